This design comes from an exercise in tuning for small area and a short achievable clock period on the open sky130 flow, not from production work. Only simulation tests tie the RTL to the original design; equivalence was not proved. Order is by start time. A run may have started before the one above it ended, and the first run may already hold edits. Not every run is shown, and edits may drop behaviour that the tests do not exercise. Power is estimated from default activity; no workload was simulated.

<file path="flow/design.v">
module float_mul(
	input wire clk,
	input wire [31:0] v1,
	input wire [31:0] v2,
	output wire [31:0] vres
);
	assign vres = res;
	reg [7:0] v1e;
	reg [7:0] v2e;
	reg [23:0] v1v;
	reg [23:0] v2v;
	reg v1o;
	reg v2o;
	reg [7:0] re;
	reg [47:0] rv;
	reg ro;
	reg [31:0] res;
	always @(posedge clk) begin
		v1e <= (v1[30:23] - 8'h7F);
		v2e <= (v2[30:23] - 8'h7F);
		v1v <= {1'b1, v1[22:0]};
		v2v <= {1'b1, v2[22:0]};
		v1o <= v1[31];
		v2o <= v2[31];
		re <= v1e + v2e;
		rv <= v1v * v2v;
		ro <= v1o ^ v2o;
		if (rv[47]) begin
			res <= {ro, re + 8'h80, rv[46:24] + {22'b0, rv[23]}};
		end else begin
			res <= {ro, re + 8'h7F, rv[45:23] + {22'b0, rv[22]}};
		end
	end
endmodule
</file>
<file path="flow/run.sh">
#!/bin/bash
# synth_recipe.tcl (not shown) runs the flow's synth.tcl, then flattens the netlist and writes it again
# the make line also repeats each setting of config.mk as NAME=value (left out here)
make -C /OpenROAD-flow-scripts/flow DESIGN_CONFIG=/design/flow/config.mk WORK_HOME=/design/flow/orfs CLKGATE_MAP_FILE= SYNTH_SCRIPT=/design/flow/synth_recipe.tcl finish
</file>
<file path="flow/config.mk">
export PLATFORM = sky130hd
export DESIGN_NAME = float_mul
export DESIGN_NICKNAME = float_mul
export VERILOG_FILES = /design/flow/design.v
export SDC_FILE = /design/flow/constraint.sdc
export NUM_CORES = 4
export LEC_CHECK = 0
export CAP_MARGIN = 20
export CORE_MARGIN = 2
export CORE_UTILIZATION = 40
export SLEW_MARGIN = 20
</file>
<file path="flow/constraint.sdc">
create_clock -name core_clock -period 8.5 [get_ports {clk}]
set_input_delay 1.7000 -clock core_clock [delete_from_list [all_inputs] [get_ports {clk}]]
set_output_delay 1.7000 -clock core_clock [all_outputs]
set_load 0.01 [all_outputs]
</file>
==> summary.txt, run 1 <==
Final layout
The finished layout holds between 3000 and 4000 standard cells, fillers aside. In the layout the commonest cells are inv_1, fa_1, nand2_1, and2_1, ha_1. The fraction of final layout cells with drive strength greater than 1 is 0.0361. In the final design database the tool counted 3241 nets. The most common cell after layout, fill and taps aside is inv_1. For this run, the share of the core covered by cells in the final layout is 0.450. The number of diodes is 0.

From synthesis to final layout, the design area changed by 10.6%.

Drt
After detailed routing, the number of vias per cell comes to 5.01. The number of routed nets with antenna violations is 0. The average wire per standard cell is 19.2 µm.

The detailed-route via count is roughly 16000. The post-detailed-routing wire length is 62700 µm. For this run, design rule violations remaining after detail routing come to 0.

The DRC marker count from the first detailed-route iteration is 928. The first TritonRoute pass finished after 5 iterations.

Critical path
The critical path goes through clkinv_1 > nor2_1 > fa_1 > fa_1 > inv_1 > fa_1 > inv_1 > fa_1 > fa_1 > fa_1 > fa_1 > ha_1 > a21oi_1 > o211ai_1 > a311oi_1 > o221ai_1 > a31oi_1 > o21ai_0 > a21oi_1 > o21ai_0 > xor2_1. The worst setup path is captured at a flip-flop. The biggest cell delay along the critical path is 0.76 ns. The cell type of the slowest stage on the worst timing path is dfxtp_1.

The required arrival time at the worst endpoint is 8.86 ns. Measured in cells, the most critical reg-to-reg path has a length of 21. The worst setup path is launched from a flip-flop. The startpoint-to-endpoint class of the critical path is flip-flop to flip-flop.

The worst-path maximum fanout is 16. The most prevalent standard cell on the critical path is fa_1. Data on the critical path arrives at its endpoint at roughly 8.0 ns.

Logic synthesis
Synthesis handed over a netlist of 2463 instances. Ranked by total cell area, the synthesized netlist is headed by fa_1, dfxtp_1, ha_1. The number of nets in the synthesized netlist is 3193. The most frequently used flop master after synthesis is dfxtp_1.

Of all cell types, the one taking the most synthesized area is fa_1. The number of flops mapped to enable cells by yosys is 0. The cell area that synthesis handed to floorplanning was 22500 µm². The share of the Yosys chip area taken by registers is 0.116. Counting flops with an async set or reset pin after synthesis yields a share of 0. The share of synthesized area in the top cell type comes to 0.428. For this run, the number of Yosys warnings is 1.

The count of cell types in the netlist is between 50 and 60. The synthesized design contains 131 register bits. The synthesized area per cell is 9.15 µm².

Die
After floorplanning, the core was divided into 86 placement rows. The core region is 55400 µm². For this design the top-level I/O count stands at 97.

The chip width is 241 µm. The area enclosed by the die boundary is 58200 µm². The initial utilization of the core area, before any placement, comes to 0.407. From bottom edge to top edge, the die measures 241 µm.

CTS
The CTS buffer count is 17. The clock sink count is 131. The largest buffer count on any clock path is 2. The clock-pin slew of the registers on the worst-case setup and hold paths is 0.09 ns. The clock latency on the worst-skew pair is about 0.5 ns. In this run, post-CTS hold repair placed 0 buffers. Clock tree synthesis selected as its root buffer the cell clkbuf_16. The number of gates resized after CTS was 0. After clock tree synthesis, the setup repair step added 0 buffers. The CTS tree is built.

The maximum level of the CTS H-tree is 4.

Global routing
The wire length of the first global-routing pass is approximately 100000 µm. The largest net degree at the start of global routing is 54. Global routing finished with a remaining overflow of 0. The total routing usage reported by global routing is 0.233.

The number of global-route vias before repair was between 15000 and 20000. The number of antenna violations at the first check in global routing is 2.

Timing
The worst-case headroom to the max-slew limit is 0.215. Setup slack closes at 0.897 ns. The share of the clock period used by the worst path is 0.894. Setup total negative slack on the finished layout was measured at 0 ns. For the final database, setup skew stands at about 0.022 ns. The number of hold violations in the final report was 0. The top achievable clock speed is 132 MHz. Setup repair after global routing left no endpoint under its margin. For the pin with the worst max-slew slack, the measured transition is 1.18 ns. Subtracting the final worst setup slack from the clock period gives 7.60 ns. The number of max-slew violations in the final report is 0. The number of setup violations in the final report is 0.

Placed design
Summed over all nets, the half-perimeter wirelength after detailed placement is about 51000 µm. At the placement stage, the worst setup path has a slack of 0.938 ns. The number of I/O port buffers is 96. The global placement routability congestion is 0.919.

The cell count after placement is 3240.

Status
The run finished with no timing, DRC or antenna violations.

Hold path
Along the worst hold path, the cell count comes to 0. The path class of the tightest hold or removal check is flip-flop to flip-flop.

Run
The total of max-cap violations is 0.
through the flow:
stage                     hold WS, ns  area (µm²)
after floorplan                 0.310       22500
after global routing            0.344       24900
after detailed placement        0.314       24400
after CTS                       0.334       24900
after global placement          0.316       24400
final                           0.329       24900
flip-flops by register name, indices dropped and copies added, names as in the netlist, 8 cells and up:
register,flops
v1v,23
v2v,23
v1e,8
v2e,8
res,32
rv,26
re,8
cell usage after synthesis (13+ instances only):
cell type  number
nand4_1        13
nor2_1         77
fa_1          482
inv_1         577
ha_1          183
nand2_1       322
nand3_1        23
a21oi_1        54
clkbuf_1      112
xor2_1         39
o21ai_0        25
a21o_1         27
and2_1        241
nor3_1         15
dfxtp_1       131
xnor2_1        55
worst max-delay path, delay by kind of cell, from the launching register on:
kind / cells / cell delay, ns
fa+ha+maj: 8 / 3.71
buf+inv: 3 / 0.57
simple gates: 1 / 0.26
xor+xnor: 1 / 0.16
compound gates: 8 / 2.01
flops: 1 / 0.76
routing by layer:
layer  vias up  wire length [µm]  global-route usage  part of all wire
li1       7317                 -                   -                 -
met1      8428             26000               0.299              0.41
met2       553             30400               0.394              0.48
met3        98              4230              0.0420             0.067
met4         0              2070              0.0862             0.033
met5         -                 0                   0                 0
cell type report:
type	instances	area [µm²]
Fill cell	5401	30500
Multi-Input combinational cell	1640	17300
Sequential cell	131	2630
Inverter	579	2170
Timing Repair Buffer	142	1310
Tap cell	748	936
Clock buffer	17	425
Clock inverter	14	148
kinds of logic after synthesis:
family          count (synthesis)  synth area share
xor+xnor                       94            0.0365
compound gates                154            0.0449
fa+ha+maj                     665             0.530
buf+inv                       692             0.115
mux                             3           0.00144
flops                         131             0.116
simple gates                  724             0.156
worst paths after layout:
check | slack [ns] | start | to
setup / recovery | 0.90 | v2v[8] | rv[38]
hold / removal | 0.33 | ro | res[31]
setup reg to reg | 0.90 | v2v[8] | rv[38]
hold reg to reg | 0.33 | ro | res[31]
Power of run 1 is left out: the tool's default activity adds up to more than one toggle a clock period on the data nets, which glitch-free logic cannot reach.
--- run 2: outline of the changes from run 1 ---
flow/design.v: 34 -> 2663 lines; modules unchanged: 0
  float_mul: edited, 34 -> 2629 lines, shown in part
  fa: new, 4 lines
  g_and2: new, 3 lines
  g_aoi21: new, 3 lines
  g_inv: new, 3 lines
  g_mux2: new, 3 lines
  g_nand2: new, 3 lines
  g_nor2: new, 3 lines
  g_oai21: new, 3 lines
  g_or2: new, 3 lines
  g_xnor2: new, 3 lines
  g_xor2: new, 3 lines
==> module float_mul, changes in run 2, first 133 of 2648 lines <==
@@ -6,28 +6,2623 @@
 );
-	assign vres = res;
-	reg [7:0] v1e;
-	reg [7:0] v2e;
-	reg [23:0] v1v;
-	reg [23:0] v2v;
-	reg v1o;
-	reg v2o;
-	reg [7:0] re;
-	reg [47:0] rv;
-	reg ro;
+	reg [22:0] ma;
+	reg [11:0] bone;
+	reg [11:0] btwo;
+	reg [10:0] bneg;
+	reg [7:0] e1;
+	reg s1;
+	reg [94:0] r2;
+	reg [7:0] e2;
+	reg s2;
 	reg [31:0] res;
+	wire pp1;
+	wire pp2;
+	wire pp3;
+	wire pp4;
+	wire pp5;
+	wire pp6;
+	wire pp7;
+	wire pp8;
+	wire pp9;
+	wire pp10;
+	wire pp11;
+	wire pp12;
+	wire pp13;
+	wire pp14;
+	wire pp15;
+	wire pp16;
+	wire pp17;
+	wire pp18;
+	wire pp19;
+	wire pp20;
+	wire pp21;
+	wire pp22;
+	wire pp23;
+	wire pp24;
+	wire pp25;
+	wire nn26;
+	wire pp27;
+	wire pp28;
+	wire pp29;
+	wire pp30;
+	wire pp31;
+	wire pp32;
+	wire pp33;
+	wire pp34;
+	wire pp35;
+	wire pp36;
+	wire pp37;
+	wire pp38;
+	wire pp39;
+	wire pp40;
+	wire pp41;
+	wire pp42;
+	wire pp43;
+	wire pp44;
+	wire pp45;
+	wire pp46;
+	wire pp47;
+	wire pp48;
+	wire pp49;
+	wire pp50;
+	wire pp51;
+	wire nn52;
+	wire pp53;
+	wire pp54;
+	wire pp55;
+	wire pp56;
+	wire pp57;
+	wire pp58;
+	wire pp59;
+	wire pp60;
+	wire pp61;
+	wire pp62;
+	wire pp63;
+	wire pp64;
+	wire pp65;
+	wire pp66;
+	wire pp67;
+	wire pp68;
+	wire pp69;
+	wire pp70;
+	wire pp71;
+	wire pp72;
+	wire pp73;
+	wire pp74;
+	wire pp75;
+	wire pp76;
+	wire pp77;
+	wire nn78;
+	wire pp79;
+	wire pp80;
+	wire pp81;
+	wire pp82;
+	wire pp83;
+	wire pp84;
+	wire pp85;
+	wire pp86;
+	wire pp87;
+	wire pp88;
+	wire pp89;
+	wire pp90;
+	wire pp91;
+	wire pp92;
+	wire pp93;
+	wire pp94;
+	wire pp95;
+	wire pp96;
+	wire pp97;
+	wire pp98;
+	wire pp99;
+	wire pp100;
+	wire pp101;
+	wire pp102;
+	wire pp103;
+	wire nn104;
+	wire pp105;
+	wire pp106;
+	wire pp107;
+	wire pp108;
+	wire pp109;
+	wire pp110;
+	wire pp111;
==> module fa as of run 2 <==
module fa(input wire a, input wire b, input wire c, output wire s, output wire co);
	assign s = a ^ b ^ c;
	assign co = (a & b) | (a & c) | (b & c);
endmodule
==> module g_and2 as of run 2 <==
module g_and2(input wire a, b, output wire y);
	assign y = a & b;
endmodule
==> module g_aoi21 as of run 2 <==
module g_aoi21(input wire a, b, c, output wire y);
	assign y = ~((a & b) | c);
endmodule
==> module g_inv as of run 2 <==
module g_inv(input wire a, output wire y);
	assign y = ~a;
endmodule
==> module g_mux2 as of run 2 <==
module g_mux2(input wire a, b, s, output wire y);
	assign y = s ? b : a;
endmodule
==> module g_nand2 as of run 2 <==
module g_nand2(input wire a, b, output wire y);
	assign y = ~(a & b);
endmodule
==> module g_nor2 as of run 2 <==
module g_nor2(input wire a, b, output wire y);
	assign y = ~(a | b);
endmodule
==> module g_oai21 as of run 2 <==
module g_oai21(input wire a, b, c, output wire y);
	assign y = ~((a | b) & c);
endmodule
==> module g_or2 as of run 2 <==
module g_or2(input wire a, b, output wire y);
	assign y = a | b;
endmodule
==> module g_xnor2 as of run 2 <==
module g_xnor2(input wire a, b, output wire y);
	assign y = ~(a ^ b);
endmodule
==> module g_xor2 as of run 2 <==
module g_xor2(input wire a, b, output wire y);
	assign y = a ^ b;
endmodule
--- a/flow/config.mk
+++ b/flow/config.mk
@@ -7,5 +7,9 @@
 export LEC_CHECK = 0
+export ABC_CLOCK_PERIOD_IN_PS = 1500
 export CAP_MARGIN = 20
 export CORE_MARGIN = 2
-export CORE_UTILIZATION = 40
+export CORE_UTILIZATION = 60
+export SETUP_SLACK_MARGIN = 5
 export SLEW_MARGIN = 20
+export SYNTH_HIERARCHICAL = 1
+export SYNTH_MINIMUM_KEEP_SIZE = 0
==> summary.txt, run 2 <==
Critical path
The worst-case reg-to-reg path depth is 8 (-62%). The worst-case register-to-register setup slack is 5.02 ns (+4.12 ns). The capture point of the worst reg-to-reg path is r2[50]. The critical path is of the flip-flop to flip-flop type.

The launching point of the worst reg2reg path is bone[1]. The worst-path maximum fanout came to 24 (+8). The arrival time at the worst endpoint was 3.90 ns (-4.06 ns). The worst setup path is captured at a flip-flop. The kind of launch point of the worst setup path is a flip-flop.

The required arrival time at the worst endpoint is 8.91 ns (+0.05 ns).

Logic synthesis
The count of cell types in the netlist is 29 (-44%). Of all cell types, the one taking the most synthesized area is fa_1. The net count of the mapped netlist is 2204 (-31%). The proportion of register bits with asynchronous set or reset after synthesis is 0 (unchanged). The synthesized area per cell was 10.9 µm² (+19%). The area of the mapped netlist came to 19600 µm² (-13%). The area share of the largest cell type after synthesis is 0.260 (-0.168).

The count of state elements after synthesis was 203 (+55%). The number of cells produced by synthesis was 1809 (-27%). Ranked by total cell area, the synthesized netlist is headed by fa_1, dfxtp_1, xnor2_1.

The number of flops mapped to enable cells by yosys was 0 (unchanged). The sequential area share after synthesis is 0.207 (+0.0905). The warning count from the yosys run is 7 (+6). The leading cell type by number of instances after synthesis is xnor2_1. The most frequently used flop master after synthesis is dfxtp_1. By count the netlist is led by xnor2_1, a22oi_1, fa_1, dfxtp_1, xor2_1.

Global routing
The number of global-route vias before repair came to 14800 (-20%). The total overflow reported by the global router came to 0 (unchanged). The met2 global-route usage was 0.495 (+0.101). The wire length of the first global-routing pass was 79200 µm (-22%). In this run the most used layer during global routing was met2.

The global routing usage on met3 is 0.0727 (+0.0307). The number of antenna violations at the first check in global routing is 0 (-2). The largest net degree at the start of global routing is 32 (-41%). The total routing usage reported by global routing is 0.299 (+0.0661).

The met1 track demand over resource in global routing is 0.381 (+0.0814).

Die
The area enclosed by the die boundary is 34200 µm² (-41%). The chip width is 185 µm (-23%). The number of core rows is 66 (-23%). The y dimension of the die is 185 µm (-23%). The area of the core is 32400 µm² (-42%). The number of top-level pins is 97 (unchanged). The starting density of the core is 0.607 (+0.200).

Hold path
The worst hold path startpoint is s1. The tightest min-delay check is of the flip-flop to flip-flop type. For hold timing, the worst endpoint is s2. The depth of the worst hold-timing path was 0 (unchanged).

Drt
The DRC marker count from the first detailed-route iteration is 1260 (+36%). The average wire per standard cell is 21.7 µm (+13%). The post-detailed-routing wire length came to 50400 µm (-20%).

The length of the first detailed-routing pass in iterations is 6 (+1). The mean number of vias per cell was 6.03 (+20%). The detailed-route via count is 14000 (-15%). The post-route DRC violation count came to 0 (unchanged). The number of routed nets with antenna violations is 0 (unchanged).

Timing
The top achievable clock speed came to 287 MHz (+120%). The number of setup violations in the final report is 0 (unchanged). The final setup TNS is 0 ns (unchanged). The worst-case headroom to the max-slew limit is 0.595 (+0.379). The number of hold violations in the final report is 0 (unchanged). The minimum clock period is 3.48 ns (-4.12 ns). Setup repair after global routing could not meet its margin everywhere. The slew at the pin closest to its max-slew limit is 0.608 ns (-0.567 ns).

The setup clock skew after layout is 0.0116 ns (-0.00993 ns). The smallest setup slack after layout is 5.02 ns (+4.12 ns). The share of the clock period used by the worst path was 0.410 (-0.484). The number of max-slew violations in the final report is 0 (unchanged).

Final layout
The filler cell count in the final layout is 2524 (-53%). The register with the highest flop count is r2. The most common cell after layout, fill and taps aside is xnor2_1. Leaving out fill and tap cells, the most frequent cells in the layout are xnor2_1, a22oi_1, fa_1, dfxtp_1, xor2_1. From synthesis to final layout, the design area changed by 14.4%. The final net count came to 2260 (-30%). The number of diodes came to 0 (unchanged).

The fraction of final layout cells with drive strength greater than 1 is 0.141 (+0.105). The largest registers in the layout are r2: 95 flops, res: 32 flops, ma: 23 flops. The number of flip-flops in the largest register was 95 (+200%).

CTS
The hold buffer count at CTS was 0 (unchanged). The CTS buffer count is 25 (+8). The clock-pin slew of the registers on the worst-case setup and hold paths came to 0.06 ns (-0.03 ns).

The CTS tree is built. The clock latency on the worst-skew pair came to 0.54 ns (+0.05 ns). The clock sink count is 203 (+55%). The largest buffer count on any clock path is 3 (+1).

The tree is rooted in a clkbuf_16. The maximum level of the CTS H-tree is 1 (-3).

Placed design
The global placement routability congestion came to 0.854 (-7.1%). The number of I/O port buffers came to 96 (unchanged). The HPWL after detailed placement came to 32300 µm (-36%).

The placement-stage worst setup slack is 4.55 ns (+3.62 ns).

Status
The flow ran to the end and the layout has no timing, DRC or antenna violations.

Run
The total of max-cap violations came to 0 (unchanged).
-- run 2: routing by layer --
layer | vias to the layer above | share of wire
met2 | 752 | 0.47
met4 | 0 | 0.035
met1 | 6993 | 0.39
met3 | 142 | 0.097
met5 | - | 0
li1 | 6126 | -
-- run 2: final cells by class --
class	instances	area, µm²	area share
Multi-Input combinational cell	1369	14600	0.649
Sequential cell	203	4080	0.182
Timing Repair Buffer	158	1970	0.0879
Clock buffer	30	674	0.0300
Tap cell	442	553	0.0246
Inverter	108	405	0.0180
Clock inverter	15	188	0.00835
-- run 2: worst max-delay path, cell delays in order (launching register included) --
cell,delay (ns)
dfxtp_1,0.37
buf_12,0.21
a22oi_1,0.10
xnor2_1,0.29
fa_1,0.49
fa_1,0.49
fa_1,0.43
fa_1,0.55
fa_1,0.41
-- run 2: cells by family after synthesis --
kind of cell,count (synthesis),share of synthesized area
AOI/OAI and AO/OA,352,0.132
xor gates and xnor gates,407,0.181
adders and majority gates,330,0.308
buffers and inverters,237,0.0561
DFF,203,0.207
muxes,91,0.0676
and+or+nand+nor,189,0.0482
-- run 2: Yosys stat by module (local to each module, per instance), a selection --
module | flip-flops and latches | times used | cells
fa | 0 | 254 | 1
float_mul | 203 | 1 | 1097
g_and2 | 0 | 72 | 1
g_aoi21 | 0 | 43 | 1
g_inv | 0 | 27 | 1
g_mux2 | 0 | 81 | 1
g_nor2 | 0 | 23 | 1
g_oai21 | 0 | 25 | 1
g_or2 | 0 | 15 | 1
g_xnor2 | 0 | 12 | 1
g_xor2 | 0 | 106 | 1
-- run 2: worst max-delay path by stage --
stage	from	depth (start not counted)	slack [ns]	endpoint
3_5_place_dp	r2[51]	11	4.55	res[29]
5_1_grt	bone[8]	10	4.98	r2[56]
2_1_floorplan	bneg[7]	10	5.16	r2[56]
6_report	bone[1]	8	5.02	r2[50]
4_1_cts	bone[8]	8	5.01	r2[52]
3_3_place_gp	v1[24]	8	4.67	e1[7]
-- run 2: stage by stage --
stage | instances | util | cell area (µm²) | hold WS, ns
detailed placement | 2274 | 0.645 | 20900 | 0.312
CTS | 2319 | 0.676 | 21900 | 0.326
floorplan | 1809 | - | 19600 | 0.310
global route | 2325 | 0.694 | 22500 | 0.329
global placement | 2274 | 0.645 | 20900 | 0.311
finish | 2325 | 0.694 | 22500 | 0.326
-- run 2: what timing repair did --
action | in CTS | in global routing
resized for setup | 33 | 110
setup endpoints to repair | 42 | 56
buffers inserted | 0 | 0
cloned | 0 | 6
pin swaps | 0 | 11
Power of run 2 is not shown: the default activity estimate is doubtful for this run.
## Run 3: large edit since run 2, in outline
flow/design.v: 2663 -> 2692 lines; modules unchanged: 10
  float_mul: edited, 2629 -> 2661 lines, shown in part
  removed: g_mux2
==> module float_mul, changes in run 3, first 132 of 2870 lines <==
@@ -12,3 +12,4 @@
 	reg s1;
-	reg [94:0] r2;
+	reg [75:0] r2;
+	reg rlc;
 	reg [7:0] e2;
@@ -369,50 +370,50 @@
 	wire c353;
-	wire s354;
-	wire c355;
-	wire s356;
-	wire c357;
-	wire s358;
-	wire c359;
-	wire s360;
-	wire c361;
-	wire s362;
-	wire c363;
-	wire s364;
-	wire c365;
-	wire s366;
-	wire c367;
-	wire s368;
-	wire c369;
-	wire s370;
-	wire c371;
-	wire s372;
-	wire c373;
-	wire s374;
-	wire c375;
-	wire s376;
-	wire c377;
-	wire s378;
-	wire c379;
-	wire s380;
-	wire c381;
-	wire s382;
-	wire c383;
-	wire s384;
-	wire c385;
-	wire s386;
-	wire c387;
-	wire s388;
-	wire c389;
-	wire s390;
-	wire c391;
-	wire s392;
-	wire c393;
-	wire s394;
-	wire c395;
-	wire s396;
-	wire c397;
-	wire s398;
-	wire c399;
-	wire s400;
-	wire c401;
+	wire lg354;
+	wire lp355;
+	wire lg356;
+	wire lp357;
+	wire lg358;
+	wire lp359;
+	wire lg360;
+	wire lp361;
+	wire lg362;
+	wire lp363;
+	wire lg364;
+	wire lp365;
+	wire lg366;
+	wire lp367;
+	wire lg368;
+	wire lp369;
+	wire lg370;
+	wire lp371;
+	wire lg372;
+	wire lp373;
+	wire lg374;
+	wire lp375;
+	wire lg376;
+	wire lp377;
+	wire lg378;
+	wire lp379;
+	wire lg380;
+	wire lp381;
+	wire lg382;
+	wire lp383;
+	wire lg384;
+	wire lp385;
+	wire lg386;
+	wire lp387;
+	wire lg388;
+	wire lp389;
+	wire lg390;
+	wire lp391;
+	wire lg392;
+	wire lp393;
+	wire lg394;
+	wire lp395;
+	wire lg396;
+	wire lp397;
+	wire lg398;
+	wire lp399;
+	wire lg400;
+	wire lp401;
 	wire s402;
@@ -582,96 +583,96 @@
 	wire s566;
-	wire s567;
-	wire c568;
-	wire s569;
-	wire c570;
-	wire s571;
-	wire c572;
-	wire s573;
-	wire c574;
-	wire s575;
-	wire c576;
-	wire s577;
-	wire c578;
-	wire s579;
-	wire c580;
-	wire s581;
-	wire c582;
-	wire s583;
-	wire c584;
-	wire s585;
-	wire c586;
-	wire s587;
-	wire c588;
-	wire s589;
-	wire c590;
-	wire s591;
removed: flow/run.sh
==> flow/flow/run.sh (new file) <==
#!/bin/bash
set -euo pipefail
bash standard.sh "BUFFER_PORTS_ARGS=-buffer_cell sky130_fd_sc_hd__buf_1" finish > standard_make.log 2>&1
==> flow/standard.sh (new file) <==
#!/bin/bash
# synth_recipe.tcl (not shown) runs the flow's synth.tcl, then flattens the netlist and writes it again
# the make line also repeats each setting of config.mk as NAME=value (left out here)
make -C /OpenROAD-flow-scripts/flow DESIGN_CONFIG=/design/flow/config.mk WORK_HOME=/design/flow/orfs CLKGATE_MAP_FILE= SYNTH_SCRIPT=/design/flow/synth_recipe.tcl "${@:-finish}"
==> summary.txt, run 3 <==
Final layout
The most common cell after layout, fill and taps aside is xnor2_1. The filler cell count in the final layout is 2401 (-4.9%). The layout overhead on the synthesized area is 13.3%.

The largest registers in the layout are r2: 76 flops, res: 32 flops, ma: 23 flops. The fraction of final layout cells with drive strength greater than 1 was 0.123 (-0.0174). The number of flip-flops in the largest register is 76 (-20%). The number of diodes is 0 (unchanged). Ranked by flip-flop count, first place goes to r2. In the layout the commonest cells are xnor2_1, fa_1, a22oi_1, dfxtp_1, inv_1.

The final core utilization was 0.691 (-0.00286). The final net count is 2306 (+2.0%).

Logic synthesis
The most frequently used flop master after synthesis is dfxtp_1. The warning count from the yosys run is 7 (unchanged). The number of cells produced by synthesis is 1841 (+1.8%). The area of the mapped netlist is 18700 µm² (-4.7%). The proportion of register bits with asynchronous set or reset after synthesis came to 0 (unchanged).

The sequential area share after synthesis came to 0.198 (-0.00900). The number of flops mapped to enable cells by yosys is 0 (unchanged). The commonest cells after synthesis are xnor2_1, a22oi_1, fa_1, dfxtp_1, xor2_1.

The net count of the mapped netlist is 2246 (+1.9%). The synthesized area per cell came to 10.2 µm² (-6.4%). The largest total area in the synthesized netlist belongs to fa_1.

The count of state elements after synthesis came to 185 (-8.9%). After synthesis, the cell types taking the most area are fa_1, dfxtp_1, xnor2_1. The leading cell type by number of instances after synthesis is xnor2_1. The area share of the largest cell type after synthesis is 0.273 (+0.0129). The count of cell types in the netlist is 39 (+34%).

CTS
The library cell used as clock root buffer is clkbuf_16. The clock latency on the worst-skew pair came to 0.47 ns (-0.07 ns). TritonCTS built the clock tree. The largest buffer count on any clock path came to 2 (-1). The CTS buffer count came to 17 (-32%). The hold buffer count at CTS is 0 (unchanged). The clock-pin slew of the registers on the worst-case setup and hold paths is 0.07 ns (about the same).

The maximum level of the CTS H-tree is 4 (+3). The clock sink count came to 185 (-8.9%).

Drt
The detailed-route via count is 14300 (+1.8%). The length of the first detailed-routing pass in iterations is 7 (+1). The number of routed nets with antenna violations is 0 (unchanged).

The DRC marker count from the first detailed-route iteration is 1469 (+17%). The post-route DRC violation count is 0 (unchanged). The average wire per standard cell is 21.9 µm (+0.80%). The mean number of vias per cell is 6.18 (+2.5%). The post-detailed-routing wire length came to 50500 µm (+0.15%).

Die
The y dimension of the die is 181 µm (-2.3%). The area of the core was 30700 µm² (-5.3%). The number of top-level pins is 97 (unchanged). The number of core rows is 64 (-3.0%). The chip width is 181 µm (-2.3%). The starting density of the core was 0.610 (+0.00344). The area enclosed by the die boundary is 32600 µm² (-4.6%).

Critical path
The worst-path maximum fanout came to 12 (-50%). The worst register-to-register path ends at r2[29]. The arrival time at the worst endpoint is 3.81 ns (-0.09 ns).

The endpoint class of the critical path is a flip-flop. STA classifies the critical path startpoint as a flip-flop. The required arrival time at the worst endpoint came to 8.83 ns (-0.08 ns). In this run the critical register-to-register path is launched from btwo[2].

The critical path startpoint is btwo[2]. The worst-case reg-to-reg path depth is 8 (unchanged). The worst-case register-to-register setup slack is 5.02 ns (about the same). The worst setup path is of the flip-flop to flip-flop kind.

Global routing
The total overflow reported by the global router is 0 (unchanged). The number of global-route vias before repair is 14800 (-0.013%). The total routing usage reported by global routing is 0.301 (+0.00192). The number of antenna violations at the first check in global routing came to 0 (unchanged). The wire length of the first global-routing pass was 77900 µm (-1.6%). The largest net degree at the start of global routing is 55 (+72%).

Hold path
The depth of the worst hold-timing path is 0 (unchanged). In this run the most critical hold path is launched from e1[6]. The capture endpoint of the worst hold path is e2[6]. The min-delay analysis places its worst path in the category flip-flop to flip-flop.

Placed design
The global placement routability congestion is 0.842 (-1.4%). The HPWL after detailed placement came to 33100 µm (+2.3%). The number of I/O port buffers came to 96 (unchanged).

Timing
The slew at the pin closest to its max-slew limit is 0.499 ns (-0.108 ns). The number of max-slew violations in the final report is 0 (unchanged). The number of hold violations in the final report was 0 (unchanged).

The worst-case headroom to the max-slew limit is 0.666 (+0.0712). The setup clock skew after layout is 0.0237 ns (+0.0121 ns). The share of the clock period used by the worst path is 0.410 (about the same). The minimum clock period is 3.48 ns (-0.000400 ns). Setup repair after global routing could not meet its margin everywhere. The top achievable clock speed was 287 MHz (about the same). The number of setup violations in the final report is 0 (unchanged). The final setup TNS came to 0 ns (unchanged).

Run
The total of max-cap violations is 0 (unchanged).

Status
The flow ran to the end and the layout has no timing, DRC or antenna violations.
==> run 3: cell count changes in the layout (fill, tap and decap cells not counted), sizes merged, moves of 10 or more <==
cell | previous run | this run
nor2b | 1 | 25
a31oi | 0 | 22
mux2 | 91 | 12
nand2 | 69 | 108
ha | 75 | 85
buf | 56 | 172
a211oi | 1 | 23
dfxtp | 203 | 185
clkdlybuf4s50 | 96 | 0
==> run 3: repair_timing <==
| item | CTS | global route |
|---|---|---|
| resized for setup | 55 | 151 |
| cloned | 0 | 10 |
| buffers inserted | 1 | 22 |
| setup endpoints to repair | 79 | 56 |
| pin swaps | 0 | 21 |
==> run 3: critical path, stage by stage (launching register included) <==
cell     delay (ns)
dfxtp_2        0.37
buf_12         0.16
a22oi_1        0.20
xnor2_1        0.18
fa_1           0.52
fa_1           0.48
fa_2           0.54
fa_1           0.43
fa_1           0.44
==> run 3: how the worst max path moves through the flow <==
| stage | slack [ns] | cells past startpoint | end |
|---|---|---|---|
| floorplan | 5.00 | 8 | r2[35] |
| global route | 4.96 | 8 | r2[43] |
| detailed placement | 4.41 | 7 | r2[35] |
| finish | 5.02 | 8 | r2[29] |
| global placement | 4.49 | 7 | r2[33] |
| CTS | 4.97 | 7 | r2[35] |
==> run 3: cell families (layout without fill, tap and decap cells) <==
| kind of cell | after synthesis | count (layout) | synth area share |
|---|---|---|---|
| AND/OR/NAND/NOR | 250 | 250 | 0.0652 |
| multiplexers | 17 | 17 | 0.0119 |
| buffers and inverters | 256 | 329 | 0.0549 |
| AO/OA/AOI/OAI | 396 | 396 | 0.155 |
| flip-flops | 185 | 185 | 0.198 |
| adder cells (fa/ha/maj) | 340 | 340 | 0.330 |
| XOR/XNOR | 397 | 397 | 0.186 |
==> run 3: metal layers <==
metal / vias up / routed length (µm) / GRT usage
met2: 763 / 23600 / 0.487
met3: 142 / 4600 / 0.0618
met4: 0 / 1520 / 0.111
met1: 7120 / 20800 / 0.401
li1: 6240 / - / -
met5: - / 0 / 0
==> run 3: metrics by stage <==
step                cell area (µm²)  std cells  worst slack [ns]  hold WS (ns)
global route                  21200       2310              4.96         0.332
finish                        21200       2310              5.02         0.329
CTS                           20100       2278              4.97         0.329
detailed placement            19400       2245              4.41         0.312
global placement              19400       2245              4.49         0.310
floorplan                     18700       1841              5.00         0.310
==> run 3: area by class of cell <==
cell class,count,area (µm²),area share
Sequential cell,185,3770,0.178
Tap cell,396,495,0.0234
Clock inverter,14,160,0.00755
Multi-Input combinational cell,1400,14200,0.670
Clock buffer,18,429,0.0202
Inverter,113,424,0.0200
Timing Repair Buffer,184,1720,0.0809
==> run 3: Yosys stat by module (local to each module, per instance), a selection <==
module,area [µm²],flip-flops and latches,cells
g_aoi21,8.76,0,1
g_oai21,5.00,0,1
g_nor2,3.75,0,1
g_xnor2,8.76,0,1
float_mul,11400,185,1241
g_or2,6.26,0,1
Power of run 3 is not shown: the default activity estimate is doubtful for this run.
==> run 4: changes to the inputs <==
--- a/flow/design.v
+++ b/flow/design.v
@@ -371,3 +371,2 @@
 	wire lg354;
-	wire lp355;
 	wire lg356;
@@ -389,3 +388,2 @@
 	wire lg372;
-	wire lp373;
 	wire lg374;
@@ -398,22 +396,7 @@
 	wire lp381;
-	wire lg382;
-	wire lp383;
 	wire lg384;
-	wire lp385;
-	wire lg386;
-	wire lp387;
 	wire lg388;
 	wire lp389;
-	wire lg390;
-	wire lp391;
-	wire lg392;
-	wire lp393;
-	wire lg394;
-	wire lp395;
 	wire lg396;
-	wire lp397;
-	wire lg398;
-	wire lp399;
 	wire lg400;
-	wire lp401;
 	wire s402;
@@ -1069,3 +1052,2 @@
 	wire p1052;
-	wire g1053;
 	wire p1054;
@@ -1119,3 +1101,2 @@
 	wire p1102;
-	wire g1103;
 	wire p1104;
@@ -1747,3 +1728,2 @@
 	assign lg354 = bneg[0] & pp1;
-	assign lp355 = bneg[0] ^ pp1;
 	assign lg356 = s338 & pp27;
@@ -1765,3 +1745,2 @@
 	assign lg372 = 1'b0 | (pp2 & lg354);
-	assign lp373 = pp2 & lp355;
 	assign lg374 = lg358 | (lp359 & lg356);
@@ -1774,22 +1753,7 @@
 	assign lp381 = lp371 & lp369;
-	assign lg382 = lg356 | (lp357 & lg372);
-	assign lp383 = lp357 & lp373;
 	assign lg384 = lg374 | (lp375 & lg372);
-	assign lp385 = lp375 & lp373;
-	assign lg386 = lg364 | (lp365 & lg376);
-	assign lp387 = lp365 & lp377;
 	assign lg388 = lg378 | (lp379 & lg376);
 	assign lp389 = lp379 & lp377;
-	assign lg390 = lg360 | (lp361 & lg384);
-	assign lp391 = lp361 & lp385;
-	assign lg392 = lg376 | (lp377 & lg384);
-	assign lp393 = lp377 & lp385;
-	assign lg394 = lg386 | (lp387 & lg384);
-	assign lp395 = lp387 & lp385;
 	assign lg396 = lg388 | (lp389 & lg384);
-	assign lp397 = lp389 & lp385;
-	assign lg398 = lg368 | (lp369 & lg396);
-	assign lp399 = lp369 & lp397;
 	assign lg400 = lg380 | (lp381 & lg396);
-	assign lp401 = lp381 & lp397;
 	fa u_s402 (.a(bneg[5]), .b(pp11), .c(pp35), .s(s402), .co(c403));
@@ -2203,3 +2167,2 @@
 	g_xor2 u_p1052 (.a(r2[72]), .b(r2[73]), .y(p1052));
-	g_and2 u_g1053 (.a(r2[74]), .b(r2[75]), .y(g1053));
 	g_xor2 u_p1054 (.a(r2[74]), .b(r2[75]), .y(p1054));
@@ -2253,3 +2216,2 @@
 	g_xor2 u_p1102 (.a(p1052), .b(g1049), .y(p1102));
-	g_and2 u_g1103 (.a(p1054), .b(g1051), .y(g1103));
 	g_xor2 u_p1104 (.a(p1054), .b(g1051), .y(p1104));
--- a/flow/config.mk
+++ b/flow/config.mk
@@ -11,2 +11,4 @@
 export CORE_UTILIZATION = 60
+export CTS_CLUSTER_DIAMETER = 100
+export CTS_CLUSTER_SIZE = 30
 export SETUP_SLACK_MARGIN = 5
@@ -15 +17,2 @@
 export SYNTH_MINIMUM_KEEP_SIZE = 0
+export TNS_END_PERCENT = 5
==> summary.txt, run 4 <==
Placed design
The area of placed instances was 19400 µm² (about the same). The HPWL after detailed placement is 32800 µm (-0.99%). The number of I/O port buffers is 96 (unchanged). The placement-stage worst setup slack is 4.44 ns (+0.0284 ns). The global placement routability congestion came to 0.859 (+2.0%).

Critical path
The worst-path maximum fanout is 25 (+13). The worst-case register-to-register setup slack is 5.05 ns (+0.04 ns). The arrival time at the worst endpoint is 3.78 ns (-0.03 ns). The required arrival time at the worst endpoint came to 8.83 ns (about the same). The kind of launch point of the worst setup path is a flip-flop. The critical path is of the flip-flop to flip-flop type.

The endpoint class of the critical path is a flip-flop.

Die
The chip width is 181 µm (about the same). The area enclosed by the die boundary is 32600 µm² (about the same). The number of core rows came to 64 (unchanged).

The starting density of the core is 0.610 (about the same). The y dimension of the die is 181 µm (about the same). The area of the core came to 30700 µm² (unchanged).

The number of top-level pins is 97 (unchanged).

CTS
The clock sink count came to 185 (unchanged). The CTS buffer count came to 17 (unchanged). The library cell used as clock root buffer is clkbuf_16. The clock-pin slew of the registers on the worst-case setup and hold paths is 0.07 ns (about the same). The largest buffer count on any clock path came to 2 (unchanged). The clock latency on the worst-skew pair is 0.46 ns (about the same). The CTS tree is built. The maximum level of the CTS H-tree is 4 (unchanged).

Timing
The share of the clock period used by the worst path is 0.406 (-0.00434). The number of max-slew violations in the final report is 0 (unchanged). Setup repair after global routing could not meet its margin everywhere.

The number of setup violations in the final report is 0 (unchanged). The number of hold violations in the final report is 0 (unchanged). The smallest setup slack after layout is 5.05 ns (+0.0369 ns). The minimum clock period was 3.45 ns (-0.0369 ns). The slew at the pin closest to its max-slew limit is 0.540 ns (+0.0401 ns). The top achievable clock speed is 290 MHz (+1.1%).

The setup clock skew after layout is 0.0111 ns (-0.0127 ns). The final hold slack is 0.330 ns (+0.000586 ns). The worst-case headroom to the max-slew limit is 0.640 (-0.0256). The final setup TNS is 0 ns (unchanged).

Logic synthesis
The area share of the largest cell type after synthesis is 0.273 (about the same). The synthesized-area fraction occupied by ao, oa, aoi and oai cells was 0.155 (about the same). fa_1 takes more of the synthesized area than any other cell.

Among all flip-flop cells after synthesis, the most frequent one is dfxtp_1. The count of state elements after synthesis was 185 (unchanged). The count of cell types in the netlist is 40 (+2.6%). The proportion of register bits with asynchronous set or reset after synthesis is 0 (unchanged). The leading cell type by number of instances after synthesis is xnor2_1. The net count of the mapped netlist is 2246 (unchanged). The synthesized area per cell is 10.2 µm² (about the same).

The sequential area share after synthesis is 0.198 (about the same). The warning count from the yosys run is 7 (unchanged). The largest family of logic cells by synthesized area is adder cells. The xor-xnor portion of the synthesized cell area is 0.186 (about the same). The area share of fa/ha/maj cells after synthesis came to 0.330 (about the same). The share of synthesized cell area in and, or, nand and nor gates is 0.0653 (+0.0000887). After synthesis, the most frequently instantiated cells are xnor2_1, a22oi_1, fa_1, dfxtp_1, xor2_1. The multiplexer fraction of the synthesized cell area is 0.0119 (about the same). The number of cells produced by synthesis is 1841 (unchanged). The number of flops mapped to enable cells by yosys is 0 (unchanged). The area of the mapped netlist came to 18700 µm² (about the same). By area the synthesized netlist is led by fa_1, dfxtp_1, xnor2_1.

Global routing
The wire length of the first global-routing pass is 77300 µm (-0.88%). The number of global-route vias before repair is 14500 (-2.5%). The largest net degree at the start of global routing came to 55 (unchanged). The total routing usage reported by global routing is 0.301 (about the same).

The total overflow reported by the global router is 0 (unchanged). The number of antenna violations at the first check in global routing is 0 (unchanged).

Final layout
The final net count was 2290 (-0.69%). The number of diodes is 0 (unchanged). The area growth from synthesis to layout is 10.4%.

In the layout the commonest cells are xnor2_1, a22oi_1, fa_1, dfxtp_1, inv_1. The library cell used most frequently in the layout, excluding fill and tap cells, is xnor2_1. The summed area of non-filler cells in the final layout was 20600 µm² (-2.6%). The filler cell count in the final layout is 2466 (+2.7%). In the final layout, the registers with the most flip-flops are r2: 76 flops, res: 32 flops, ma: 23 flops. The number of flip-flops in the largest register is 76 (unchanged). The register with the highest flop count is r2. The fraction of final layout cells with drive strength greater than 1 is 0.101 (-0.0221).

Drt
The length of the first detailed-routing pass in iterations is 6 (-1). The DRC marker count from the first detailed-route iteration came to 1360 (-7.4%). The detailed-route via count is 14000 (-2.2%). The post-detailed-routing wire length is 48200 µm (-4.5%).

The number of routed nets with antenna violations is 0 (unchanged). The average wire per standard cell was 21.0 µm (-3.8%). The mean number of vias per cell is 6.08 (-1.5%). The post-route DRC violation count is 0 (unchanged).

Status
The run finished with no timing, DRC or antenna violations.

Run
The total of max-cap violations is 0 (unchanged).

Hold path
The tightest min-delay check is of the flip-flop to flip-flop type.
## run 4: changes by cell type in the layout (fill, tap and decap cells not counted), sizes merged
| cell | change |
|---|---|
| and2b | +1 |
| buf | -5 |
| bufinv | -1 |
| clkbuf | -11 |
| clkinv | -3 |
| clkinvlp | +1 |
| inv | +3 |
| nor2b | -1 |
## run 4: final cells by class
cell class | instances | area (µm²) | area share
Timing Repair Buffer | 168 | 1260 | 0.0611
Clock buffer | 18 | 429 | 0.0208
Inverter | 113 | 424 | 0.0205
Clock inverter | 14 | 155 | 0.00751
Sequential cell | 185 | 3760 | 0.182
Multi-Input combinational cell | 1400 | 14100 | 0.684
Tap cell | 396 | 495 | 0.0240
## run 4: worst max-delay path, cell delays in order (launching register included)
cell     delay, ns
dfxtp_1       0.32
buf_6         0.23
a21oi_1       0.12
xnor2_1       0.16
fa_1          0.59
fa_1          0.52
fa_1          0.41
fa_1          0.54
fa_1          0.43
## run 4: kinds of logic (layout without fill, tap and decap cells)
group                    after synthesis  in the layout
AND/OR/NAND/NOR                      250            250
buffers and inverters                256            313
AO/OA/AOI/OAI                        396            396
multiplexers                          17             17
flip-flops                           185            185
XOR/XNOR                             397            397
adder cells (fa/ha/maj)              340            340
## run 4: per-module statistics from Yosys (local to each module, per instance), a selection
module	cell area (µm²)	times used	cells inside	flops+latches
fa	20.0	254	1	0
g_inv	3.75	29	1	0
g_oai21	5.00	22	1	0
float_mul	11400	1	1241	185
g_aoi21	8.76	38	1	0
g_xnor2	8.76	12	1	0
g_or2	6.26	15	1	0
## run 4: final timing paths
path / startpoint / to / cells after the start
setup reg to reg: ma[22] / r2[29] / 8
hold reg to reg: e1[7] / e2[7] / 0
hold / removal: e1[7] / e2[7] / 0
setup / recovery: ma[22] / r2[29] / 8
## run 4: repair_timing
item | in CTS | in global routing
hold buffers | 0 | 0
pin swaps | 1 | 8
setup buffers | 0 | 16
resized for setup | 50 | 85
setup endpoints to repair | 75 | 59
gates cloned | 0 | 1
## run 4: metal layers
| layer | GRT usage | wire length (µm) | vias to the layer above |
|---|---|---|---|
| li1 | - | - | 6204 |
| met1 | 0.407 | 20500 | 6960 |
| met2 | 0.473 | 22300 | 692 |
| met3 | 0.0786 | 4300 | 95 |
| met4 | 0.101 | 1150 | 0 |
| met5 | 0 | 0 | - |
## run 4: metrics by stage
step / cells / utilization
after floorplan: 1841 / -
after global placement: 2245 / 0.632
after detailed placement: 2245 / 0.632
after CTS: 2277 / 0.656
after global routing: 2294 / 0.673
final: 2294 / 0.673
Power of run 4 is not shown: the default activity estimate is doubtful for this run.
==> run 5: changes to the inputs <==
--- a/flow/design.v
+++ b/flow/design.v
@@ -1220,72 +1220,2 @@
 	wire q1222;
-	wire n1223;
-	wire h1224;
-	wire h1225;
-	wire h1226;
-	wire h1227;
-	wire h1228;
-	wire h1229;
-	wire h1230;
-	wire h1231;
-	wire h1232;
-	wire h1233;
-	wire h1234;
-	wire h1235;
-	wire h1236;
-	wire h1237;
-	wire h1238;
-	wire h1239;
-	wire h1240;
-	wire h1241;
-	wire h1242;
-	wire h1243;
-	wire h1244;
-	wire h1245;
-	wire h1246;
-	wire h1247;
-	wire h1248;
-	wire h1249;
-	wire h1250;
-	wire h1251;
-	wire h1252;
-	wire h1253;
-	wire h1254;
-	wire h1255;
-	wire h1256;
-	wire h1257;
-	wire h1258;
-	wire h1259;
-	wire h1260;
-	wire h1261;
-	wire h1262;
-	wire h1263;
-	wire h1264;
-	wire h1265;
-	wire h1266;
-	wire h1267;
-	wire h1268;
-	wire h1269;
-	wire h1270;
-	wire h1271;
-	wire h1272;
-	wire h1273;
-	wire h1274;
-	wire h1275;
-	wire h1276;
-	wire h1277;
-	wire h1278;
-	wire h1279;
-	wire h1280;
-	wire h1281;
-	wire h1282;
-	wire h1283;
-	wire h1284;
-	wire h1285;
-	wire h1286;
-	wire h1287;
-	wire h1288;
-	wire h1289;
-	wire h1290;
-	wire h1291;
-	wire h1292;
 	wire k1293;
@@ -1304,79 +1234,126 @@
 	wire k1306;
-	wire k1307;
-	wire m1308;
-	wire m1309;
-	wire m1310;
+	wire n1307;
+	wire h1308;
+	wire h1309;
+	wire h1310;
 	wire m1311;
-	wire m1312;
-	wire m1313;
-	wire m1314;
+	wire h1312;
+	wire h1313;
+	wire h1314;
 	wire m1315;
-	wire m1316;
-	wire m1317;
-	wire m1318;
-	wire m1319;
-	wire m1320;
+	wire n1316;
+	wire h1317;
+	wire h1318;
+	wire h1319;
+	wire h1320;
 	wire m1321;
-	wire m1322;
-	wire m1323;
-	wire m1324;
-	wire m1325;
-	wire m1326;
+	wire h1322;
+	wire h1323;
+	wire n1324;
+	wire h1325;
+	wire h1326;
 	wire m1327;
-	wire m1328;
-	wire m1329;
-	wire m1330;
-	wire m1331;
+	wire h1328;
+	wire h1329;
+	wire h1330;
+	wire h1331;
 	wire m1332;
-	wire m1333;
-	wire m1334;
-	wire m1335;
-	wire m1336;
+	wire h1333;
+	wire h1334;
+	wire h1335;
+	wire h1336;
 	wire m1337;
-	wire m1338;
-	wire m1339;
-	wire m1340;
-	wire m1341;
+	wire h1338;
+	wire h1339;
+	wire h1340;
+	wire h1341;
 	wire m1342;
-	wire m1343;
-	wire m1344;
-	wire m1345;
-	wire m1346;
+	wire h1343;
+	wire h1344;
+	wire h1345;
+	wire h1346;
 	wire m1347;
-	wire m1348;
-	wire m1349;
-	wire m1350;
-	wire m1351;
+	wire h1348;
+	wire h1349;
+	wire h1350;
+	wire h1351;
 	wire m1352;
-	wire m1353;
-	wire m1354;
-	wire m1355;
-	wire m1356;
+	wire h1353;
+	wire h1354;
+	wire h1355;
+	wire h1356;
 	wire m1357;
-	wire m1358;
-	wire m1359;
-	wire m1360;
-	wire m1361;
+	wire h1358;
+	wire h1359;
+	wire h1360;
+	wire h1361;
 	wire m1362;
-	wire m1363;
-	wire m1364;
-	wire m1365;
-	wire m1366;
+	wire h1363;
+	wire h1364;
+	wire h1365;
+	wire h1366;
 	wire m1367;
-	wire m1368;
-	wire m1369;
-	wire m1370;
-	wire m1371;
+	wire h1368;
+	wire h1369;
+	wire h1370;
+	wire h1371;
 	wire m1372;
-	wire m1373;
-	wire m1374;
-	wire m1375;
-	wire m1376;
+	wire h1373;
+	wire h1374;
+	wire h1375;
+	wire h1376;
 	wire m1377;
-	wire m1378;
-	wire m1379;
-	wire m1380;
-	wire m1381;
+	wire h1378;
+	wire h1379;
+	wire h1380;
+	wire h1381;
 	wire m1382;
-	wire m1383;
+	wire h1383;
+	wire h1384;
+	wire h1385;
+	wire h1386;
+	wire m1387;
+	wire h1388;
+	wire h1389;
+	wire h1390;
+	wire h1391;
+	wire m1392;
+	wire h1393;
+	wire h1394;
+	wire h1395;
+	wire h1396;
+	wire m1397;
+	wire h1398;
+	wire h1399;
+	wire h1400;
+	wire h1401;
+	wire m1402;
+	wire h1403;
+	wire h1404;
+	wire h1405;
+	wire h1406;
+	wire m1407;
+	wire h1408;
+	wire h1409;
+	wire h1410;
+	wire h1411;
+	wire m1412;
+	wire h1413;
+	wire h1414;
+	wire h1415;
+	wire h1416;
+	wire m1417;
+	wire h1418;
+	wire h1419;
+	wire h1420;
+	wire h1421;
+	wire m1422;
+	wire m1423;
+	wire m1424;
+	wire m1425;
+	wire m1426;
+	wire m1427;
+	wire m1428;
+	wire m1429;
+	wire m1430;
 	wire [47:0] prod;
@@ -2335,72 +2312,2 @@
 	g_nand2 u_q1222 (.a(q1188), .b(q1206), .y(q1222));
-	g_inv u_n1223 (.a(p1058), .y(n1223));
-	g_xor2 u_h1224 (.a(p1060), .b(g1057), .y(h1224));
-	g_or2 u_h1225 (.a(g1057), .b(p1058), .y(h1225));
-	g_xor2 u_h1226 (.a(p1060), .b(h1225), .y(h1226));
-	g_xnor2 u_h1227 (.a(p1062), .b(q1105), .y(h1227));
-	g_nand2 u_h1228 (.a(q1105), .b(q1106), .y(h1228));
-	g_xor2 u_h1229 (.a(p1062), .b(h1228), .y(h1229));
-	g_xnor2 u_h1230 (.a(p1064), .b(q1129), .y(h1230));
-	g_nand2 u_h1231 (.a(q1129), .b(q1130), .y(h1231));
-	g_xor2 u_h1232 (.a(p1064), .b(h1231), .y(h1232));
-	g_xor2 u_h1233 (.a(p1066), .b(q1131), .y(h1233));
-	g_or2 u_h1234 (.a(q1131), .b(q1132), .y(h1234));
-	g_xor2 u_h1235 (.a(p1066), .b(h1234), .y(h1235));
-	g_xnor2 u_h1236 (.a(p1068), .b(q1161), .y(h1236));
-	g_nand2 u_h1237 (.a(q1161), .b(q1162), .y(h1237));
-	g_xor2 u_h1238 (.a(p1068), .b(h1237), .y(h1238));
-	g_xor2 u_h1239 (.a(p1070), .b(q1165), .y(h1239));
-	g_or2 u_h1240 (.a(q1165), .b(q1166), .y(h1240));
-	g_xor2 u_h1241 (.a(p1070), .b(h1240), .y(h1241));
-	g_xor2 u_h1242 (.a(p1072), .b(q1167), .y(h1242));
-	g_or2 u_h1243 (.a(q1167), .b(q1168), .y(h1243));
-	g_xor2 u_h1244 (.a(p1072), .b(h1243), .y(h1244));
-	g_xnor2 u_h1245 (.a(p1074), .b(q1169), .y(h1245));
-	g_nand2 u_h1246 (.a(q1169), .b(q1170), .y(h1246));
-	g_xor2 u_h1247 (.a(p1074), .b(h1246), .y(h1247));
-	g_xnor2 u_h1248 (.a(p1076), .b(q1191), .y(h1248));
-	g_nand2 u_h1249 (.a(q1191), .b(q1192), .y(h1249));
-	g_xor2 u_h1250 (.a(p1076), .b(h1249), .y(h1250));
-	g_xor2 u_h1251 (.a(p1078), .b(q1193), .y(h1251));
-	g_or2 u_h1252 (.a(q1193), .b(q1194), .y(h1252));
-	g_xor2 u_h1253 (.a(p1078), .b(h1252), .y(h1253));
-	g_xor2 u_h1254 (.a(p1080), .b(q1195), .y(h1254));
-	g_or2 u_h1255 (.a(q1195), .b(q1196), .y(h1255));
-	g_xor2 u_h1256 (.a(p1080), .b(h1255), .y(h1256));
-	g_xnor2 u_h1257 (.a(p1082), .b(q1197), .y(h1257));
-	g_nand2 u_h1258 (.a(q1197), .b(q1198), .y(h1258));
-	g_xor2 u_h1259 (.a(p1082), .b(h1258), .y(h1259));
-	g_xor2 u_h1260 (.a(p1084), .b(q1199), .y(h1260));
-	g_or2 u_h1261 (.a(q1199), .b(q1200), .y(h1261));
-	g_xor2 u_h1262 (.a(p1084), .b(h1261), .y(h1262));
-	g_xnor2 u_h1263 (.a(p1086), .b(q1201), .y(h1263));
-	g_nand2 u_h1264 (.a(q1201), .b(q1202), .y(h1264));
-	g_xor2 u_h1265 (.a(p1086), .b(h1264), .y(h1265));
-	g_xnor2 u_h1266 (.a(p1088), .b(q1203), .y(h1266));
-	g_nand2 u_h1267 (.a(q1203), .b(q1204), .y(h1267));
-	g_xor2 u_h1268 (.a(p1088), .b(h1267), .y(h1268));
-	g_xor2 u_h1269 (.a(p1090), .b(q1205), .y(h1269));
-	g_or2 u_h1270 (.a(q1205), .b(q1206), .y(h1270));
-	g_xor2 u_h1271 (.a(p1090), .b(h1270), .y(h1271));
-	g_xnor2 u_h1272 (.a(p1092), .b(q1207), .y(h1272));
-	g_nand2 u_h1273 (.a(q1207), .b(q1208), .y(h1273));
-	g_xor2 u_h1274 (.a(p1092), .b(h1273), .y(h1274));
-	g_xor2 u_h1275 (.a(p1094), .b(q1211), .y(h1275));
-	g_or2 u_h1276 (.a(q1211), .b(q1212), .y(h1276));
-	g_xor2 u_h1277 (.a(p1094), .b(h1276), .y(h1277));
-	g_xor2 u_h1278 (.a(p1096), .b(q1213), .y(h1278));
-	g_or2 u_h1279 (.a(q1213), .b(q1214), .y(h1279));
-	g_xor2 u_h1280 (.a(p1096), .b(h1279), .y(h1280));
-	g_xnor2 u_h1281 (.a(p1098), .b(q1215), .y(h1281));
-	g_nand2 u_h1282 (.a(q1215), .b(q1216), .y(h1282));
-	g_xor2 u_h1283 (.a(p1098), .b(h1282), .y(h1283));
-	g_xor2 u_h1284 (.a(p1100), .b(q1217), .y(h1284));
-	g_or2 u_h1285 (.a(q1217), .b(q1218), .y(h1285));
-	g_xor2 u_h1286 (.a(p1100), .b(h1285), .y(h1286));
-	g_xnor2 u_h1287 (.a(p1102), .b(q1219), .y(h1287));
-	g_nand2 u_h1288 (.a(q1219), .b(q1220), .y(h1288));
-	g_xor2 u_h1289 (.a(p1102), .b(h1288), .y(h1289));
-	g_xnor2 u_h1290 (.a(p1104), .b(q1221), .y(h1290));
-	g_nand2 u_h1291 (.a(q1221), .b(q1222), .y(h1291));
-	g_xor2 u_h1292 (.a(p1104), .b(h1291), .y(h1292));
 	g_or2 u_k1293 (.a(p1006), .b(k1055), .y(k1293));
@@ -2419,159 +2326,206 @@
 	assign k1306 = n1004 ? k1305 : k1304;
-	assign k1307 = k1300 ? h1292 : h1290;
+	g_inv u_n1307 (.a(k1300), .y(n1307));
+	g_oai21 u_h1308 (.a(q1222), .b(n1307), .c(q1221), .y(h1308));
+	g_xor2 u_h1309 (.a(p1104), .b(h1308), .y(h1309));
 	wire [22:0] fa_;
 	wire [22:0] fb_;
-	assign m1308 = k1302 ? n1223 : p1058;
-	assign fa_[0] = m1308;
+	g_xor2 u_h1310 (.a(p1058), .b(k1302), .y(h1310));
+	assign fa_[0] = h1310;
 	assign fb_[0] = k1306;
-	assign m1309 = k1307 ? fa_[0] : fb_[0];
-	assign frac[0] = m1309;
-	assign m1310 = k1302 ? h1226 : h1224;
-	assign fa_[1] = m1310;
-	assign m1311 = k1301 ? n1223 : p1058;
-	assign fb_[1] = m1311;
-	assign m1312 = k1307 ? fa_[1] : fb_[1];
-	assign frac[1] = m1312;
-	assign m1313 = k1302 ? h1229 : h1227;
-	assign fa_[2] = m1313;
-	assign m1314 = k1301 ? h1226 : h1224;
-	assign fb_[2] = m1314;
-	assign m1315 = k1307 ? fa_[2] : fb_[2];
-	assign frac[2] = m1315;
-	assign m1316 = k1302 ? h1232 : h1230;
-	assign fa_[3] = m1316;
-	assign m1317 = k1301 ? h1229 : h1227;
-	assign fb_[3] = m1317;
-	assign m1318 = k1307 ? fa_[3] : fb_[3];
-	assign frac[3] = m1318;
-	assign m1319 = k1302 ? h1235 : h1233;
-	assign fa_[4] = m1319;
-	assign m1320 = k1301 ? h1232 : h1230;
-	assign fb_[4] = m1320;
-	assign m1321 = k1307 ? fa_[4] : fb_[4];
-	assign frac[4] = m1321;
-	assign m1322 = k1302 ? h1238 : h1236;
-	assign fa_[5] = m1322;
-	assign m1323 = k1301 ? h1235 : h1233;
-	assign fb_[5] = m1323;
-	assign m1324 = k1307 ? fa_[5] : fb_[5];
-	assign frac[5] = m1324;
-	assign m1325 = k1302 ? h1241 : h1239;
-	assign fa_[6] = m1325;
-	assign m1326 = k1301 ? h1238 : h1236;
-	assign fb_[6] = m1326;
-	assign m1327 = k1307 ? fa_[6] : fb_[6];
-	assign frac[6] = m1327;
-	assign m1328 = k1302 ? h1244 : h1242;
-	assign fa_[7] = m1328;
-	assign m1329 = k1301 ? h1241 : h1239;
-	assign fb_[7] = m1329;
-	assign m1330 = k1307 ? fa_[7] : fb_[7];
-	assign frac[7] = m1330;
-	assign m1331 = k1302 ? h1247 : h1245;
-	assign fa_[8] = m1331;
-	assign m1332 = k1301 ? h1244 : h1242;
-	assign fb_[8] = m1332;
-	assign m1333 = k1307 ? fa_[8] : fb_[8];
-	assign frac[8] = m1333;
-	assign m1334 = k1302 ? h1250 : h1248;
-	assign fa_[9] = m1334;
-	assign m1335 = k1301 ? h1247 : h1245;
-	assign fb_[9] = m1335;
-	assign m1336 = k1307 ? fa_[9] : fb_[9];
-	assign frac[9] = m1336;
-	assign m1337 = k1302 ? h1253 : h1251;
-	assign fa_[10] = m1337;
-	assign m1338 = k1301 ? h1250 : h1248;
-	assign fb_[10] = m1338;
-	assign m1339 = k1307 ? fa_[10] : fb_[10];
-	assign frac[10] = m1339;
-	assign m1340 = k1302 ? h1256 : h1254;
-	assign fa_[11] = m1340;
-	assign m1341 = k1301 ? h1253 : h1251;
-	assign fb_[11] = m1341;
-	assign m1342 = k1307 ? fa_[11] : fb_[11];
-	assign frac[11] = m1342;
-	assign m1343 = k1302 ? h1259 : h1257;
-	assign fa_[12] = m1343;
-	assign m1344 = k1301 ? h1256 : h1254;
-	assign fb_[12] = m1344;
-	assign m1345 = k1307 ? fa_[12] : fb_[12];
-	assign frac[12] = m1345;
-	assign m1346 = k1302 ? h1262 : h1260;
-	assign fa_[13] = m1346;
-	assign m1347 = k1301 ? h1259 : h1257;
-	assign fb_[13] = m1347;
-	assign m1348 = k1307 ? fa_[13] : fb_[13];
-	assign frac[13] = m1348;
-	assign m1349 = k1302 ? h1265 : h1263;
-	assign fa_[14] = m1349;
-	assign m1350 = k1301 ? h1262 : h1260;
-	assign fb_[14] = m1350;
-	assign m1351 = k1307 ? fa_[14] : fb_[14];
-	assign frac[14] = m1351;
-	assign m1352 = k1302 ? h1268 : h1266;
-	assign fa_[15] = m1352;
-	assign m1353 = k1301 ? h1265 : h1263;
-	assign fb_[15] = m1353;
-	assign m1354 = k1307 ? fa_[15] : fb_[15];
-	assign frac[15] = m1354;
-	assign m1355 = k1302 ? h1271 : h1269;
-	assign fa_[16] = m1355;
-	assign m1356 = k1301 ? h1268 : h1266;
-	assign fb_[16] = m1356;
-	assign m1357 = k1307 ? fa_[16] : fb_[16];
-	assign frac[16] = m1357;
-	assign m1358 = k1302 ? h1274 : h1272;
-	assign fa_[17] = m1358;
-	assign m1359 = k1301 ? h1271 : h1269;
-	assign fb_[17] = m1359;
-	assign m1360 = k1307 ? fa_[17] : fb_[17];
-	assign frac[17] = m1360;
-	assign m1361 = k1302 ? h1277 : h1275;
-	assign fa_[18] = m1361;
-	assign m1362 = k1301 ? h1274 : h1272;
-	assign fb_[18] = m1362;
-	assign m1363 = k1307 ? fa_[18] : fb_[18];
-	assign frac[18] = m1363;
-	assign m1364 = k1302 ? h1280 : h1278;
-	assign fa_[19] = m1364;
-	assign m1365 = k1301 ? h1277 : h1275;
-	assign fb_[19] = m1365;
-	assign m1366 = k1307 ? fa_[19] : fb_[19];
-	assign frac[19] = m1366;
-	assign m1367 = k1302 ? h1283 : h1281;
-	assign fa_[20] = m1367;
-	assign m1368 = k1301 ? h1280 : h1278;
-	assign fb_[20] = m1368;
-	assign m1369 = k1307 ? fa_[20] : fb_[20];
-	assign frac[20] = m1369;
-	assign m1370 = k1302 ? h1286 : h1284;
-	assign fa_[21] = m1370;
-	assign m1371 = k1301 ? h1283 : h1281;
-	assign fb_[21] = m1371;
-	assign m1372 = k1307 ? fa_[21] : fb_[21];
-	assign frac[21] = m1372;
-	assign m1373 = k1302 ? h1289 : h1287;
-	assign fa_[22] = m1373;
-	assign m1374 = k1301 ? h1286 : h1284;
-	assign fb_[22] = m1374;
-	assign m1375 = k1307 ? fa_[22] : fb_[22];
-	assign frac[22] = m1375;
+	assign m1311 = h1309 ? fa_[0] : fb_[0];
+	assign frac[0] = m1311;
+	g_aoi21 u_h1312 (.a(p1058), .b(k1302), .c(g1057), .y(h1312));
+	g_xnor2 u_h1313 (.a(p1060), .b(h1312), .y(h1313));
+	assign fa_[1] = h1313;
+	g_xor2 u_h1314 (.a(p1058), .b(k1301), .y(h1314));
+	assign fb_[1] = h1314;
+	assign m1315 = h1309 ? fa_[1] : fb_[1];
+	assign frac[1] = m1315;
+	g_inv u_n1316 (.a(k1302), .y(n1316));
+	g_oai21 u_h1317 (.a(q1106), .b(n1316), .c(q1105), .y(h1317));
+	g_xor2 u_h1318 (.a(p1062), .b(h1317), .y(h1318));
+	assign fa_[2] = h1318;
+	g_aoi21 u_h1319 (.a(p1058), .b(k1301), .c(g1057), .y(h1319));
+	g_xnor2 u_h1320 (.a(p1060), .b(h1319), .y(h1320));
+	assign fb_[2] = h1320;
+	assign m1321 = h1309 ? fa_[2] : fb_[2];
+	assign frac[2] = m1321;
+	g_oai21 u_h1322 (.a(q1130), .b(n1316), .c(q1129), .y(h1322));
+	g_xor2 u_h1323 (.a(p1064), .b(h1322), .y(h1323));
+	assign fa_[3] = h1323;
+	g_inv u_n1324 (.a(k1301), .y(n1324));
+	g_oai21 u_h1325 (.a(q1106), .b(n1324), .c(q1105), .y(h1325));
+	g_xor2 u_h1326 (.a(p1062), .b(h1325), .y(h1326));
+	assign fb_[3] = h1326;
+	assign m1327 = h1309 ? fa_[3] : fb_[3];
+	assign frac[3] = m1327;
+	g_aoi21 u_h1328 (.a(q1132), .b(k1302), .c(q1131), .y(h1328));
+	g_xnor2 u_h1329 (.a(p1066), .b(h1328), .y(h1329));
+	assign fa_[4] = h1329;
+	g_oai21 u_h1330 (.a(q1130), .b(n1324), .c(q1129), .y(h1330));
+	g_xor2 u_h1331 (.a(p1064), .b(h1330), .y(h1331));
+	assign fb_[4] = h1331;
+	assign m1332 = h1309 ? fa_[4] : fb_[4];
+	assign frac[4] = m1332;
+	g_oai21 u_h1333 (.a(q1162), .b(n1316), .c(q1161), .y(h1333));
+	g_xor2 u_h1334 (.a(p1068), .b(h1333), .y(h1334));
+	assign fa_[5] = h1334;
+	g_aoi21 u_h1335 (.a(q1132), .b(k1301), .c(q1131), .y(h1335));
+	g_xnor2 u_h1336 (.a(p1066), .b(h1335), .y(h1336));
+	assign fb_[5] = h1336;
+	assign m1337 = h1309 ? fa_[5] : fb_[5];
+	assign frac[5] = m1337;
+	g_aoi21 u_h1338 (.a(q1166), .b(k1302), .c(q1165), .y(h1338));
+	g_xnor2 u_h1339 (.a(p1070), .b(h1338), .y(h1339));
+	assign fa_[6] = h1339;
+	g_oai21 u_h1340 (.a(q1162), .b(n1324), .c(q1161), .y(h1340));
+	g_xor2 u_h1341 (.a(p1068), .b(h1340), .y(h1341));
+	assign fb_[6] = h1341;
+	assign m1342 = h1309 ? fa_[6] : fb_[6];
+	assign frac[6] = m1342;
+	g_aoi21 u_h1343 (.a(q1168), .b(k1302), .c(q1167), .y(h1343));
+	g_xnor2 u_h1344 (.a(p1072), .b(h1343), .y(h1344));
+	assign fa_[7] = h1344;
+	g_aoi21 u_h1345 (.a(q1166), .b(k1301), .c(q1165), .y(h1345));
+	g_xnor2 u_h1346 (.a(p1070), .b(h1345), .y(h1346));
+	assign fb_[7] = h1346;
+	assign m1347 = h1309 ? fa_[7] : fb_[7];
+	assign frac[7] = m1347;
+	g_oai21 u_h1348 (.a(q1170), .b(n1316), .c(q1169), .y(h1348));
+	g_xor2 u_h1349 (.a(p1074), .b(h1348), .y(h1349));
+	assign fa_[8] = h1349;
+	g_aoi21 u_h1350 (.a(q1168), .b(k1301), .c(q1167), .y(h1350));
+	g_xnor2 u_h1351 (.a(p1072), .b(h1350), .y(h1351));
+	assign fb_[8] = h1351;
+	assign m1352 = h1309 ? fa_[8] : fb_[8];
+	assign frac[8] = m1352;
+	g_oai21 u_h1353 (.a(q1192), .b(n1316), .c(q1191), .y(h1353));
+	g_xor2 u_h1354 (.a(p1076), .b(h1353), .y(h1354));
+	assign fa_[9] = h1354;
+	g_oai21 u_h1355 (.a(q1170), .b(n1324), .c(q1169), .y(h1355));
+	g_xor2 u_h1356 (.a(p1074), .b(h1355), .y(h1356));
+	assign fb_[9] = h1356;
+	assign m1357 = h1309 ? fa_[9] : fb_[9];
+	assign frac[9] = m1357;
+	g_aoi21 u_h1358 (.a(q1194), .b(k1302), .c(q1193), .y(h1358));
+	g_xnor2 u_h1359 (.a(p1078), .b(h1358), .y(h1359));
+	assign fa_[10] = h1359;
+	g_oai21 u_h1360 (.a(q1192), .b(n1324), .c(q1191), .y(h1360));
+	g_xor2 u_h1361 (.a(p1076), .b(h1360), .y(h1361));
+	assign fb_[10] = h1361;
+	assign m1362 = h1309 ? fa_[10] : fb_[10];
+	assign frac[10] = m1362;
+	g_aoi21 u_h1363 (.a(q1196), .b(k1302), .c(q1195), .y(h1363));
+	g_xnor2 u_h1364 (.a(p1080), .b(h1363), .y(h1364));
+	assign fa_[11] = h1364;
+	g_aoi21 u_h1365 (.a(q1194), .b(k1301), .c(q1193), .y(h1365));
+	g_xnor2 u_h1366 (.a(p1078), .b(h1365), .y(h1366));
+	assign fb_[11] = h1366;
+	assign m1367 = h1309 ? fa_[11] : fb_[11];
+	assign frac[11] = m1367;
+	g_oai21 u_h1368 (.a(q1198), .b(n1316), .c(q1197), .y(h1368));
+	g_xor2 u_h1369 (.a(p1082), .b(h1368), .y(h1369));
+	assign fa_[12] = h1369;
+	g_aoi21 u_h1370 (.a(q1196), .b(k1301), .c(q1195), .y(h1370));
+	g_xnor2 u_h1371 (.a(p1080), .b(h1370), .y(h1371));
+	assign fb_[12] = h1371;
+	assign m1372 = h1309 ? fa_[12] : fb_[12];
+	assign frac[12] = m1372;
+	g_aoi21 u_h1373 (.a(q1200), .b(k1302), .c(q1199), .y(h1373));
+	g_xnor2 u_h1374 (.a(p1084), .b(h1373), .y(h1374));
+	assign fa_[13] = h1374;
+	g_oai21 u_h1375 (.a(q1198), .b(n1324), .c(q1197), .y(h1375));
+	g_xor2 u_h1376 (.a(p1082), .b(h1375), .y(h1376));
+	assign fb_[13] = h1376;
+	assign m1377 = h1309 ? fa_[13] : fb_[13];
+	assign frac[13] = m1377;
+	g_oai21 u_h1378 (.a(q1202), .b(n1316), .c(q1201), .y(h1378));
+	g_xor2 u_h1379 (.a(p1086), .b(h1378), .y(h1379));
+	assign fa_[14] = h1379;
+	g_aoi21 u_h1380 (.a(q1200), .b(k1301), .c(q1199), .y(h1380));
+	g_xnor2 u_h1381 (.a(p1084), .b(h1380), .y(h1381));
+	assign fb_[14] = h1381;
+	assign m1382 = h1309 ? fa_[14] : fb_[14];
+	assign frac[14] = m1382;
+	g_oai21 u_h1383 (.a(q1204), .b(n1316), .c(q1203), .y(h1383));
+	g_xor2 u_h1384 (.a(p1088), .b(h1383), .y(h1384));
+	assign fa_[15] = h1384;
+	g_oai21 u_h1385 (.a(q1202), .b(n1324), .c(q1201), .y(h1385));
+	g_xor2 u_h1386 (.a(p1086), .b(h1385), .y(h1386));
+	assign fb_[15] = h1386;
+	assign m1387 = h1309 ? fa_[15] : fb_[15];
+	assign frac[15] = m1387;
+	g_aoi21 u_h1388 (.a(q1206), .b(k1302), .c(q1205), .y(h1388));
+	g_xnor2 u_h1389 (.a(p1090), .b(h1388), .y(h1389));
+	assign fa_[16] = h1389;
+	g_oai21 u_h1390 (.a(q1204), .b(n1324), .c(q1203), .y(h1390));
+	g_xor2 u_h1391 (.a(p1088), .b(h1390), .y(h1391));
+	assign fb_[16] = h1391;
+	assign m1392 = h1309 ? fa_[16] : fb_[16];
+	assign frac[16] = m1392;
+	g_oai21 u_h1393 (.a(q1208), .b(n1316), .c(q1207), .y(h1393));
+	g_xor2 u_h1394 (.a(p1092), .b(h1393), .y(h1394));
+	assign fa_[17] = h1394;
+	g_aoi21 u_h1395 (.a(q1206), .b(k1301), .c(q1205), .y(h1395));
+	g_xnor2 u_h1396 (.a(p1090), .b(h1395), .y(h1396));
+	assign fb_[17] = h1396;
+	assign m1397 = h1309 ? fa_[17] : fb_[17];
+	assign frac[17] = m1397;
+	g_aoi21 u_h1398 (.a(q1212), .b(k1302), .c(q1211), .y(h1398));
+	g_xnor2 u_h1399 (.a(p1094), .b(h1398), .y(h1399));
+	assign fa_[18] = h1399;
+	g_oai21 u_h1400 (.a(q1208), .b(n1324), .c(q1207), .y(h1400));
+	g_xor2 u_h1401 (.a(p1092), .b(h1400), .y(h1401));
+	assign fb_[18] = h1401;
+	assign m1402 = h1309 ? fa_[18] : fb_[18];
+	assign frac[18] = m1402;
+	g_aoi21 u_h1403 (.a(q1214), .b(k1302), .c(q1213), .y(h1403));
+	g_xnor2 u_h1404 (.a(p1096), .b(h1403), .y(h1404));
+	assign fa_[19] = h1404;
+	g_aoi21 u_h1405 (.a(q1212), .b(k1301), .c(q1211), .y(h1405));
+	g_xnor2 u_h1406 (.a(p1094), .b(h1405), .y(h1406));
+	assign fb_[19] = h1406;
+	assign m1407 = h1309 ? fa_[19] : fb_[19];
+	assign frac[19] = m1407;
+	g_oai21 u_h1408 (.a(q1216), .b(n1316), .c(q1215), .y(h1408));
+	g_xor2 u_h1409 (.a(p1098), .b(h1408), .y(h1409));
+	assign fa_[20] = h1409;
+	g_aoi21 u_h1410 (.a(q1214), .b(k1301), .c(q1213), .y(h1410));
+	g_xnor2 u_h1411 (.a(p1096), .b(h1410), .y(h1411));
+	assign fb_[20] = h1411;
+	assign m1412 = h1309 ? fa_[20] : fb_[20];
+	assign frac[20] = m1412;
+	g_aoi21 u_h1413 (.a(q1218), .b(k1302), .c(q1217), .y(h1413));
+	g_xnor2 u_h1414 (.a(p1100), .b(h1413), .y(h1414));
+	assign fa_[21] = h1414;
+	g_oai21 u_h1415 (.a(q1216), .b(n1324), .c(q1215), .y(h1415));
+	g_xor2 u_h1416 (.a(p1098), .b(h1415), .y(h1416));
+	assign fb_[21] = h1416;
+	assign m1417 = h1309 ? fa_[21] : fb_[21];
+	assign frac[21] = m1417;
+	g_oai21 u_h1418 (.a(q1220), .b(n1316), .c(q1219), .y(h1418));
+	g_xor2 u_h1419 (.a(p1102), .b(h1418), .y(h1419));
+	assign fa_[22] = h1419;
+	g_aoi21 u_h1420 (.a(q1218), .b(k1301), .c(q1217), .y(h1420));
+	g_xnor2 u_h1421 (.a(p1100), .b(h1420), .y(h1421));
+	assign fb_[22] = h1421;
+	assign m1422 = h1309 ? fa_[22] : fb_[22];
+	assign frac[22] = m1422;
 	assign ex1 = e2 + 8'd1;
-	assign m1376 = k1307 ? ex1[0] : e2[0];
-	assign ex[0] = m1376;
-	assign m1377 = k1307 ? ex1[1] : e2[1];
-	assign ex[1] = m1377;
-	assign m1378 = k1307 ? ex1[2] : e2[2];
-	assign ex[2] = m1378;
-	assign m1379 = k1307 ? ex1[3] : e2[3];
-	assign ex[3] = m1379;
-	assign m1380 = k1307 ? ex1[4] : e2[4];
-	assign ex[4] = m1380;
-	assign m1381 = k1307 ? ex1[5] : e2[5];
-	assign ex[5] = m1381;
-	assign m1382 = k1307 ? ex1[6] : e2[6];
-	assign ex[6] = m1382;
-	assign m1383 = k1307 ? ex1[7] : e2[7];
-	assign ex[7] = m1383;
+	assign m1423 = h1309 ? ex1[0] : e2[0];
+	assign ex[0] = m1423;
+	assign m1424 = h1309 ? ex1[1] : e2[1];
+	assign ex[1] = m1424;
+	assign m1425 = h1309 ? ex1[2] : e2[2];
+	assign ex[2] = m1425;
+	assign m1426 = h1309 ? ex1[3] : e2[3];
+	assign ex[3] = m1426;
+	assign m1427 = h1309 ? ex1[4] : e2[4];
+	assign ex[4] = m1427;
+	assign m1428 = h1309 ? ex1[5] : e2[5];
+	assign ex[5] = m1428;
+	assign m1429 = h1309 ? ex1[6] : e2[6];
+	assign ex[6] = m1429;
+	assign m1430 = h1309 ? ex1[7] : e2[7];
+	assign ex[7] = m1430;
 	assign vres = res;
==> summary.txt, run 5 <==
Pwr
Across the VDD grid, the largest voltage drop is 0.251 mV. The power per unit of standard cell area is 413 nW/µm². The internal power of the cells totals 4.52 mW. The net switching component of the power is 3.90 mW. The share of total power dissipated in sequential elements is 0.175.

The static leakage power is 7.94 nW. The logic gate share of total power is 0.727. Of the total power, the clock network draws 0.097. The fraction of power spent switching nets is 0.463.

Timing
The worst-case headroom to the max-slew limit is 0.581 (-0.0598). The number of hold violations in the final report is 0 (unchanged). The final setup TNS came to 0 ns (unchanged).

The top achievable clock speed is 289 MHz (-0.55%). The final hold slack is 0.329 ns (-0.000347 ns). The number of setup violations in the final report is 0 (unchanged).

The share of the clock period used by the worst path came to 0.408 (+0.00223). The setup clock skew after layout is 0.0147 ns (+0.00369 ns). The slew at the pin closest to its max-slew limit is 0.629 ns (+0.0897 ns).

The number of max-slew violations in the final report was 0 (unchanged). The minimum clock period is 3.47 ns (+0.0189 ns). Setup repair after global routing could not meet its margin everywhere.

Logic synthesis
The count of cell types in the netlist is 31 (-23%). The commonest cells after synthesis are xnor2_1, a22oi_1, fa_1, dfxtp_1, buf_2. The xor-xnor portion of the synthesized cell area is 0.188 (+0.00191). The leading cell type by number of instances after synthesis is xnor2_1.

The area share of the largest cell type after synthesis is 0.276 (+0.00280). The number of cells produced by synthesis is 1759 (-4.5%). The warning count from the yosys run is 7 (unchanged). The area of the mapped netlist is 18500 µm² (-1.0%).

The sequential area share after synthesis is 0.200 (+0.00203). The count of state elements after synthesis is 185 (unchanged). The number of flops mapped to enable cells by yosys is 0 (unchanged). The area share of fa/ha/maj cells after synthesis is 0.333 (+0.00339).

The most frequently used flop master after synthesis is dfxtp_1. The proportion of register bits with asynchronous set or reset after synthesis is 0 (unchanged). The synthesized-area fraction occupied by ao, oa, aoi and oai cells is 0.156 (+0.00152). The share of synthesized cell area in and, or, nand and nor gates is 0.0422 (-0.0231). After synthesis, the cell types taking the most area are fa_1, dfxtp_1, xnor2_1. The synthesized area per cell is 10.5 µm² (+3.6%). After synthesis, the largest family of logic cells by area is adder cells. The multiplexer fraction of the synthesized cell area is 0.0224 (+0.0105).

The biggest area consumer among synthesized cells is fa_1. The net count of the mapped netlist is 2164 (-3.7%).

Drt
The post-route DRC violation count was 0 (unchanged). The number of routed nets with antenna violations came to 0 (unchanged). The length of the first detailed-routing pass in iterations was 6 (unchanged).

The DRC marker count from the first detailed-route iteration came to 1101 (-19%). The detailed-route via count is 13300 (-4.8%). The post-detailed-routing wire length came to 47500 µm (-1.4%). The mean number of vias per cell came to 5.99 (-1.4%).

The average wire per standard cell is 21.5 µm (+2.1%).

Final layout
The number of flip-flops in the largest register is 76 (unchanged). Counting flops per register, the top entry is r2. The non-filler instance count after layout came to 2215 (-3.4%). The layout overhead on the synthesized area is 10.1%. The number of diodes is 0 (unchanged). The top cell types in the final layout, fill and taps aside, are xnor2_1, a22oi_1, fa_1, dfxtp_1, inv_1.

The most common cell after layout, fill and taps aside is xnor2_1. The filler cell count in the final layout was 2438 (-1.1%). The summed area of non-filler cells in the final layout is 20400 µm² (-1.3%). The fraction of final layout cells with drive strength greater than 1 is 0.128 (+0.0269).

In the final layout, the registers with the most flip-flops are r2: 76 flops, res: 32 flops, ma: 23 flops. The final net count is 2211 (-3.4%).

Global routing
The total overflow reported by the global router is 0 (unchanged). The total routing usage reported by global routing was 0.304 (+0.00288). The number of global-route vias before repair is 14300 (-0.70%).

The wire length of the first global-routing pass is 77100 µm (-0.18%). The largest net degree at the start of global routing came to 31 (-44%). The number of antenna violations at the first check in global routing was 0 (unchanged).

Die
The chip width is 180 µm (-0.50%). The area enclosed by the die boundary was 32300 µm² (-0.99%). The number of core rows was 64 (unchanged). The number of top-level pins came to 97 (unchanged).

The area of the core is 30500 µm² (-0.52%). The starting density of the core is 0.607 (-0.00303). The y dimension of the die came to 180 µm (-0.50%).

CTS
The clock sink count is 185 (unchanged). The clock latency on the worst-skew pair is 0.47 ns (about the same). The hold buffer count at CTS is 0 (unchanged). The tree is rooted in a clkbuf_16.

The maximum level of the CTS H-tree came to 4 (unchanged). The largest buffer count on any clock path came to 2 (unchanged). The clock-pin slew of the registers on the worst-case setup and hold paths was 0.08 ns (about the same). The CTS buffer count came to 17 (unchanged). The CTS tree is built.

Critical path
The required arrival time at the worst endpoint was 8.85 ns (+0.02 ns). The worst-path maximum fanout came to 24 (-4.0%). The arrival time at the worst endpoint is 3.82 ns (+0.04 ns). The worst setup path is of the flip-flop to flip-flop kind. The worst setup path is captured at a flip-flop.

STA classifies the critical path startpoint as a flip-flop.

Placed design
The area of placed instances was 19100 µm² (-1.4%). The HPWL after detailed placement is 31800 µm (-2.8%). The global placement routability congestion is 0.881 (+2.6%). The cell count after placement is 2169 (-3.4%). The number of I/O port buffers is 96 (unchanged).

Run
The total of max-cap violations is 0 (unchanged).

Status
The run finished with no timing, DRC or antenna violations.

Hold path
The path class of the lowest-slack min-delay path is flip-flop to flip-flop.
==> run 5: cell types whose count changed in the layout (fill, tap and decap cells not counted), moves of 7 or more <==
cell	change
nand2_1	-56
xor2_1	-18
nor2b_1	-22
a31oi_1	-22
o21ai_1	+22
buf_8	+7
a21oi_2	+23
a211oi_1	-23
or2_1	-11
mux2_2	+24
xnor2_1	+12
==> run 5: final cells by class <==
cell class,count,area (µm²),area share
clock inverter,15,186,0.00915
multi-input combinational,1327,13900,0.683
tap,396,495,0.0243
clock buffer,17,425,0.0209
sequential,185,3740,0.183
inverter,115,432,0.0212
timing repair buffer,160,1180,0.0581
==> run 5: path summary, 6_finish.rpt <==
check | cells past startpoint | from | slack [ns] | to
min reg2reg | 0 | s2 | 0.33 | res[31]
min | 0 | s2 | 0.33 | res[31]
max reg2reg | 10 | btwo[4] | 5.03 | r2[37]
max | 10 | btwo[4] | 5.03 | r2[37]
==> run 5: worst max-delay path: stages (launching register included) <==
cell,delay (ns)
dfxtp_1,0.33
buf_6,0.26
a22oi_1,0.13
xnor2_1,0.18
fa_1,0.55
inv_1,0.06
ha_1,0.28
inv_1,0.05
fa_1,0.51
fa_1,0.57
fa_1,0.41
==> run 5: per-module statistics from Yosys (local to each module, per instance) <==
| module | copies in the design | cells inside | area (µm²) | flops+latches |
|---|---|---|---|---|
| float_mul | 1 | 1136 | 11000 | 185 |
| g_or2 | 4 | 1 | 6.26 | 0 |
| g_and2 | 63 | 1 | 6.26 | 0 |
| g_xnor2 | 22 | 1 | 8.76 | 0 |
| g_nand2 | 36 | 1 | 3.75 | 0 |
| g_oai21 | 44 | 1 | 5.00 | 0 |
| fa | 254 | 1 | 20.0 | 0 |
| g_aoi21 | 60 | 1 | 8.76 | 0 |
| g_nor2 | 21 | 1 | 3.75 | 0 |
| g_xor2 | 88 | 1 | 8.76 | 0 |
| g_inv | 31 | 1 | 3.75 | 0 |
==> run 5: what timing repair did <==
action                     4_1_cts  5_1_grt
gates resized for setup         34      100
setup buffers                    0       14
pin swaps                        0        8
setup endpoints to repair       77       58
==> run 5: cells by family after synthesis <==
| logic type | count (synthesis) |
|---|---|
| AND/OR/NAND/NOR | 158 |
| buffers and inverters | 247 |
| XOR/XNOR | 397 |
| AO/OA/AOI/OAI | 395 |
| multiplexers | 37 |
| flip-flops | 185 |
| adder cells (fa/ha/maj) | 340 |
==> run 5: power by group through the flow <==
stage	clock network [mW]	registers (mW)	logic (mW)
4_1_cts	0.841	1.48	6.00
5_1_grt	0.883	1.52	6.98
6_report	0.818	1.48	6.13
3_3_place_gp	0	1.49	5.78
3_5_place_dp	0	1.50	5.92
2_1_floorplan	0	1.50	4.57
==> run 5: per-layer routing <==
layer  up-vias  share of wire  GRT usage  routed length [µm]
met5         -              0          0                   0
met4         0          0.029     0.0956                1370
met3       107          0.086     0.0770                4100
met2       613           0.47      0.489               22200
met1      6624           0.42      0.406               19900
li1       5934              -          -                   -
==> run 5: through the flow <==
step / utilization / worst slack (ns) / power (mW)
6_report: 0.668 / 5.03 / 8.42
2_1_floorplan: - / 5.10 / 6.07
4_1_cts: 0.650 / 4.96 / 8.32
3_3_place_gp: 0.626 / 4.46 / 7.27
3_5_place_dp: 0.626 / 4.38 / 7.42
5_1_grt: 0.668 / 4.94 / 9.38
--- run 6: outline of the changes from run 5 ---
flow/design.v: 2608 -> 2608 lines; modules unchanged: 10
  float_mul: edited, 2577 -> 2577 lines, shown in part
==> module float_mul, changes in run 6, first 131 of 2117 lines <==
@@ -12,3 +12,3 @@
 	reg s1;
-	reg [75:0] r2;
+	reg [73:0] r2;
 	reg rlc;
@@ -370,13 +370,13 @@
 	wire c353;
-	wire lg354;
-	wire lg356;
-	wire lp357;
-	wire lg358;
-	wire lp359;
-	wire lg360;
-	wire lp361;
-	wire lg362;
-	wire lp363;
+	wire s354;
+	wire c355;
+	wire s356;
+	wire c357;
+	wire s358;
+	wire c359;
+	wire s360;
+	wire c361;
+	wire s362;
+	wire c363;
 	wire lg364;
-	wire lp365;
 	wire lg366;
@@ -388,2 +388,3 @@
 	wire lg372;
+	wire lp373;
 	wire lg374;
@@ -396,23 +397,20 @@
 	wire lp381;
+	wire lg382;
+	wire lp383;
 	wire lg384;
+	wire lg386;
+	wire lp387;
 	wire lg388;
 	wire lp389;
+	wire lg390;
+	wire lp391;
+	wire lg392;
+	wire lp393;
 	wire lg396;
 	wire lg400;
-	wire s402;
-	wire c403;
-	wire s404;
-	wire c405;
-	wire s406;
-	wire c407;
-	wire s408;
-	wire c409;
-	wire s410;
-	wire c411;
-	wire s412;
-	wire c413;
-	wire s414;
-	wire c415;
-	wire s416;
-	wire c417;
+	wire lp401;
+	wire lg402;
+	wire lp403;
+	wire lg410;
+	wire lg416;
 	wire s418;
@@ -660,16 +658,16 @@
 	wire s660;
-	wire s661;
-	wire c662;
-	wire s663;
-	wire c664;
-	wire s665;
-	wire c666;
-	wire s667;
-	wire c668;
-	wire s669;
-	wire c670;
-	wire s671;
-	wire c672;
-	wire s673;
-	wire c674;
+	wire c661;
+	wire s662;
+	wire c663;
+	wire s664;
+	wire c665;
+	wire s666;
+	wire c667;
+	wire s668;
+	wire c669;
+	wire s670;
+	wire c671;
+	wire s672;
+	wire c673;
+	wire s674;
 	wire s675;
@@ -801,12 +799,12 @@
 	wire s801;
-	wire s802;
-	wire c803;
-	wire s804;
-	wire c805;
-	wire s806;
-	wire c807;
-	wire s808;
-	wire c809;
-	wire s810;
-	wire c811;
+	wire c802;
+	wire s803;
+	wire c804;
+	wire s805;
+	wire c806;
+	wire s807;
+	wire c808;
+	wire s809;
+	wire c810;
+	wire s811;
 	wire s812;
@@ -954,8 +952,8 @@
 	wire s954;
-	wire g955;
-	wire p956;
-	wire g957;
-	wire p958;
-	wire g959;
==> summary.txt, run 6 <==
Status
The flow ran to the end and the layout has no timing, DRC or antenna violations.

Hold path
The tightest min-delay check is of the flip-flop to flip-flop type. The capture endpoint of the worst hold path is e2[7]. The worst hold path begins at e1[7].

The depth of the worst hold-timing path is 0 (unchanged).

Die
The y dimension of the die is 180 µm (about the same). The starting density of the core is 0.607 (about the same). The number of top-level pins is 97 (unchanged). The chip width is 180 µm (about the same).

The number of core rows is 64 (unchanged). The area enclosed by the die boundary is 32300 µm² (about the same). The area of the core is 30500 µm² (unchanged).

Pwr
The logic gate share of total power is 0.729 (+0.002). The net switching component of the power is 3.91 mW (about the same). The proportion of power drawn by flip-flops and latches is 0.173 (-0.002). The power per unit of standard cell area is 416 nW/µm² (+0.68%). The static leakage power is 7.83 nW (-1.4%). The internal portion of total power came to 4.46 mW (-1.3%). The largest vdd supply drop is 0.220 mV (-13%). The fraction of power spent switching nets is 0.467 (+0.00347).

The clock group share of total power is 0.098 (about the same).

Critical path
The critical path is of the flip-flop to flip-flop type. The worst register-to-register path ends at r2[35]. The worst-case register-to-register setup slack was 5.00 ns (-0.04 ns). The arrival time at the worst endpoint is 3.84 ns (+0.02 ns).

The launching point of the worst reg2reg path is bneg[6]. The worst-path maximum fanout is 27 (+13%). The required arrival time at the worst endpoint was 8.84 ns (about the same).

STA classifies the critical path endpoint as a flip-flop. STA classifies the critical path startpoint as a flip-flop. The worst-case reg-to-reg path depth came to 9 (-1).

CTS
The maximum level of the CTS H-tree came to 4 (unchanged). The CTS buffer count came to 17 (unchanged). The clock-pin slew of the registers on the worst-case setup and hold paths is 0.08 ns (about the same). The largest buffer count on any clock path is 2 (unchanged).

The CTS tree is built. The hold buffer count at CTS was 0 (unchanged). The clock latency on the worst-skew pair is 0.46 ns (about the same). The clock sink count is 183 (-1.1%).

The library cell used as clock root buffer is clkbuf_16.

Drt
The DRC marker count from the first detailed-route iteration came to 1111 (+0.91%). The number of routed nets with antenna violations is 0 (unchanged). The post-route DRC violation count is 0 (unchanged). The length of the first detailed-routing pass in iterations is 7 (+1). The post-detailed-routing wire length is 48000 µm (+1.0%). The mean number of vias per cell is 6.10 (+1.7%). The average wire per standard cell is 21.8 µm (+1.5%). The detailed-route via count is 13400 (+1.3%).

Logic synthesis
The number of flops mapped to enable cells by yosys is 0 (unchanged). The warning count from the yosys run is 7 (unchanged). The area share of the largest cell type after synthesis came to 0.276 (about the same). The area of the mapped netlist is 18500 µm² (about the same).

The net count of the mapped netlist is 2163 (-0.046%). The number of cells produced by synthesis is 1757 (-0.11%). The count of state elements after synthesis came to 183 (-1.1%). In the synthesized netlist, the cells that appear most often are xnor2_1, a22oi_1, fa_1, dfxtp_1, buf_2. The sequential area share after synthesis came to 0.198 (-0.00200).

The biggest area consumer among synthesized cells is fa_1. The synthesized area per cell is 10.5 µm² (about the same). The most frequently used flop master after synthesis is dfxtp_1.

The count of cell types in the netlist is 34 (+9.7%). The proportion of register bits with asynchronous set or reset after synthesis was 0 (unchanged). By area the synthesized netlist is led by fa_1, dfxtp_1, xnor2_1. The leading cell type by number of instances after synthesis is xnor2_1.

Placed design
The global placement routability congestion is 0.848 (-3.8%). The HPWL after detailed placement is 31600 µm (-0.77%). The number of I/O port buffers is 96 (unchanged).

Final layout
Compared with the post-synthesis result, the final layout area differs by 8.70%. The register with the highest flop count is r2. The fraction of final layout cells with drive strength greater than 1 was 0.118 (-0.00979). The number of flip-flops in the largest register came to 74 (-2.6%). The final net count is 2202 (-0.41%). The largest registers in the layout are r2: 74 flops, res: 32 flops, ma: 23 flops. The library cells used most frequently in the layout, excluding fill and tap cells, are xnor2_1, a22oi_1, fa_1, dfxtp_1, inv_1.

The library cell used most frequently in the layout, excluding fill and tap cells, is xnor2_1. The number of diodes is 0 (unchanged).

Timing
The worst-case headroom to the max-slew limit is 0.586 (+0.00498). The setup clock skew after layout is 0.0152 ns (+0.000422 ns). The final setup TNS is 0 ns (unchanged). The slew at the pin closest to its max-slew limit is 0.622 ns (-0.00747 ns). The minimum clock period was 3.50 ns (+0.0360 ns).

The top achievable clock speed is 286 MHz (-1.0%). The number of max-slew violations in the final report is 0 (unchanged). The share of the clock period used by the worst path came to 0.412 (+0.00423).

The number of hold violations in the final report came to 0 (unchanged). The final hold slack is 0.328 ns (-0.00101 ns). Setup repair after global routing could not meet its margin everywhere. The number of setup violations in the final report is 0 (unchanged).

Global routing
The number of global-route vias before repair came to 14300 (-0.42%). The largest net degree at the start of global routing was 31 (unchanged). The total overflow reported by the global router is 0 (unchanged). The wire length of the first global-routing pass is 77200 µm (about the same). The number of antenna violations at the first check in global routing is 1 (+1). The total routing usage reported by global routing was 0.305 (+0.00104).

Run
The total of max-cap violations was 0 (unchanged).
## run 6: layout make-up
| cell class | count | area (µm²) |
|---|---|---|
| Clock buffer | 17 | 425 |
| Clock inverter | 15 | 180 |
| Fill cell | 2460 | 10400 |
| Inverter | 115 | 432 |
| Multi-Input combinational cell | 1327 | 13900 |
| Sequential cell | 183 | 3680 |
| Tap cell | 396 | 495 |
| Timing Repair Buffer | 152 | 1010 |
## run 6: Yosys stat by module, one instance, submodules excluded
module	cell area [µm²]	flops+latches	copies in the design	cells inside
float_mul	11000	183	1	1138
g_and2	6.26	0	62	1
g_xnor2	8.76	0	22	1
g_nor2	3.75	0	21	1
g_aoi21	8.76	0	60	1
g_oai21	5.00	0	43	1
fa	20.0	0	254	1
g_xor2	8.76	0	87	1
g_inv	3.75	0	31	1
g_or2	6.26	0	4	1
g_nand2	3.75	0	35	1
## run 6: power groups by stage
stage               registers [mW]  logic (mW)  clock network (mW)
finish                        1.45        6.10               0.817
global route                  1.49        6.97               0.877
CTS                           1.45        6.10               0.842
detailed placement            1.47        6.01                   0
global placement              1.46        5.88                   0
floorplan                     1.48        4.59                   0
## run 6: critical path, cell delays in order, from the launching register on
cell and delay (ns):
dfxtp_1 0.31, buf_4 0.47, xnor2_1 0.21, fa_1 0.51, inv_1 0.04, ha_1 0.27, inv_1 0.07, fa_1 0.52
fa_1 0.57, fa_1 0.40
## run 6: cell families (layout without fill, tap and decap cells)
kind of cell,after synthesis,after routing,synth area share
buf+inv,247,299,0.0592
fa+ha+maj,341,341,0.334
xor+xnor,396,396,0.187
simple gates,158,158,0.0422
flops,183,183,0.198
compound gates,395,395,0.157
mux,37,37,0.0224
## run 6: routing by layer
metal  part of all wire  wire (µm)  global-route usage
met5            0.00023         11                   0
met4              0.033       1560               0.114
met3              0.087       4200              0.0606
met2               0.47      22500               0.495
met1               0.41      19700               0.407
## run 6: worst max path at each step
stage | startpoint | endpoint | slack, ns | depth (start not counted)
detailed placement | ma[22] | r2[27] | 4.48 | 7
global route | bone[6] | r2[33] | 4.92 | 8
CTS | bone[2] | r2[31] | 4.98 | 8
floorplan | bneg[7] | r2[35] | 5.11 | 10
finish | bneg[6] | r2[35] | 5.00 | 9
global placement | ma[16] | r2[27] | 4.48 | 7
## run 6: per-stage QoR
step	power [mW]	std cells	cell area, µm²	util	worst slack [ns]
final	8.37	2205	20100	0.659	5.00
after global routing	9.34	2205	20100	0.659	4.92
after CTS	8.39	2204	19900	0.652	4.98
after detailed placement	7.48	2171	19100	0.626	4.48
after global placement	7.34	2171	19100	0.626	4.48
after floorplan	6.07	1757	18500	-	5.11
## run 6: repair_timing
item                       CTS  global route
pin swaps                    0             4
setup endpoints to repair   76            57
cloned                       0             0
setup buffers                1             1
gates resized for setup     46            47

port drivers added, routing unchanged:
In the flow no input, the clock included, has a driving cell. The finished layouts below were timed again as built, in two steps. Step 1 (the two cells are an assumption about what drives the block):
set clk [get_ports {clk}]
set_driving_cell -lib_cell sky130_fd_sc_hd__clkbuf_16 $clk
set_driving_cell -lib_cell sky130_fd_sc_hd__buf_2 [delete_from_list [all_inputs] $clk]
Step 2 adds t to the input delays and takes it off the output delays; t is the mean of the earliest and latest rising clock arrival at the registers after step 1. Input paths then give back, and output paths get back, about the clock's delay inside the block. Slacks: ideal ports / drivers / drivers and shift; pairs: ideal ports / drivers.
run	t, ns	setup WS [ns]	clock arrival spread, ns
run 1	0.535	0.897 / 0.897 / 0.897	0.025 / 0.024
run 2	0.589	5.015 / 5.015 / 4.619	0.012 / 0.012
run 3	0.514	5.016 / 5.016 / 5.016	0.024 / 0.024
run 4	0.511	5.053 / 5.053 / 5.035	0.012 / 0.012
run 5	0.516	5.034 / 5.034 / 5.034	0.015 / 0.015
run 6	0.510	4.998 / 4.998 / 4.978	0.016 / 0.015
After both steps every run listed still meets setup and hold. For run 2, which loses most, drivers alone change the setup slack by 0.000 ns; drivers and shift together by -0.396 ns.
